From an optimization exercise on the open Yosys and OpenROAD flow, aimed at small area; shortcuts taken in it are not production practice.
RTL that was checked went through simulation tests only; none was proved equivalent to the original.
The runs stand in the order in which they began. Some may have run side by side, so a run need not build on the results above it, and the first need not be the original design.
The series may have gaps, and a smaller design here may also do less where the tests do not look.
No functional check of the RTL was part of runs 2 to 6 and 8.
Power is estimated from default activity; no workload was simulated.

### flow/run.sh
#!/bin/bash
# synth_recipe.tcl (not shown) runs the flow's synth.tcl, then flattens the netlist and writes it again
# the make line also repeats each setting of config.mk as NAME=value (left out here)
make -C /OpenROAD-flow-scripts/flow DESIGN_CONFIG=/design/flow/config.mk WORK_HOME=/design/flow/orfs CLKGATE_MAP_FILE= SYNTH_SCRIPT=/design/flow/synth_recipe.tcl finish
### flow/config.mk
export PLATFORM = sky130hd
export DESIGN_NAME = UART_CONTROLLER
export DESIGN_NICKNAME = UART_CONTROLLER
export VERILOG_FILES = /design/flow/design.v
export SDC_FILE = /design/flow/constraint.sdc
export NUM_CORES = 4
export LEC_CHECK = 0
export CAP_MARGIN = 20
export CORE_MARGIN = 2
export CORE_UTILIZATION = 40
export SLEW_MARGIN = 20
### flow/constraint.sdc
create_clock -name core_clock -period 10.0 [get_ports {clk}]
set_input_delay 2.0000 -clock core_clock [delete_from_list [all_inputs] [get_ports {clk}]]
set_output_delay 2.0000 -clock core_clock [all_outputs]
set_load 0.01 [all_outputs]
### flow/design.v
module UART_RECEIVER 
  #(
    parameter WORD_SIZE = 8,
    parameter CLOCK_FREQ = 50000000,
    parameter BAUD_RATE = 1250000
  )
  (
    input wire clk,
    input wire rst,
    input wire rx,
    output reg[WORD_SIZE-1:0] data_read,
    output reg rx_avbl_i  
  );
  wire baud; 
  localparam BAUD_LIMIT = CLOCK_FREQ / BAUD_RATE;
  localparam QTR_BAUD = BAUD_LIMIT / 4;
  localparam THR_QTR_BAUD = BAUD_LIMIT * 4 / 5;
  reg[15:0] baud_counter;
  assign baud = (baud_counter == 0);
  wire qtr_baud, thr_qtr_baud;
  assign qtr_baud = (baud_counter == QTR_BAUD);
  assign thr_qtr_baud = (baud_counter == THR_QTR_BAUD);
  reg[2:0] STATE;
  localparam IDLE = 0;
  localparam START = 1;
  localparam WAIT = 2;
  localparam LISTEN = 3;
  localparam STOP = 4;
  localparam SECONDWAIT = 5;
  reg[$clog2(WORD_SIZE)-1:0] bit_counter;
  wire negedge_rx; reg prev_rx;
  assign negedge_rx = (prev_rx && ~rx);
  always @ (posedge clk) begin
    if (rst) begin
      STATE <= IDLE;
      bit_counter <= 0;
      rx_avbl_i <= 0;
      baud_counter <= 0;
    end else if (STATE != IDLE) begin
      if (baud_counter == BAUD_LIMIT) begin
        baud_counter <= 0;
      end else begin
        baud_counter <= (baud_counter + 1);
      end
    end else begin
      baud_counter <= 0;
    end
    if (baud && ~rst) begin
      case (STATE) 
        IDLE: begin 
          if (negedge_rx) begin  
            STATE <= START;
            baud_counter <= 1;  
          end
        end
        START: begin
          STATE <= WAIT;
        end
        WAIT: begin 
        end
        LISTEN: begin 
          data_read[WORD_SIZE-1-bit_counter] <= rx;  
          if (bit_counter == (WORD_SIZE-1)) begin
            bit_counter <= 0;
            STATE <= STOP;
          end else begin
            bit_counter <= (bit_counter + 1);
          end
        end
        STOP: begin 
          if (rx) begin  
            rx_avbl_i <= 1;
          end else begin
            rx_avbl_i <= 0;
          end
          STATE <= SECONDWAIT;
        end
        default: begin
          STATE <= IDLE;
        end
      endcase
    end else if (qtr_baud) begin
      case (STATE)
        WAIT: begin
          STATE <= LISTEN;
          baud_counter <= 0;
        end
        default: begin
        end
      endcase
    end else if (thr_qtr_baud) begin
      case (STATE)
        SECONDWAIT: begin
          STATE <= IDLE;  
        end
      endcase
    end
    if (rx_avbl_i) begin
      rx_avbl_i <= 0;
    end
    prev_rx <= rx;
  end
endmodule
module UART_TRANSMITTER
  #(
    parameter WORD_SIZE = 8,
    parameter CLOCK_FREQ = 50000000,
    parameter BAUD_RATE = 1250000
  )
  (
    input wire clk,
    input wire rst,
    input wire[WORD_SIZE-1:0] data_send,
    input wire tx_send_i,
    output reg tx_avbl_i,
    output reg tx
  );
  wire baud; 
  localparam BAUD_LIMIT = CLOCK_FREQ / BAUD_RATE;
  localparam TWO_BAUD_LIMIT = 2 * BAUD_LIMIT;  
  reg[15:0] baud_counter;
  assign baud = (baud_counter == 0);
  reg[$clog2(WORD_SIZE)-1:0] bit_counter;
  reg[1:0] STATE;
  localparam IDLE = 0;
  localparam START = 1;
  localparam TRANSMIT = 2;
  localparam DONE = 3;
  always @ (posedge clk) begin
    if (rst) begin
      baud_counter <= 0;
    end else begin
      case (STATE)
        IDLE: begin
          if (baud || baud_counter == TWO_BAUD_LIMIT) begin
            baud_counter <= 0;
          end else begin
            baud_counter <= (baud_counter + 1);
          end
        end
        START: begin
          if (baud_counter == BAUD_LIMIT) begin
            baud_counter <= 0;
          end else begin
            baud_counter <= (baud_counter + 1);
          end
        end
        TRANSMIT: begin
          if (baud_counter == BAUD_LIMIT) begin
            baud_counter <= 0;
          end else begin
            baud_counter <= (baud_counter + 1);
          end
        end
        DONE: begin
          if (baud_counter == BAUD_LIMIT) begin
            baud_counter <= 0;
          end else begin
            baud_counter <= (baud_counter + 1);
          end
        end
      endcase
    end
  end
  always @ (posedge clk) begin
    if (rst) begin
      STATE <= IDLE;
      bit_counter <= 0;
      tx <= 1;
    end else begin
      case (STATE) 
        IDLE: begin 
          if (baud) begin
            if (tx_send_i) begin
              STATE <= START;
            end
            tx <= 1;
          end
        end
        START: begin
          tx <= 0;
          STATE <= TRANSMIT;
        end
        TRANSMIT: begin 
          if (baud) begin
            tx <= data_send[WORD_SIZE-bit_counter-1];
            if (bit_counter == (WORD_SIZE-1)) begin
              bit_counter <= 0;
              STATE <= DONE;
            end else begin
              bit_counter <= (bit_counter + 1);
              STATE <= TRANSMIT;
            end
        end
        end
        DONE: begin
          if (baud) begin
            tx <= 1;
            STATE <= IDLE;
          end
        end
      endcase
    end
  end
  always @ (posedge clk) begin
    if (rst) begin
      tx_avbl_i <= 0;
    end else begin
      case (STATE) 
        IDLE: begin 
          if (baud && ~tx_send_i) begin
            tx_avbl_i <= 1;
          end else begin
            tx_avbl_i <= 0;
          end
        end
        default: begin
          tx_avbl_i <= 0;
        end
      endcase
    end
  end
endmodule
module UART_CONTROLLER 
  #(
    parameter rx_RING_SIZE =15,
    parameter tx_RING_SIZE = 15,
    parameter WORD_SIZE = 8
  )
  (
    input wire clk,
    input wire rst,
    input wire[WORD_SIZE-1:0] data_in,
    input wire write_nic,  
    input wire read_nic,  
    input wire rx,
    output reg[WORD_SIZE-1:0] data_out,
    output reg read_nic_i,  
    output wire tx
  );
  wire rx_data_i; wire[WORD_SIZE-1:0] rx_data;  
  reg tx_data_i; reg[WORD_SIZE-1:0] tx_data;  
  wire tx_avbl_i;
  reg[WORD_SIZE-1:0] rx_ring_buffer[rx_RING_SIZE-1:0];  
  reg[$clog2(rx_RING_SIZE)-1:0] rx_ring_size;  
  reg[$clog2(rx_RING_SIZE)-1:0] rx_read_ptr;  
  reg[$clog2(rx_RING_SIZE)-1:0] rx_write_ptr;  
  reg[WORD_SIZE-1:0] tx_ring_buffer[tx_RING_SIZE-1:0];  
  reg[$clog2(tx_RING_SIZE)-1:0] tx_ring_size;  
  reg[$clog2(tx_RING_SIZE)-1:0] tx_read_ptr;  
  reg[$clog2(tx_RING_SIZE)-1:0] tx_write_ptr;  
  UART_RECEIVER uart_receiver(
    .clk(clk), 
    .rst(rst), 
    .rx(rx), 
    .data_read(rx_data),
    .rx_avbl_i(rx_data_i)
  );
  UART_TRANSMITTER uart_transmitter(
    .clk(clk), 
    .rst(rst), 
    .data_send(tx_data),
    .tx_send_i(tx_data_i),
    .tx_avbl_i(tx_avbl_i),
    .tx(tx)
  );
  always @ (posedge clk) begin
    if (rst) begin
      rx_ring_size <= 0;
      rx_read_ptr <= 0;
      rx_write_ptr <= 0;
      read_nic_i <= 0;
      data_out <= 0;
    end else begin
      if (rx_data_i) begin  
        rx_ring_buffer[rx_write_ptr] <= rx_data;
        if (rx_write_ptr == (rx_RING_SIZE-1)) begin
          rx_write_ptr <= 0;
        end else begin
          rx_write_ptr <= (rx_write_ptr + 1);
        end
        if (rx_ring_size != rx_RING_SIZE) begin
          rx_ring_size = (rx_ring_size + 1);
        end else begin 
          if (rx_read_ptr == (rx_RING_SIZE-1)) begin
            rx_read_ptr <= 0;
          end else begin
            rx_read_ptr <= (rx_read_ptr + 1);
          end
        end
      end
      if (rx_ring_size >= 1 && ~read_nic_i && ~read_nic) begin
        read_nic_i <= 1;
      end else begin
        read_nic_i <= 0;
      end
      if (read_nic) begin
        data_out <= rx_ring_buffer[rx_read_ptr];
        if (rx_read_ptr == (rx_RING_SIZE - 1)) begin
          rx_read_ptr <= 0;
        end else begin
          rx_read_ptr <= (rx_read_ptr + 1);
        end
        rx_ring_size <= (rx_ring_size - 1);
      end
    end
  end
  always @ (posedge clk) begin
    if (rst) begin 
      tx_ring_size <= 0;
      tx_read_ptr <= 0;
      tx_write_ptr <= 0;
      tx_data_i <= 0;
    end else begin 
      if (tx_ring_size >= 1 && tx_avbl_i && ~tx_data_i) begin
        tx_data <= tx_ring_buffer[tx_read_ptr];
        tx_data_i <= 1;
        tx_ring_size = (tx_ring_size - 1);
        if (tx_read_ptr == (tx_RING_SIZE-1)) begin
          tx_read_ptr <= 0;
        end else begin
          tx_read_ptr <= (tx_read_ptr + 1);
        end
      end else begin
        tx_data_i <= 0;
      end
      if (write_nic) begin
        tx_ring_buffer[tx_write_ptr] <= data_in;
        if (tx_write_ptr == (tx_RING_SIZE - 1)) begin
          tx_write_ptr <= 0;
        end else begin
          tx_write_ptr <= (tx_write_ptr + 1);
        end
        if (tx_ring_size != tx_RING_SIZE) begin
          tx_ring_size <= (tx_ring_size + 1);
        end else begin
          if (tx_read_ptr == (tx_RING_SIZE - 1)) begin
            tx_read_ptr <= 0;
          end else begin
            tx_read_ptr <= (tx_read_ptr + 1);
          end
        end
      end
    end
  end
endmodule
==> key figures, run 1 <==
Global routing
  • Gr ovfl total: 0
  • Vias in the first global route: 8056
  • Largest net degree at the start of global routing: 47
  • First-pass GRT wire length: 44300 um
  • GRT Total Usage: 0.148
  • Antenna violations before repair: 0

Synth
  • Synthesized area: 14300 um^2
  • Sequential cell area fraction in the yosys report: 0.650
  • FF+latch count, synth: 337
  • Commonest cells in the netlist: edfxtp_1 (256), nor2_1 (89), dfxtp_1 (81)
  • Cell taking the most area after synthesis: edfxtp_1
  • Ys Warns: 3
  • Top_reg_cell synth: edfxtp_1
  • Synth cell types: 70
  • Mapped Cells: 1016
  • Count leader, synth: edfxtp_1
  • Post-synth EDFFs: 256
  • Ys async rst share: 0
  • Largest cells by area after synthesis: edfxtp_1 (54%), dfxtp_1 (11%), mux4_2 (7.5%)
  • Synthesized area per cell: 14.1 um^2
  • Yosys top cell area share: 0.537

STA
  • Setup violators final: 0
  • Max Freq: 260 MHz
  • Final Cycle Share: 0.385
  • Slew at the pin closest to its max-slew limit: 1.04 ns
  • Tmin final: 3.85 ns
  • Fin Clk Skew: 0.0247 ns
  • Final Slew Violations: 0
  • Slew margin rel.: 0.304
  • Final hold violation count: 0
  • RSZ-0062 raised after global routing: no
  • Setup TNS: 0 ns

Final layout
  • ANT cells: 0
  • Layout cells sized above 1: 0.130
  • Final std cells w/o fill: 1518
  • Synth-to-layout area growth: 12.7%
  • Final Util: 0.456
  • Layout net count: 1069

Clocking
  • TritonCTS clock tree: done
  • Post-CTS setup repair buffer count: 0
  • H-tree depth: 2
  • Clk sinks: 337
  • Hold_buf cts: 0
  • CTS root buffer: clkbuf_16
  • Post_cts resized: 0
  • Clk latency of the worst-skew pair: 0.52 ns
  • Total CTS buffers: 36
  • Clock Tree Buf Depth: 3
  • Clock-pin slew of the registers on the worst-case setup and hold paths: 0.06 ns

Routing
  • DRT antenna net count: 0
  • WL/cell: 18.2 um
  • Vias: 8103
  • # DRC: 0
  • Final WL: 27600 um
  • DR pass1 iterations: 4
  • Vias per cell: 5.34
  • Initial DRC count: 459

Placement
  • Post-DP HPWL: 16900 um
  • Routability congestion estimate: 0.777
  • Number of I/O port buffers: 22
  • Post-Place Cells: 1453

Pwr
  • Leak: 5.20 nW
  • Max VDD drop: 0.112 mV
  • Pwr Total: 3.41 mW
  • Pwr/cell area: 211 nW/um^2

Setup path
  • CP arrival: 3.98 ns
  • Buf/Inv on CP: 2
  • Worst-path maximum fanout: 11
  • CP Launch Type: primary input
  • CP max stage cell: clkdlybuf4s50_1
  • CP max stage delay: 0.74 ns
  • CP endpoint kind: flip-flop
  • WS Path Type: in -> reg
  • Data required time of the worst path: 10.13 ns
  • CP Cell Sequence: clkdlybuf4s50_1 -> inv_1 -> or3_1 -> nor2_1
  • Cell family with most CP delay: simple AND/OR/NAND/NOR gates

Floorplanning
  • Chip Height: 193 um
  • Die area: 37300 um^2
  • Starting Density: 0.405
  • Die W: 193 um
  • Core area: 35400 um^2
  • Site Rows: 69
  • I/O Pins: 23

Flow run
  • MaxCap Viol Count: 0

Outcome
  • Status: timing/DRC/antenna clean

Hold path
  • Worst min path class: reg -> reg
==> cell type report <==
type,count,area (um^2)
multi-input cells,595,4690
well taps,461,577
inverters,28,105
clock inverters,18,199
fillers,3155,19300
repair buffers,32,290
flip-flops and latches,337,9310
clock buffers,47,972
==> placed cells by master, fill, tap and decap left out, types with 4 or more instances in the layout <==
cell type and n:
a211oi_1 18, a21oi_1 44, a22o_1 12, a31oi_1 8, and2_1 4, and3_1 9, and4_1 5, buf_4 10
bufinv_16 4, clkbuf_1 8, clkbuf_16 36, clkdlybuf4s50_1 21, clkinv_1 7, clkinv_2 4, dfxtp_1 79, edfxtp_1 256
ha_1 26, inv_1 28, mux2i_1 43, mux4_2 48, nand2_1 56, nand2b_1 11, nand3_1 26, nand3b_1 4
nand4_1 12, nor2_1 89, nor2b_1 27, nor3_1 14, nor3_2 6, nor4_1 5, o21ai_0 30, o31ai_1 5
xnor2_1 12, xor2_1 20
==> power by group <==
| part | internal (mW) | switching, mW | total (mW) | leakage [nW] |
|---|---|---|---|---|
| registers | 1.55 | 0.0460 | 1.59 | 2.96 |
| logic | 0.223 | 0.282 | 0.505 | 1.66 |
| clock network | 0.790 | 0.521 | 1.31 | 0.569 |
| total | 2.56 | 0.849 | 3.41 | 5.20 |
==> metrics by stage <==
step / worst slack (ns) / hold slack (ns) / cell area, um^2
after global routing: 6.00 / 0.479 / 16100
after global placement: 5.48 / 0.438 / 14900
after CTS: 5.89 / 0.467 / 16100
after detailed placement: 5.37 / 0.448 / 15000
final: 6.15 / 0.454 / 16100
after floorplan: 6.27 / 0.425 / 14300
==> state kept, by name (all words and copies together), names as in the netlist, 3 cells and up <==
register                       cells
rx_ring_buffer                   120
tx_ring_buffer                   120
uart_receiver.baud_counter        16
uart_transmitter.baud_counter     16
data_out                           8
tx_data                            8
uart_receiver.data_read            8
rx_read_ptr                        4
rx_ring_size                       4
rx_write_ptr                       4
tx_read_ptr                        4
tx_ring_size                       4
tx_write_ptr                       4
uart_receiver.STATE                3
uart_receiver.bit_counter          3
uart_transmitter.bit_counter       3
==> final timing paths <==
path,startpoint,to,slack [ns],depth (start not counted)
max,write_nic,tx_ring_buffer[6][7],6.15,4
min,read_nic_i,read_nic_i,0.45,1
max reg2reg,tx_ring_size[1],tx_read_ptr[1],7.15,11
min reg2reg,read_nic_i,read_nic_i,0.45,1
==> logic make-up (layout without fill, tap and decap cells) <==
logic type               Yosys count  after routing  share of synthesized area
AND/OR/NAND/NOR                  295            295                      0.107
XOR/XNOR                          32             32                     0.0196
buffers and inverters             84            125                     0.0256
AO/OA/AOI/OAI                    151            151                     0.0699
multiplexers                      91             91                      0.105
adder cells (fa/ha/maj)           26             26                     0.0227
flip-flops                       337            337                      0.650
==> routing by layer <==
metal / vias to the layer above / routed length [um] / global-route usage
li1: 3885 / - / -
met4: 0 / 539 / 0.0416
met2: 144 / 13200 / 0.242
met3: 38 / 1020 / 0.0223
met5: - / 0 / 0
met1: 4036 / 12900 / 0.206
==> inputs of run 2 (changes only) <==
==> flow/design.v (replaced) <==
module UART_RECEIVER
  #(
    parameter WORD_SIZE = 8,
    parameter CLOCK_FREQ = 50000000,
    parameter BAUD_RATE = 1250000
  )
  (
    input wire clk,
    input wire rst,
    input wire rx,
    output reg[WORD_SIZE-1:0] data_read,
    output reg rx_avbl_i
  );
  localparam BAUD_LIMIT = CLOCK_FREQ / BAUD_RATE;
  localparam QTR_BAUD = BAUD_LIMIT / 4;
  localparam THR_QTR_BAUD = BAUD_LIMIT * 4 / 5;
  reg[5:0] baud_counter;    
  wire baud = (baud_counter == 0);
  wire qtr_baud = (baud_counter == QTR_BAUD);
  wire thr_qtr_baud = (baud_counter == THR_QTR_BAUD);
  reg[2:0] STATE;
  localparam IDLE = 0;
  localparam START = 1;
  localparam WAIT = 2;
  localparam LISTEN = 3;
  localparam STOP = 4;
  localparam SECONDWAIT = 5;
  reg[2:0] bit_counter;
  reg prev_rx;
  wire negedge_rx = (prev_rx && ~rx);
  always @ (posedge clk) begin
    if (rst) begin
      STATE <= IDLE;
      bit_counter <= 0;
      rx_avbl_i <= 0;
      baud_counter <= 0;
    end else if (STATE != IDLE) begin
      if (baud_counter == BAUD_LIMIT) begin
        baud_counter <= 0;
      end else begin
        baud_counter <= (baud_counter + 1);
      end
    end else begin
      baud_counter <= 0;
    end
    if (baud && ~rst) begin
      case (STATE)
        IDLE: begin
          if (negedge_rx) begin
            STATE <= START;
            baud_counter <= 1;
          end
        end
        START: begin
          STATE <= WAIT;
        end
        WAIT: begin
        end
        LISTEN: begin
          data_read <= {data_read[WORD_SIZE-2:0], rx};
          if (bit_counter == (WORD_SIZE-1)) begin
            bit_counter <= 0;
            STATE <= STOP;
          end else begin
            bit_counter <= (bit_counter + 1);
          end
        end
        STOP: begin
          if (rx) begin
            rx_avbl_i <= 1;
          end else begin
            rx_avbl_i <= 0;
          end
          STATE <= SECONDWAIT;
        end
        default: begin
          STATE <= IDLE;
        end
      endcase
    end else if (qtr_baud) begin
      case (STATE)
        WAIT: begin
          STATE <= LISTEN;
          baud_counter <= 0;
        end
        default: begin
        end
      endcase
    end else if (thr_qtr_baud) begin
      case (STATE)
        SECONDWAIT: begin
          STATE <= IDLE;
        end
      endcase
    end
    if (rx_avbl_i) begin
      rx_avbl_i <= 0;
    end
    prev_rx <= rx;
  end
endmodule
module UART_TRANSMITTER
  #(
    parameter WORD_SIZE = 8,
    parameter CLOCK_FREQ = 50000000,
    parameter BAUD_RATE = 1250000
  )
  (
    input wire clk,
    input wire rst,
    input wire[WORD_SIZE-1:0] data_send,
    input wire tx_send_i,
    output reg tx_avbl_i,
    output reg tx
  );
  wire baud; 
  localparam BAUD_LIMIT = CLOCK_FREQ / BAUD_RATE;
  localparam TWO_BAUD_LIMIT = 2 * BAUD_LIMIT;  
  reg[6:0] baud_counter;    
  assign baud = (baud_counter == 0);
  reg[$clog2(WORD_SIZE)-1:0] bit_counter;
  reg[1:0] STATE;
  localparam IDLE = 0;
  localparam START = 1;
  localparam TRANSMIT = 2;
  localparam DONE = 3;
  always @ (posedge clk) begin
    if (rst) begin
      baud_counter <= 0;
    end else begin
      case (STATE)
        IDLE: begin
          if (baud || baud_counter == TWO_BAUD_LIMIT) begin
            baud_counter <= 0;
          end else begin
            baud_counter <= (baud_counter + 1);
          end
        end
        START: begin
          if (baud_counter == BAUD_LIMIT) begin
            baud_counter <= 0;
          end else begin
            baud_counter <= (baud_counter + 1);
          end
        end
        TRANSMIT: begin
          if (baud_counter == BAUD_LIMIT) begin
            baud_counter <= 0;
          end else begin
            baud_counter <= (baud_counter + 1);
          end
        end
        DONE: begin
          if (baud_counter == BAUD_LIMIT) begin
            baud_counter <= 0;
          end else begin
            baud_counter <= (baud_counter + 1);
          end
        end
      endcase
    end
  end
  always @ (posedge clk) begin
    if (rst) begin
      STATE <= IDLE;
      bit_counter <= 0;
      tx <= 1;
    end else begin
      case (STATE) 
        IDLE: begin 
          if (baud) begin
            if (tx_send_i) begin
              STATE <= START;
            end
            tx <= 1;
          end
        end
        START: begin
          tx <= 0;
          STATE <= TRANSMIT;
        end
        TRANSMIT: begin 
          if (baud) begin
            tx <= data_send[WORD_SIZE-bit_counter-1];
            if (bit_counter == (WORD_SIZE-1)) begin
              bit_counter <= 0;
              STATE <= DONE;
            end else begin
              bit_counter <= (bit_counter + 1);
              STATE <= TRANSMIT;
            end
        end
        end
        DONE: begin
          if (baud) begin
            tx <= 1;
            STATE <= IDLE;
          end
        end
      endcase
    end
  end
  always @ (posedge clk) begin
    if (rst) begin
      tx_avbl_i <= 0;
    end else begin
      case (STATE) 
        IDLE: begin 
          if (baud && ~tx_send_i) begin
            tx_avbl_i <= 1;
          end else begin
            tx_avbl_i <= 0;
          end
        end
        default: begin
          tx_avbl_i <= 0;
        end
      endcase
    end
  end
endmodule
module UART_CONTROLLER
  #(
    parameter rx_RING_SIZE =15,
    parameter tx_RING_SIZE = 15,
    parameter WORD_SIZE = 8
  )
  (
    input wire clk,
    input wire rst,
    input wire[WORD_SIZE-1:0] data_in,
    input wire write_nic,
    input wire read_nic,
    input wire rx,
    output reg[WORD_SIZE-1:0] data_out,
    output reg read_nic_i,
    output wire tx
  );
  wire rx_data_i; wire[WORD_SIZE-1:0] rx_data;
  reg tx_data_i; reg[WORD_SIZE-1:0] tx_data;
  wire tx_avbl_i;
  UART_RECEIVER uart_receiver(
    .clk(clk),
    .rst(rst),
    .rx(rx),
    .data_read(rx_data),
    .rx_avbl_i(rx_data_i)
  );
  UART_TRANSMITTER uart_transmitter(
    .clk(clk),
    .rst(rst),
    .data_send(tx_data),
    .tx_send_i(tx_data_i),
    .tx_avbl_i(tx_avbl_i),
    .tx(tx)
  );
  reg[WORD_SIZE-1:0] rx_q[0:14];    
  reg[3:0] rx_ring_size;
  reg[3:0] rx_dist;                 
  integer i;
  always @ (posedge clk) begin
    if (rx_data_i) begin
      rx_q[0] <= rx_data;
      for (i = 1; i < 15; i = i + 1) rx_q[i] <= rx_q[i-1];
    end
  end
  reg[WORD_SIZE-1:0] rx_head;
  always @* begin
    case (rx_dist)
      4'd0: rx_head = rx_q[14];
      4'd1: rx_head = rx_q[0];
      4'd2: rx_head = rx_q[1];
      4'd3: rx_head = rx_q[2];
      4'd4: rx_head = rx_q[3];
      4'd5: rx_head = rx_q[4];
      4'd6: rx_head = rx_q[5];
      4'd7: rx_head = rx_q[6];
      4'd8: rx_head = rx_q[7];
      4'd9: rx_head = rx_q[8];
      4'd10: rx_head = rx_q[9];
      4'd11: rx_head = rx_q[10];
      4'd12: rx_head = rx_q[11];
      4'd13: rx_head = rx_q[12];
      default: rx_head = rx_q[13];
    endcase
  end
  wire rx_full = (rx_ring_size == 4'd15);
  wire[3:0] rx_size1 = (rx_data_i && !rx_full) ? rx_ring_size + 4'd1 : rx_ring_size;
  wire rx_inc = rx_data_i;
  wire rx_dec = read_nic | (rx_data_i & rx_full);
  always @ (posedge clk) begin
    if (rst) begin
      rx_ring_size <= 0;
      rx_dist <= 0;
      read_nic_i <= 0;
      data_out <= 0;
    end else begin
      read_nic_i <= (rx_size1 != 0) && !read_nic_i && !read_nic;
      rx_ring_size <= read_nic ? rx_size1 - 4'd1 : rx_size1;
      if (rx_inc && !rx_dec)
        rx_dist <= (rx_dist == 4'd14) ? 4'd0 : rx_dist + 4'd1;
      else if (rx_dec && !rx_inc)
        rx_dist <= (rx_dist == 4'd0) ? 4'd14 : rx_dist - 4'd1;
      if (read_nic) data_out <= rx_head;
    end
  end
  reg[WORD_SIZE-1:0] tx_q[0:14];    
  reg[3:0] tx_ring_size;
  always @ (posedge clk) begin
    if (write_nic) begin
      tx_q[0] <= data_in;
      for (i = 1; i < 15; i = i + 1) tx_q[i] <= tx_q[i-1];
    end
  end
  reg[WORD_SIZE-1:0] tx_head;
  always @* begin
    case (tx_ring_size)
      4'd1: tx_head = tx_q[0];
      4'd2: tx_head = tx_q[1];
      4'd3: tx_head = tx_q[2];
      4'd4: tx_head = tx_q[3];
      4'd5: tx_head = tx_q[4];
      4'd6: tx_head = tx_q[5];
      4'd7: tx_head = tx_q[6];
      4'd8: tx_head = tx_q[7];
      4'd9: tx_head = tx_q[8];
      4'd10: tx_head = tx_q[9];
      4'd11: tx_head = tx_q[10];
      4'd12: tx_head = tx_q[11];
      4'd13: tx_head = tx_q[12];
      4'd14: tx_head = tx_q[13];
      default: tx_head = tx_q[14];
    endcase
  end
  wire take = (tx_ring_size != 0) && tx_avbl_i && !tx_data_i;
  wire[3:0] tx_size1 = take ? tx_ring_size - 4'd1 : tx_ring_size;
  always @ (posedge clk) begin
    if (take) tx_data <= tx_head;
    if (rst) begin
      tx_ring_size <= 0;
      tx_data_i <= 0;
    end else begin
      tx_data_i <= take;
      tx_ring_size <= (write_nic && tx_size1 != 4'd15) ? tx_size1 + 4'd1 : tx_size1;
    end
  end
endmodule
==> run 2 against run 1 <==
Effect of this change: still clean; clock power down 9%; sequential power down 5%; via count down 9.7%; fmax up 13%; power down 0.39%; critical endpoint is now data_out[4].
==> key figures, run 2 <==
Outcome
  • Status: timing/DRC/antenna clean (unchanged)

Setup path
  • WS Path Type: reg -> out (was in -> reg)
  • Start point of the critical path: data_out[4] (was write_nic)
  • CP max stage delay: 0.55 ns (was 0.74 ns)
  • Worst-path maximum fanout: 2 (was 11)
  • Reg2reg end: tx_ring_size[3] (was tx_read_ptr[1])
  • CP endpoint kind: output pin (was flip-flop)
  • CP arrival: 1.42 ns (was 3.98 ns)
  • Reg2Reg Launch Point: tx_ring_size[0] (was tx_ring_size[1])
  • CP Cell Sequence: clkdlybuf4s50_1 (was clkdlybuf4s50_1 -> inv_1 -> or3_1 -> nor2_1)
  • CP max stage cell: clkdlybuf4s50_1 (unchanged)
  • Cell family with most CP delay: buffers and inverters (was simple AND/OR/NAND/NOR gates)
  • Data required time of the worst path: 8.00 ns (was 10.13 ns)
  • CP Launch Type: flip-flop (was primary input)
  • Buf/Inv on CP: 1 (was 2)
  • CP Depth: 1 (was 4)
  • Worst Reg-to-Reg Cells: 9 (was 11)
  • Reg2Reg Setup Slack: 7.37 ns (was 7.15 ns)
  • Worst Setup EP: data_out[4] (was tx_ring_buffer[6][7])

Placement
  • Post-DP HPWL: 13600 um (was 16900 um)
  • Routability congestion estimate: 0.723 (was 0.777)
  • Post-DP Area: 13100 um^2 (was 15000 um^2)
  • Number of I/O port buffers: 22 (unchanged)

Final layout
  • ANT cells: 0 (unchanged)
  • Final instance area: 14200 um^2 (was 16100 um^2)
  • Commonest non-fill, non-tap cell in the layout: edfxtp_1 (unchanged)
  • Final Util: 0.461 (was 0.456)
  • Largest regs: rx_q: 120 flops, tx_q: 120 flops (was rx_ring_buffer: 120 flops, tx_ring_buffer: 120 flops)
  • Layout net count: 932 (was 1069)
  • Synth-to-layout area growth: 12.9% (was 12.7%)
  • Commonest cells after routing, fill and taps aside: edfxtp_1 (256), nor2_1 (49), dfxtp_1 (48), nand2_1 (45), a21oi_1 (40) (was edfxtp_1 (256), nor2_1 (89), dfxtp_1 (79), nand2_1 (56), mux4_2 (48))
  • Layout cells sized above 1: 0.0962 (was 0.130)

Synth
  • Sequential cell area fraction in the yosys report: 0.693 (was 0.650)
  • Cell taking the most area after synthesis: edfxtp_1 (unchanged)
  • Ys async rst share: 0 (unchanged)
  • Mapped Cells: 867 (was 1016)
  • Commonest cells in the netlist: edfxtp_1 (256), dfxtp_1 (50), nor2_1 (49) (was edfxtp_1 (256), nor2_1 (89), dfxtp_1 (81))
  • Count leader, synth: edfxtp_1 (unchanged)
  • Top_reg_cell synth: edfxtp_1 (unchanged)
  • Synthesized area: 12500 um^2 (was 14300 um^2)
  • Synthesized area per cell: 14.5 um^2 (was 14.1 um^2)
  • Post-synth EDFFs: 256 (unchanged)
  • FF+latch count, synth: 306 (was 337)
  • Ys Warns: 5 (was 3)
  • Largest cells by area after synthesis: edfxtp_1 (61%), dfxtp_1 (8.0%), ha_1 (2.9%) (was edfxtp_1 (54%), dfxtp_1 (11%), mux4_2 (7.5%))
  • Yosys top cell area share: 0.613 (was 0.537)
  • Synth cell types: 74 (was 70)

Global routing
  • Vias in the first global route: 7126 (was 8056)
  • GRT Total Usage: 0.145 (was 0.148)
  • First-pass GRT wire length: 38600 um (was 44300 um)
  • Antenna violations before repair: 0 (unchanged)
  • Largest net degree at the start of global routing: 92 (was 47)
  • Gr ovfl total: 0 (unchanged)

Pwr
  • Pwr Total: 3.40 mW (was 3.41 mW)
  • Pwr/cell area: 240 nW/um^2 (was 211 nW/um^2)
  • Leak: 4.70 nW (was 5.20 nW)
  • Max VDD drop: 0.121 mV (was 0.112 mV)

STA
  • Final Cycle Share: 0.342 (was 0.385)
  • Slew at the pin closest to its max-slew limit: 0.921 ns (was 1.04 ns)
  • Tmin final: 3.42 ns (was 3.85 ns)
  • Slew margin rel.: 0.386 (was 0.304)
  • Setup TNS: 0 ns (unchanged)
  • Max Freq: 292 MHz (was 260 MHz)
  • Setup violators final: 0 (unchanged)
  • Fin Clk Skew: 0.0230 ns (was 0.0247 ns)
  • Final Slew Violations: 0 (unchanged)
  • RSZ-0062 raised after global routing: no (unchanged)
  • Final hold violation count: 0 (unchanged)

Hold path
  • Worst min path class: reg -> reg (unchanged)

Clocking
  • Total CTS buffers: 34 (was 36)
  • H-tree depth: 2 (unchanged)
  • Clk latency of the worst-skew pair: 0.52 ns (about the same)
  • CTS root buffer: clkbuf_16 (unchanged)
  • TritonCTS clock tree: done (unchanged)
  • Post_cts resized: 0 (unchanged)
  • Clock Tree Buf Depth: 3 (unchanged)
  • Post-CTS setup repair buffer count: 0 (unchanged)
  • Clk sinks: 306 (was 337)
  • Clock-pin slew of the registers on the worst-case setup and hold paths: 0.06 ns (about the same)
  • Hold_buf cts: 0 (unchanged)

Floorplanning
  • Chip Height: 181 um (was 193 um)
  • Site Rows: 64 (was 69)
  • Core area: 30700 um^2 (was 35400 um^2)
  • I/O Pins: 23 (unchanged)
  • Die area: 32800 um^2 (was 37300 um^2)
  • Starting Density: 0.408 (was 0.405)
  • Die W: 181 um (was 193 um)

Routing
  • Vias: 7321 (was 8103)
  • Vias per cell: 5.58 (was 5.34)
  • # DRC: 0 (unchanged)
  • WL/cell: 18.1 um (was 18.2 um)
  • Final WL: 23800 um (was 27600 um)
  • Initial DRC count: 595 (was 459)
  • DRT antenna net count: 0 (unchanged)
  • DR pass1 iterations: 5 (was 4)

Flow run
  • MaxCap Viol Count: 0 (unchanged)
==> run 2: changes by cell type in the layout (fill, tap and decap cells not counted), sizes merged, moves of 14 or more <==
cell	change
a221oi	+19
a222oi	+17
a22oi	+22
dfxtp	-31
mux2i	-30
mux4	-42
nor2	-40
nor2b	-15
xor2	-14
==> run 2: layer usage <==
metal	track usage	vias up	wire length (um)
met5	0	-	0
met1	0.207	3632	11400
li1	-	3475	-
met2	0.226	176	10800
met3	0.0248	38	1110
met4	0.0455	0	499
==> run 2: layout make-up <==
class                      instances  area [um^2]
sequential                       306         8690
multi-input combinational        487         3480
tap                              396          495
clock buffer                      40          873
fill                            2759        16600
timing repair buffer              37          334
clock inverter                    21          193
inverter                          24         90.1
==> run 2: worst min-delay path by stage <==
stage | cells after the start | from | end | slack (ns)
2_1_floorplan | 0 | uart_receiver.data_read[7] | rx_q[0][7] | 0.40
3_3_place_gp | 0 | uart_receiver.data_read[7] | rx_q[0][7] | 0.42
3_5_place_dp | 0 | uart_receiver.data_read[7] | rx_q[0][7] | 0.43
4_1_cts | 0 | tx_q[12][3] | tx_q[13][3] | 0.43
5_1_grt | 0 | rx_q[1][2] | rx_q[2][2] | 0.44
6_report | 0 | tx_q[9][5] | tx_q[10][5] | 0.43
==> run 2: metrics by stage <==
stage / setup slack, ns / hold slack [ns] / std cells
detailed placement: 6.11 / 0.432 / 1250
finish: 6.58 / 0.432 / 1311
global route: 6.37 / 0.443 / 1311
CTS: 6.53 / 0.433 / 1311
floorplan: 5.53 / 0.400 / 867
global placement: 6.14 / 0.416 / 1250
==> run 2: cells by family after synthesis <==
kind of cell / after synthesis / share of synthesized area
multiplexers: 25 / 0.0268
XOR/XNOR: 14 / 0.00977
AND/OR/NAND/NOR: 189 / 0.0796
buffers and inverters: 74 / 0.0297
adder cells (fa/ha/maj): 29 / 0.0289
AO/OA/AOI/OAI: 230 / 0.133
flip-flops: 306 / 0.693
==> run 2: power breakdown <==
part	internal, mW	leakage (nW)	switching (mW)	total, mW
logic	0.271	1.37	0.417	0.688
registers	1.47	2.81	0.0495	1.51
clock network	0.706	0.523	0.489	1.19
total	2.44	4.70	0.955	3.40
==> inputs of run 3 (changes only) <==
--- a/flow/config.mk
+++ b/flow/config.mk
@@ -8,4 +8,6 @@
 export CAP_MARGIN = 20
 export CORE_MARGIN = 2
 export CORE_UTILIZATION = 40
+export CTS_BUF_LIST = sky130_fd_sc_hd__clkbuf_4
+export HOLD_SLACK_MARGIN = 0
 export SLEW_MARGIN = 20
==> run 3 against run 2 <==
Effect of this change: clock skew increased by 0.048 ns; clock power decreased by 12%; final cell count increased by 6.2%; worst hold slack got worse by 0.0091 ns; synthesized cell count unchanged; via count increased by 4.5%; critical endpoint unchanged.
==> key figures, run 3 <==
Global routing
  • Vias in the first global route: 7538 (was 7126)
  • Antenna violations before repair: 1 (was 0)
  • Gr ovfl total: 0 (unchanged)
  • First-pass GRT wire length: 39500 um (was 38600 um)
  • Largest net degree at the start of global routing: 92 (unchanged)
  • GRT Total Usage: 0.149 (was 0.145)

Placement
  • Post-DP HPWL: 13600 um (unchanged)
  • Number of I/O port buffers: 22 (unchanged)
  • Post-DP Area: 13100 um^2 (unchanged)
  • Post-Place Cells: 1250 (unchanged)
  • Routability congestion estimate: 0.723 (unchanged)

Synth
  • Ys Warns: 5 (unchanged)
  • Cell taking the most area after synthesis: edfxtp_1 (unchanged)
  • Largest cells by area after synthesis: edfxtp_1 (61%), dfxtp_1 (8.0%), ha_1 (2.9%) (unchanged)
  • Count leader, synth: edfxtp_1 (unchanged)
  • Mapped Cells: 867 (unchanged)
  • Synth cell types: 74 (unchanged)
  • Ys async rst share: 0 (unchanged)
  • Synthesized area per cell: 14.5 um^2 (unchanged)
  • FF+latch count, synth: 306 (unchanged)
  • Synthesized area: 12500 um^2 (unchanged)
  • Top_reg_cell synth: edfxtp_1 (unchanged)
  • Yosys top cell area share: 0.613 (unchanged)
  • Sequential cell area fraction in the yosys report: 0.693 (unchanged)
  • Post-synth EDFFs: 256 (unchanged)
  • Commonest cells in the netlist: edfxtp_1 (256), dfxtp_1 (50), nor2_1 (49) (unchanged)

Floorplanning
  • Starting Density: 0.408 (unchanged)
  • Die area: 32800 um^2 (unchanged)
  • Site Rows: 64 (unchanged)
  • I/O Pins: 23 (unchanged)
  • Die W: 181 um (unchanged)
  • Chip Height: 181 um (unchanged)
  • Core area: 30700 um^2 (unchanged)

Clocking
  • H-tree depth: 3 (was 2)
  • Total CTS buffers: 83 (was 34)
  • TritonCTS clock tree: done (unchanged)
  • Post-CTS setup repair buffer count: 0 (unchanged)
  • Clk sinks: 306 (unchanged)
  • Clk latency of the worst-skew pair: 0.74 ns (was 0.52 ns)
  • Clock-pin slew of the registers on the worst-case setup and hold paths: 0.07 ns (was 0.06 ns)
  • Clock Tree Buf Depth: 3 (unchanged)
  • Post_cts resized: 0 (unchanged)
  • Hold_buf cts: 0 (unchanged)
  • CTS root buffer: clkbuf_4 (was clkbuf_16)

Hold path
  • Worst min path class: reg -> reg (unchanged)
  • Hold Path Cell Cnt: 0 (unchanged)

Routing
  • Vias per cell: 5.50 (was 5.58)
  • Final WL: 24300 um (was 23800 um)
  • # DRC: 0 (unchanged)
  • Vias: 7654 (was 7321)
  • Initial DRC count: 709 (was 595)
  • DRT antenna net count: 0 (unchanged)
  • WL/cell: 17.4 um (was 18.1 um)
  • DR pass1 iterations: 5 (unchanged)

Setup path
  • CP Launch Type: flip-flop (unchanged)
  • Worst Reg-to-Reg Cells: 9 (unchanged)
  • Worst-path maximum fanout: 2 (unchanged)
  • CP endpoint kind: output pin (unchanged)
  • CP Cell Sequence: clkdlybuf4s50_1 (unchanged)
  • CP max stage delay: 0.55 ns (about the same)
  • Cell family with most CP delay: buffers and inverters (unchanged)
  • Buf/Inv on CP: 1 (unchanged)
  • CP arrival: 1.62 ns (was 1.42 ns)
  • Data required time of the worst path: 8.00 ns (about the same)
  • CP max stage cell: clkdlybuf4s50_1 (unchanged)
  • WS Path Type: reg -> out (unchanged)
  • CP Depth: 1 (unchanged)

Final layout
  • Synth-to-layout area growth: 12.4% (was 12.9%)
  • Largest regs: rx_q: 120 flops, tx_q: 120 flops (unchanged)
  • Multi-input combinational cell area: 3480 um^2 (unchanged)
  • Layout net count: 981 (was 932)
  • Commonest cells after routing, fill and taps aside: edfxtp_1 (256), clkbuf_4 (119), nor2_1 (49), dfxtp_1 (48), nand2_1 (45) (was edfxtp_1 (256), nor2_1 (49), dfxtp_1 (48), nand2_1 (45), a21oi_1 (40))
  • Layout cells sized above 1: 0.169 (was 0.0962)
  • Final std cells w/o fill: 1392 (was 1311)
  • Commonest non-fill, non-tap cell in the layout: edfxtp_1 (unchanged)
  • Final instance area: 14100 um^2 (was 14200 um^2)
  • Fillers: 2798 (was 2759)
  • Reg area: 8690 um^2 (unchanged)

STA
  • Max Freq: 276 MHz (was 292 MHz)
  • Slew margin rel.: 0.376 (was 0.386)
  • Fin Clk Skew: 0.0710 ns (was 0.0230 ns)
  • Tmin final: 3.62 ns (was 3.42 ns)
  • Final Cycle Share: 0.362 (was 0.342)
  • Final Slew Violations: 0 (unchanged)
  • Slew at the pin closest to its max-slew limit: 0.936 ns (was 0.921 ns)
  • RSZ-0062 raised after global routing: no (unchanged)
  • Setup TNS: 0 ns (unchanged)
  • Setup violators final: 0 (unchanged)
  • Final hold violation count: 0 (unchanged)

Pwr
  • Leak: 4.77 nW (was 4.70 nW)
  • Pwr Total: 3.26 mW (was 3.40 mW)
  • Pwr/cell area: 231 nW/um^2 (was 240 nW/um^2)
  • Max VDD drop: 0.0975 mV (was 0.121 mV)

Outcome
  • Status: timing/DRC/antenna clean (unchanged)

Flow run
  • MaxCap Viol Count: 0 (unchanged)
==> run 3: cell counts after synthesis <==
No cell type changed its count.
==> run 3: cells by family (layout without fill, tap and decap cells) <==
| kind of cell | Yosys count | after routing | share of synthesized area |
|---|---|---|---|
| AOI/OAI and AO/OA | 230 | 230 | 0.133 |
| xor gates and xnor gates | 14 | 14 | 0.00977 |
| adders and majority gates | 29 | 29 | 0.0289 |
| buffers and inverters | 74 | 202 | 0.0297 |
| DFF | 306 | 306 | 0.693 |
| muxes | 25 | 25 | 0.0268 |
| other | 0 | 1 | 0 |
| and+or+nand+nor | 189 | 189 | 0.0796 |
==> run 3: power by group <==
part	internal [mW]	switching, mW	total, mW
clock network	0.546	0.507	1.05
registers	1.47	0.0497	1.51
logic	0.271	0.418	0.689
==> run 3: final cells by class <==
class,count,share of cell area
diodes,1,0.000178
clock buffers,119,0.0634
clock inverters,22,0.00728
inverters,24,0.00639
multi-input cells,487,0.247
flip-flops and latches,306,0.617
well taps,396,0.0352
repair buffers,37,0.0237
==> run 3: layer usage <==
layer | global-route usage | share of wire | wire length [um] | vias to the layer above
li1 | - | - | - | 3617
met3 | 0.0367 | 0.062 | 1500 | 47
met5 | 0 | 0 | 0 | -
met1 | 0.204 | 0.46 | 11200 | 3745
met2 | 0.227 | 0.45 | 11000 | 245
met4 | 0.0650 | 0.021 | 498 | 0
==> run 3: final timing paths <==
path	endpoint	slack (ns)	start
max	data_out[4]	6.38	data_out[4]
min	rx_q[8][2]	0.42	rx_q[7][2]
max reg2reg	tx_ring_size[3]	7.35	tx_ring_size[0]
min reg2reg	rx_q[8][2]	0.42	rx_q[7][2]
==> run 3: per-stage QoR <==
stage,hold slack (ns),setup slack [ns],util
4_1_cts,0.418,6.27,0.458
2_1_floorplan,0.400,5.53,-
3_3_place_gp,0.416,6.14,0.426
6_report,0.423,6.38,0.458
3_5_place_dp,0.432,6.11,0.426
5_1_grt,0.436,6.28,0.458
==> inputs of run 4 (changes only) <==
==> flow/design.v (replaced) <==
module uart_aoi222(input wire a1, a2, b1, b2, c1, c2, output wire y);
  assign y = ~((a1 & a2) | (b1 & b2) | (c1 & c2));
endmodule
module uart_nand4(input wire a, b, c, d, output wire y);
  assign y = ~(a & b & c & d);
endmodule
module uart_orn(input wire a, b, output wire y);
  assign y = a | ~b;
endmodule
module uart_nor2(input wire a, b, output wire y);
  assign y = ~(a | b);
endmodule
module uart_predec(input wire a1, a0, kill, output wire[3:0] n);
  assign n[0] = kill | a1 | a0;
  assign n[1] = kill | a1 | ~a0;
  assign n[2] = kill | ~a1 | a0;
  assign n[3] = kill | ~(a1 & a0);
endmodule
module uart_dec15 #(parameter [59:0] CODE = 60'h0)
  (input wire[3:0] a, input wire kill, output wire[14:0] s);
  wire[3:0] nl, nh;
  uart_predec pl(.a1(a[1]), .a0(a[0]), .kill(1'b0), .n(nl));
  uart_predec ph(.a1(a[3]), .a0(a[2]), .kill(kill), .n(nh));
  genvar k;
  for (k = 0; k < 15; k = k + 1) begin : g
    uart_nor2 u(.a(nl[CODE[4*k +: 2]]), .b(nh[CODE[4*k+2 +: 2]]), .y(s[k]));
  end
endmodule
module uart_aomux15(input wire[14:0] s, input wire[14:0] d, output wire y);
  wire[4:0] t;
  wire u;
  uart_aoi222 m0(.a1(s[0]), .a2(d[0]), .b1(s[1]), .b2(d[1]), .c1(s[2]), .c2(d[2]), .y(t[0]));
  uart_aoi222 m1(.a1(s[3]), .a2(d[3]), .b1(s[4]), .b2(d[4]), .c1(s[5]), .c2(d[5]), .y(t[1]));
  uart_aoi222 m2(.a1(s[6]), .a2(d[6]), .b1(s[7]), .b2(d[7]), .c1(s[8]), .c2(d[8]), .y(t[2]));
  uart_aoi222 m3(.a1(s[9]), .a2(d[9]), .b1(s[10]), .b2(d[10]), .c1(s[11]), .c2(d[11]), .y(t[3]));
  uart_aoi222 m4(.a1(s[12]), .a2(d[12]), .b1(s[13]), .b2(d[13]), .c1(s[14]), .c2(d[14]), .y(t[4]));
  uart_nand4 n0(.a(t[0]), .b(t[1]), .c(t[2]), .d(t[3]), .y(u));
  uart_orn o0(.a(u), .b(t[4]), .y(y));
endmodule
module UART_RECEIVER
  #(
    parameter WORD_SIZE = 8,
    parameter CLOCK_FREQ = 50000000,
    parameter BAUD_RATE = 1250000
  )
  (
    input wire clk,
    input wire rst,
    input wire rx,
    output reg[WORD_SIZE-1:0] data_read,
    output reg rx_avbl_i
  );
  localparam[3:0] IDLE = 4'd0;
  localparam[3:0] START = 4'd1;
  localparam[3:0] WAIT = 4'd2;
  localparam[3:0] SECONDWAIT = 4'd3;
  localparam[3:0] STOP = 4'd4;
  localparam[3:0] L0 = 4'd8;       
  localparam[3:0] L7 = 4'd15;
  reg[3:0] phase;
  reg[5:0] baud_counter;    
  reg prev_rx;
  wire c_zero = (baud_counter == 0);
  wire c_last = baud_counter[5] & baud_counter[3];    
  wire c_qtr = baud_counter[3] & baud_counter[1];     
  wire c_thr = baud_counter[5];                       
  wire negedge_rx = prev_rx & ~rx;
  always @ (posedge clk) begin
    prev_rx <= rx;
    if (phase[3] && c_zero)
      data_read <= {data_read[WORD_SIZE-2:0], rx};
    if (rst) begin
      phase <= (phase == WAIT && baud_counter == 6'd10) ? L0 : IDLE;
      baud_counter <= 0;
      rx_avbl_i <= 0;
    end else begin
      rx_avbl_i <= (phase == STOP) && c_zero && rx;
      if (phase == IDLE)
        baud_counter <= (c_zero && negedge_rx) ? 6'd1 : 6'd0;
      else if (c_last || (phase == WAIT && c_qtr))
        baud_counter <= 0;
      else
        baud_counter <= baud_counter + 6'd1;
      case (phase)
        IDLE: if (c_zero && negedge_rx) phase <= START;
        START: if (c_zero) phase <= WAIT;
        WAIT: if (c_qtr) phase <= L0;
        STOP: if (c_zero) phase <= SECONDWAIT;
        SECONDWAIT: if (c_thr) phase <= IDLE;
        L7: if (c_zero) phase <= STOP;
        default: if (c_zero) phase <= phase + 4'd1;    
      endcase
    end
  end
endmodule
module UART_TRANSMITTER
  #(
    parameter WORD_SIZE = 8,
    parameter CLOCK_FREQ = 50000000,
    parameter BAUD_RATE = 1250000
  )
  (
    input wire clk,
    input wire rst,
    input wire[WORD_SIZE-1:0] data_send,
    input wire tx_send_i,
    output reg tx_avbl_i,
    output wire tx
  );
  localparam BAUD_LIMIT = CLOCK_FREQ / BAUD_RATE;    
  localparam[3:0] READY = 4'd0;
  localparam[3:0] START = 4'd1;
  localparam[3:0] B0    = 4'd2;
  localparam[3:0] GAP_A = 4'd4;
  localparam[3:0] GAP_B = 4'd5;
  localparam[3:0] B1    = 4'd8;     
  localparam[3:0] B8    = 4'd15;
  reg[3:0] phase;
  reg[5:0] baud_counter;    
  wire c_zero = (baud_counter == 0);
  wire c_last = baud_counter[5] & baud_counter[3];    
  always @ (posedge clk) begin
    if (rst) begin
      phase <= READY;
      baud_counter <= 0;
      tx_avbl_i <= 0;
    end else begin
      tx_avbl_i <= (phase == READY) && !tx_send_i;
      if (phase == READY)
        baud_counter <= 0;
      else if (c_last)
        baud_counter <= (phase == GAP_A) ? 6'd1 : 6'd0;
      else
        baud_counter <= baud_counter + 6'd1;
      case (phase)
        READY: if (tx_send_i) phase <= START;
        START: phase <= B0;
        B0:    if (c_zero) phase <= B1;
        GAP_A: if (c_last) phase <= GAP_B;
        GAP_B: if (c_last) phase <= READY;
        B8:    if (c_zero) phase <= GAP_A;
        default: if (c_zero) phase <= phase + 4'd1;    
      endcase
    end
  end
  wire[2:0] bit_sel = phase[2:0];
  wire data_bit = data_send[WORD_SIZE-1-bit_sel];
  assign tx = phase[3] ? data_bit : (phase != B0);
endmodule
module UART_CONTROLLER
  #(
    parameter rx_RING_SIZE =15,
    parameter tx_RING_SIZE = 15,
    parameter WORD_SIZE = 8
  )
  (
    input wire clk,
    input wire rst,
    input wire[WORD_SIZE-1:0] data_in,
    input wire write_nic,
    input wire read_nic,
    input wire rx,
    output reg[WORD_SIZE-1:0] data_out,
    output reg read_nic_i,
    output wire tx
  );
  wire rx_data_i; wire[WORD_SIZE-1:0] rx_data;
  reg tx_data_i; reg[WORD_SIZE-1:0] tx_data;
  wire tx_avbl_i;
  UART_RECEIVER uart_receiver(
    .clk(clk),
    .rst(rst),
    .rx(rx),
    .data_read(rx_data),
    .rx_avbl_i(rx_data_i)
  );
  UART_TRANSMITTER uart_transmitter(
    .clk(clk),
    .rst(rst),
    .data_send(tx_data),
    .tx_send_i(tx_data_i),
    .tx_avbl_i(tx_avbl_i),
    .tx(tx)
  );
  integer i;
  genvar b;
  reg[WORD_SIZE-1:0] rx_q[0:14];    
  reg[3:0] rx_ring_size;
  reg[3:0] rx_dist;                 
  always @ (posedge clk) begin
    if (rx_data_i) begin
      rx_q[0] <= rx_data;
      for (i = 1; i < 15; i = i + 1) rx_q[i] <= rx_q[i-1];
    end
  end
  wire[14:0] rx_sel;
  wire[WORD_SIZE-1:0] rx_head;
  uart_dec15 #(.CODE({4'd0, 4'd14, 4'd13, 4'd12, 4'd11, 4'd10, 4'd9, 4'd8,
                      4'd7, 4'd6, 4'd5, 4'd4, 4'd3, 4'd2, 4'd1}))
    rx_decode(.a(rx_dist), .kill(rst), .s(rx_sel));
  for (b = 0; b < WORD_SIZE; b = b + 1) begin : g_rx_mux
    uart_aomux15 m(.s(rx_sel),
      .d({rx_q[14][b], rx_q[13][b], rx_q[12][b], rx_q[11][b], rx_q[10][b],
          rx_q[9][b], rx_q[8][b], rx_q[7][b], rx_q[6][b], rx_q[5][b],
          rx_q[4][b], rx_q[3][b], rx_q[2][b], rx_q[1][b], rx_q[0][b]}),
      .y(rx_head[b]));
  end
  always @ (posedge clk) begin
    if (read_nic || rst) data_out <= rx_head;
  end
  wire rx_full = (rx_ring_size == 4'd15);
  wire[3:0] rx_size1 = (rx_data_i && !rx_full) ? rx_ring_size + 4'd1 : rx_ring_size;
  wire rx_inc = rx_data_i;
  wire rx_dec = read_nic | (rx_data_i & rx_full);
  always @ (posedge clk) begin
    if (rst) begin
      rx_ring_size <= 0;
      rx_dist <= 0;
      read_nic_i <= 0;
    end else begin
      read_nic_i <= (rx_size1 != 0) && !read_nic_i && !read_nic;
      rx_ring_size <= read_nic ? rx_size1 - 4'd1 : rx_size1;
      if (rx_inc && !rx_dec)
        rx_dist <= (rx_dist == 4'd14) ? 4'd0 : rx_dist + 4'd1;
      else if (rx_dec && !rx_inc)
        rx_dist <= (rx_dist == 4'd0) ? 4'd14 : rx_dist - 4'd1;
    end
  end
  reg[WORD_SIZE-1:0] tx_q[0:14];    
  reg[3:0] tx_ring_size;
  always @ (posedge clk) begin
    if (write_nic) begin
      tx_q[0] <= data_in;
      for (i = 1; i < 15; i = i + 1) tx_q[i] <= tx_q[i-1];
    end
  end
  wire[14:0] tx_sel;
  wire[WORD_SIZE-1:0] tx_head;
  uart_dec15 #(.CODE({4'd15, 4'd14, 4'd13, 4'd12, 4'd11, 4'd10, 4'd9, 4'd8,
                      4'd7, 4'd6, 4'd5, 4'd4, 4'd3, 4'd2, 4'd1}))
    tx_decode(.a(tx_ring_size), .kill(1'b0), .s(tx_sel));
  for (b = 0; b < WORD_SIZE; b = b + 1) begin : g_tx_mux
    uart_aomux15 m(.s(tx_sel),
      .d({tx_q[14][b], tx_q[13][b], tx_q[12][b], tx_q[11][b], tx_q[10][b],
          tx_q[9][b], tx_q[8][b], tx_q[7][b], tx_q[6][b], tx_q[5][b],
          tx_q[4][b], tx_q[3][b], tx_q[2][b], tx_q[1][b], tx_q[0][b]}),
      .y(tx_head[b]));
  end
  wire take = (tx_ring_size != 0) && tx_avbl_i && !tx_data_i;
  wire[3:0] tx_size1 = take ? tx_ring_size - 4'd1 : tx_ring_size;
  always @ (posedge clk) begin
    if (take) tx_data <= tx_head;
    if (rst) begin
      tx_ring_size <= 0;
      tx_data_i <= 0;
    end else begin
      tx_data_i <= take;
      tx_ring_size <= (write_nic && tx_size1 != 4'd15) ? tx_size1 + 4'd1 : tx_size1;
    end
  end
endmodule
--- a/flow/config.mk
+++ b/flow/config.mk
@@ -8,6 +8,8 @@
 export CAP_MARGIN = 20
 export CORE_MARGIN = 2
 export CORE_UTILIZATION = 40
-export CTS_BUF_LIST = sky130_fd_sc_hd__clkbuf_4
-export HOLD_SLACK_MARGIN = 0
+export CTS_BUF_LIST = sky130_fd_sc_hd__clkbuf_8
+export CTS_CLUSTER_DIAMETER = 60
+export CTS_CLUSTER_SIZE = 16
 export SLEW_MARGIN = 20
+export SYNTH_HIERARCHICAL = 1
==> run 4 against run 3 <==
Effect of this change: still clean; sequential power rose by 7%; clock skew shrank 0.053 ns; routed wire length decreased by 15%; highest routed layer unchanged.
==> key figures, run 4 <==
Setup path
  • CP endpoint kind: output pin (unchanged)
  • CP arrival: 2.39 ns (was 1.62 ns)
  • Worst-path maximum fanout: 7 (was 2)
  • Reg2Reg Setup Slack: 7.45 ns (was 7.35 ns)
  • Reg2Reg Launch Point: tx_ring_size[0] (unchanged)
  • Reg2reg end: tx_ring_size[0] (was tx_ring_size[3])
  • WS Path Type: reg -> out (unchanged)
  • Data required time of the worst path: 8.00 ns (about the same)
  • Worst Reg-to-Reg Cells: 7 (was 9)
  • Worst Setup EP: tx (was data_out[4])
  • CP Launch Type: flip-flop (unchanged)
  • Start point of the critical path: uart_transmitter.phase[0] (was data_out[4])

Routing
  • # DRC: 0 (unchanged)
  • Vias per cell: 5.62 (was 5.50)
  • Initial DRC count: 900 (was 709)
  • Vias: 6533 (was 7654)
  • DRT antenna net count: 0 (unchanged)
  • WL/cell: 17.6 um (was 17.4 um)
  • Final WL: 20500 um (was 24300 um)
  • DR pass1 iterations: 8 (was 5)

STA
  • Slew at the pin closest to its max-slew limit: 0.867 ns (was 0.936 ns)
  • Final hold violation count: 0 (unchanged)
  • Final Cycle Share: 0.439 (was 0.362)
  • Final Slew Violations: 0 (unchanged)
  • Setup violators final: 0 (unchanged)
  • Max Freq: 228 MHz (was 276 MHz)
  • Slew margin rel.: 0.420 (was 0.376)
  • Tmin final: 4.39 ns (was 3.62 ns)
  • RSZ-0062 raised after global routing: no (unchanged)
  • Setup TNS: 0 ns (unchanged)
  • Fin Clk Skew: 0.0175 ns (was 0.0710 ns)

Clocking
  • CTS root buffer: clkbuf_8 (was clkbuf_4)
  • Clk sinks: 301 (was 306)
  • Hold_buf cts: 0 (unchanged)
  • Clock-pin slew of the registers on the worst-case setup and hold paths: 0.09 ns (was 0.07 ns)
  • Total CTS buffers: 27 (was 83)
  • Post-CTS setup repair buffer count: 0 (unchanged)
  • Post_cts resized: 0 (unchanged)
  • TritonCTS clock tree: done (unchanged)
  • Clock Tree Buf Depth: 3 (unchanged)
  • H-tree depth: 1 (was 3)
  • Clk latency of the worst-skew pair: 0.56 ns (was 0.74 ns)

Synth
  • Top_reg_cell synth: edfxtp_1 (unchanged)
  • Synth cell types: 70 (was 74)
  • Post-synth EDFFs: 268 (was 256)
  • Ys async rst share: 0 (unchanged)
  • Count leader, synth: edfxtp_1 (unchanged)
  • Largest cells by area after synthesis: edfxtp_1 (69%), a222oi_1 (6.9%), dfxtp_1 (5.6%) (was edfxtp_1 (61%), dfxtp_1 (8.0%), ha_1 (2.9%))
  • Synthesized area per cell: 16.5 um^2 (was 14.5 um^2)
  • Ys Warns: 11 (was 5)
  • Commonest cells in the netlist: edfxtp_1 (268), a222oi_1 (81), nor2_1 (60) (was edfxtp_1 (256), dfxtp_1 (50), nor2_1 (49))
  • Mapped Cells: 711 (was 867)
  • FF+latch count, synth: 301 (was 306)
  • Synthesized area: 11700 um^2 (was 12500 um^2)
  • Sequential cell area fraction in the yosys report: 0.743 (was 0.693)
  • Yosys top cell area share: 0.687 (was 0.613)
  • Cell taking the most area after synthesis: edfxtp_1 (unchanged)

Placement
  • Routability congestion estimate: 0.823 (was 0.723)
  • Number of I/O port buffers: 22 (unchanged)
  • Post-Place Cells: 1117 (was 1250)
  • Post-DP Area: 12400 um^2 (was 13100 um^2)
  • Post-DP HPWL: 13500 um (was 13600 um)

Floorplanning
  • Core area: 28800 um^2 (was 30700 um^2)
  • I/O Pins: 23 (unchanged)
  • Starting Density: 0.407 (was 0.408)
  • Die area: 30700 um^2 (was 32800 um^2)
  • Chip Height: 175 um (was 181 um)
  • Die W: 175 um (was 181 um)
  • Site Rows: 62 (was 64)

Pwr
  • NetSw: 0.759 mW (was 0.975 mW)
  • Leak: 4.21 nW (was 4.77 nW)
  • Pwr/cell area: 214 nW/um^2 (was 231 nW/um^2)
  • Switching portion of total power: 0.274 (was 0.299)
  • Internal power: 2.01 mW (was 2.28 mW)
  • Pwr Total: 2.77 mW (was 3.26 mW)
  • Combinational power share: 0.154 (was 0.212)
  • Sequential fraction of design power: 0.580 (was 0.465)
  • Clock Power Share: 0.266 (was 0.323)
  • Max VDD drop: 0.145 mV (was 0.0975 mV)

Final layout
  • Synth-to-layout area growth: 10.7% (was 12.4%)
  • Commonest cells after routing, fill and taps aside: edfxtp_1 (268), a222oi_1 (81), nor2_1 (60), dfxtp_1 (32), clkbuf_8 (27) (was edfxtp_1 (256), clkbuf_4 (119), nor2_1 (49), dfxtp_1 (48), nand2_1 (45))
  • Commonest non-fill, non-tap cell in the layout: edfxtp_1 (unchanged)
  • Largest regs: rx_q: 120 flops, tx_q: 120 flops (unchanged)
  • Fillers: 2497 (was 2798)
  • Layout net count: 796 (was 981)
  • Final std cells w/o fill: 1163 (was 1392)
  • Reg area: 8710 um^2 (was 8690 um^2)
  • Final instance area: 13000 um^2 (was 14100 um^2)
  • Multi-input combinational cell area: 2910 um^2 (was 3480 um^2)
  • ANT cells: 0 (was 1)
  • Layout cells sized above 1: 0.0770 (was 0.169)

Flow run
  • MaxCap Viol Count: 0 (unchanged)

Global routing
  • Gr ovfl total: 0 (unchanged)
  • GRT Total Usage: 0.134 (was 0.149)
  • Vias in the first global route: 6368 (was 7538)
  • Antenna violations before repair: 0 (was 1)
  • Largest net degree at the start of global routing: 92 (unchanged)
  • First-pass GRT wire length: 34000 um (was 39500 um)

Outcome
  • Status: timing/DRC/antenna clean (unchanged)

Hold path
  • Hold_sp: read_nic_i (was rx_q[7][2])
  • Worst min path class: reg -> reg (unchanged)
[run 4: changes by cell type after synthesis, sizes merged, moves of 15 or more]
cell / previous run / this run
a222oi: 17 / 81
o21ai: 36 / 7
a221oi: 19 / 0
dfxtp: 50 / 33
buf: 39 / 8
nand3: 28 / 13
a22oi: 22 / 0
a21oi: 41 / 14
nand2: 45 / 11
nand4: 3 / 18
nand2b: 6 / 24
[run 4: logic make-up after synthesis]
family / after synthesis / share of synthesized area
multiplexers: 8 / 0.0101
AND/OR/NAND/NOR: 187 / 0.0874
other: 3 / 0.000961
adder cells (fa/ha/maj): 21 / 0.0224
flip-flops: 301 / 0.743
buffers and inverters: 29 / 0.0118
AO/OA/AOI/OAI: 150 / 0.115
XOR/XNOR: 12 / 0.00897
[run 4: stage by stage]
step	setup WS, ns	utilization	hold slack [ns]
final	5.61	0.451	0.421
after global routing	5.38	0.451	0.435
after CTS	5.47	0.451	0.429
after detailed placement	5.68	0.431	0.409
after global placement	5.82	0.431	0.403
after floorplan	5.42	-	0.400
[run 4: critical path, cell delays in order (launching register included)]
cell and delay, ns:
dfxtp_1 0.51, inv_1 0.13, ha_1 0.23, nand2b_1 0.15
nor2_1 0.06, a31oi_1 0.19, clkdlybuf4s50_1 0.57
[run 4: area by class of cell]
type	count	share of cell area
inverters	17	0.00492
repair buffers	25	0.0188
multi-input cells	390	0.224
clock buffers	27	0.0287
clock inverters	19	0.0147
flip-flops and latches	301	0.672
well taps	384	0.0370
[run 4: how the worst min path moves through the flow]
stage / slack, ns / depth (start not counted) / to
2_1_floorplan: 0.40 / 0 / rx_q[0][7]
3_3_place_gp: 0.40 / 0 / rx_q[0][7]
3_5_place_dp: 0.41 / 0 / rx_q[0][7]
4_1_cts: 0.43 / 1 / read_nic_i
5_1_grt: 0.44 / 0 / rx_q[0][7]
6_report: 0.42 / 1 / read_nic_i
[run 4: modules after synthesis (local to each module, per instance), a selection]
module,cells,flops+latches
UART_TRANSMITTER,81,11
uart_orn,1,0
uart_predec,4,0
uart_nor2,1,0
uart_aoi222,1,0
UART_CONTROLLER,376,270
uart_nand4,1,0
UART_RECEIVER,94,20
[run 4: routing by layer]
metal / part of all wire / track usage / up-vias
li1: - / - / 3075
met1: 0.47 / 0.198 / 3250
met2: 0.45 / 0.205 / 180
met3: 0.056 / 0.0220 / 28
met4: 0.021 / 0.0347 / 0
met5: 0 / 0 / -
[run 4: power groups by stage]
stage	Combinational [mW]	Clock (mW)	Sequential (mW)
6_report	0.426	0.738	1.61
5_1_grt	0.481	0.813	1.63
4_1_cts	0.428	0.772	1.61
2_1_floorplan	0.347	0	1.59
3_3_place_gp	0.422	0	1.63
3_5_place_dp	0.426	0	1.64
==> inputs of run 5 (changes only) <==
--- a/flow/config.mk
+++ b/flow/config.mk
@@ -8,8 +8,8 @@
 export CAP_MARGIN = 20
 export CORE_MARGIN = 2
 export CORE_UTILIZATION = 40
-export CTS_BUF_LIST = sky130_fd_sc_hd__clkbuf_8
-export CTS_CLUSTER_DIAMETER = 60
-export CTS_CLUSTER_SIZE = 16
+export CTS_BUF_LIST = sky130_fd_sc_hd__clkbuf_16
+export CTS_CLUSTER_DIAMETER = 100
+export CTS_CLUSTER_SIZE = 30
 export SLEW_MARGIN = 20
 export SYNTH_HIERARCHICAL = 1
==> run 5 against run 4 <==
Effect of this change: still clean; flip-flop and latch count unchanged; clock power decreased by 11%; global-route usage decreased by 0.16 points; routed wire length decreased by 0.67%; critical path type unchanged; largest power group unchanged.
==> key figures, run 5 <==
STA
  • RSZ-0062 raised after global routing: no (unchanged)
  • PnR worst setup slack: 5.68 ns (was 5.61 ns)
  • Slew at the pin closest to its max-slew limit: 0.874 ns (was 0.867 ns)
  • Max Freq: 232 MHz (was 228 MHz)
  • Fin Clk Skew: 0.0134 ns (was 0.0175 ns)
  • Tmin final: 4.32 ns (was 4.39 ns)
  • Hold slack: 0.423 ns (was 0.421 ns)
  • Slew margin rel.: 0.417 (was 0.420)
  • Setup TNS: 0 ns (unchanged)
  • Setup violators final: 0 (unchanged)
  • Final Cycle Share: 0.432 (was 0.439)
  • Final hold violation count: 0 (unchanged)
  • Final Slew Violations: 0 (unchanged)

Setup path
  • CP max stage cell: clkdlybuf4s50_1 (unchanged)
  • CP arrival: 2.32 ns (was 2.39 ns)
  • Worst-path maximum fanout: 7 (unchanged)
  • CP Launch Type: flip-flop (unchanged)
  • WS Path Type: reg -> out (unchanged)
  • Worst Reg-to-Reg Cells: 7 (unchanged)
  • CP endpoint kind: output pin (unchanged)
  • CP Cell Sequence: inv_1 -> ha_1 -> nand2b_1 -> nor2_1 -> a31oi_1 -> clkdlybuf4s50_1 (unchanged)
  • Data required time of the worst path: 8.00 ns (about the same)
  • CP max stage delay: 0.57 ns (about the same)

Final layout
  • Final std cells w/o fill: 1141 (was 1163)
  • Layout net count: 783 (was 796)
  • Largest regs: rx_q: 120 flops, tx_q: 120 flops (unchanged)
  • Final Util: 0.446 (was 0.451)
  • Commonest cells after routing, fill and taps aside: edfxtp_1 (268), a222oi_1 (81), nor2_1 (60), dfxtp_1 (32), nand2b_1 (24) (was edfxtp_1 (268), a222oi_1 (81), nor2_1 (60), dfxtp_1 (32), clkbuf_8 (27))
  • ANT cells: 0 (unchanged)
  • Commonest non-fill, non-tap cell in the layout: edfxtp_1 (unchanged)
  • Synth-to-layout area growth: 9.52% (was 10.7%)
  • Layout cells sized above 1: 0.0515 (was 0.0770)

Synth
  • Top_reg_cell synth: edfxtp_1 (unchanged)
  • Mapped Cells: 711 (unchanged)
  • Synth cell types: 70 (unchanged)
  • Largest cells by area after synthesis: edfxtp_1 (69%), a222oi_1 (6.9%), dfxtp_1 (5.6%) (unchanged)
  • Sequential cell area fraction in the yosys report: 0.743 (unchanged)
  • Yosys top cell area share: 0.687 (unchanged)
  • Synthesized area per cell: 16.5 um^2 (unchanged)
  • Post-synth EDFFs: 268 (unchanged)
  • Ys Warns: 11 (unchanged)
  • Commonest cells in the netlist: edfxtp_1 (268), a222oi_1 (81), nor2_1 (60) (unchanged)
  • Ys async rst share: 0 (unchanged)
  • Cell taking the most area after synthesis: edfxtp_1 (unchanged)
  • Synthesized area: 11700 um^2 (unchanged)
  • FF+latch count, synth: 301 (unchanged)
  • Count leader, synth: edfxtp_1 (unchanged)

Floorplanning
  • Starting Density: 0.407 (unchanged)
  • Die W: 175 um (unchanged)
  • Core area: 28800 um^2 (unchanged)
  • Die area: 30700 um^2 (unchanged)
  • Chip Height: 175 um (unchanged)
  • Site Rows: 62 (unchanged)
  • I/O Pins: 23 (unchanged)

Clocking
  • Total CTS buffers: 14 (was 27)
  • Clk sinks: 301 (unchanged)
  • TritonCTS clock tree: done (unchanged)
  • Post_cts resized: 0 (unchanged)
  • CTS root buffer: clkbuf_16 (was clkbuf_8)
  • Hold_buf cts: 0 (unchanged)
  • Clk latency of the worst-skew pair: 0.49 ns (was 0.56 ns)
  • Clock Tree Buf Depth: 3 (unchanged)
  • Post-CTS setup repair buffer count: 0 (unchanged)
  • H-tree depth: 1 (unchanged)
  • Clock-pin slew of the registers on the worst-case setup and hold paths: 0.11 ns (was 0.09 ns)

Global routing
  • M3 GR Usage: 0.0215 (was 0.0220)
  • M1 GR Usage: 0.195 (was 0.198)
  • Met2 GRT Util: 0.208 (was 0.205)
  • GRT Max-Usage Layer: met2 (unchanged)
  • Largest net degree at the start of global routing: 92 (unchanged)
  • Gr ovfl total: 0 (unchanged)
  • GRT Total Usage: 0.132 (was 0.134)
  • Antenna violations before repair: 0 (unchanged)
  • First-pass GRT wire length: 33700 um (was 34000 um)
  • Vias in the first global route: 6294 (was 6368)

Routing
  • Vias: 6524 (was 6533)
  • Vias per cell: 5.72 (was 5.62)
  • DRT antenna net count: 0 (unchanged)
  • Final WL: 20400 um (was 20500 um)
  • DR pass1 iterations: 6 (was 8)
  • # DRC: 0 (unchanged)
  • WL/cell: 17.9 um (was 17.6 um)
  • Initial DRC count: 959 (was 900)

Flow run
  • MaxCap Viol Count: 0 (unchanged)

Hold path
  • Worst min path class: reg -> reg (unchanged)
  • Hold Path Cell Cnt: 1 (unchanged)

Pwr
  • Leak: 4.14 nW (was 4.21 nW)
  • Max VDD drop: 0.137 mV (was 0.145 mV)
  • Pwr/cell area: 209 nW/um^2 (was 214 nW/um^2)

Placement
  • Pre-CTS setup slack: 5.68 ns (unchanged)
  • Number of I/O port buffers: 22 (unchanged)
  • Routability congestion estimate: 0.823 (unchanged)
  • Post-DP HPWL: 13500 um (unchanged)
  • Post-Place Cells: 1117 (unchanged)

Outcome
  • Status: timing/DRC/antenna clean (unchanged)
[run 5: worst paths after layout]
check / startpoint / to / slack (ns)
worst max register to register: tx_ring_size[0] / tx_ring_size[0] / 7.43
worst min-delay path: read_nic_i / read_nic_i / 0.42
worst min register to register: read_nic_i / read_nic_i / 0.42
worst max-delay path: uart_transmitter.phase[0] / tx / 5.68
[run 5: per-module statistics from Yosys (local to each module, per instance), excerpt]
module	flops+latches	cell area [um^2]	cells
uart_nand4	0	6.26	1
uart_nor2	0	3.75	1
UART_CONTROLLER	270	8720	376
uart_predec	0	31.3	4
uart_aoi222	0	10.0	1
UART_TRANSMITTER	11	733	81
UART_RECEIVER	20	1020	94
uart_orn	0	6.26	1
[run 5: cell type report]
| type | count | area [um^2] |
|---|---|---|
| Tap cell | 384 | 480 |
| Inverter | 17 | 63.8 |
| Fill cell | 2502 | 15900 |
| Clock inverter | 9 | 53.8 |
| Timing Repair Buffer | 25 | 244 |
| Sequential cell | 301 | 8710 |
| Clock buffer | 15 | 375 |
| Multi-Input combinational cell | 390 | 2910 |
[run 5: metrics by stage]
stage | total power, mW | instance area, um^2
after detailed placement | 2.06 | 12400
after global placement | 2.06 | 12400
after floorplan | 1.94 | 11800
final | 2.69 | 12800
after global routing | 2.83 | 12800
after CTS | 2.72 | 12800
[run 5: layer usage]
metal  wire length (um)  vias up
met5                  0        -
met2               9380      204
li1                   -     3046
met1               9520     3259
met3               1250       15
met4                218        0
[run 5: kinds of logic after synthesis]
kind of cell	after synthesis	synth area share
xor+xnor	12	0.00897
buf+inv	29	0.0118
flops	301	0.743
other cells	3	0.000961
simple gates	187	0.0874
mux	8	0.0101
compound gates	150	0.115
fa+ha+maj	21	0.0224
[run 5: power by group]
| part | switching, mW | internal, mW |
|---|---|---|
| sequential | 0.106 | 1.50 |
| combinational | 0.234 | 0.191 |
| clock | 0.374 | 0.282 |
[run 5: worst max-delay path, delay by kind of cell, from the launching register on]
kind	cells	cell delay, ns
simple gates	2	0.21
compound gates	1	0.19
flops	1	0.51
fa+ha+maj	1	0.23
buf+inv	2	0.70
==> inputs of run 6 (changes only) <==
--- a/flow/config.mk
+++ b/flow/config.mk
@@ -8,7 +8,7 @@
 export CAP_MARGIN = 20
 export CORE_MARGIN = 2
 export CORE_UTILIZATION = 40
-export CTS_BUF_LIST = sky130_fd_sc_hd__clkbuf_16
+export CTS_BUF_LIST = sky130_fd_sc_hd__clkbuf_8 sky130_fd_sc_hd__clkbuf_16
 export CTS_CLUSTER_DIAMETER = 100
 export CTS_CLUSTER_SIZE = 30
 export SLEW_MARGIN = 20
==> run 6 against run 5 <==
Effect of this change: flip-flop and latch count unchanged; power unchanged; routed wire length is the same; utilization is the same; global-route usage did not move; synthesized cell count unchanged; worst setup slack did not move; worst hold slack unchanged; non-clock buffer count is the same; largest cell class unchanged; still clean; final cell count is the same; cell area unchanged; critical endpoint unchanged.
==> key figures, run 6 <==
Outcome
  • Status: timing/DRC/antenna clean (unchanged)

Setup path
  • CP Cell Sequence: inv_1 -> ha_1 -> nand2b_1 -> nor2_1 -> a31oi_1 -> clkdlybuf4s50_1 (unchanged)
  • CP max stage cell: clkdlybuf4s50_1 (unchanged)
  • CP endpoint kind: output pin (unchanged)
  • Worst Reg-to-Reg Cells: 7 (unchanged)
  • Worst-path maximum fanout: 7 (unchanged)
  • WS Path Type: reg -> out (unchanged)
  • CP arrival: 2.32 ns (about the same)
  • Data required time of the worst path: 8.00 ns (about the same)
  • CP Launch Type: flip-flop (unchanged)
  • CP max stage delay: 0.57 ns (about the same)

STA
  • Hold slack: 0.423 ns (unchanged)
  • Max Freq: 232 MHz (unchanged)
  • Final Slew Violations: 0 (unchanged)
  • Slew margin rel.: 0.417 (unchanged)
  • Final Cycle Share: 0.432 (unchanged)
  • Setup TNS: 0 ns (unchanged)
  • Final hold violation count: 0 (unchanged)
  • Tmin final: 4.32 ns (unchanged)
  • Setup violators final: 0 (unchanged)
  • Fin Clk Skew: 0.0134 ns (unchanged)
  • RSZ-0062 raised after global routing: no (unchanged)
  • Slew at the pin closest to its max-slew limit: 0.874 ns (unchanged)

Synth
  • Synthesized area per cell: 16.5 um^2 (unchanged)
  • Synthesized area: 11700 um^2 (unchanged)
  • Post-synth EDFFs: 268 (unchanged)
  • Largest cells by area after synthesis: edfxtp_1 (69%), a222oi_1 (6.9%), dfxtp_1 (5.6%) (unchanged)
  • Synth cell types: 70 (unchanged)
  • Top_reg_cell synth: edfxtp_1 (unchanged)
  • Count leader, synth: edfxtp_1 (unchanged)
  • Cell taking the most area after synthesis: edfxtp_1 (unchanged)
  • Post-synthesis adder-cell area fraction: 0.0224 (unchanged)
  • Ys Warns: 11 (unchanged)
  • Post-synthesis mux area share: 0.0101 (unchanged)
  • Ys async rst share: 0 (unchanged)
  • Commonest cells in the netlist: edfxtp_1 (268), a222oi_1 (81), nor2_1 (60) (unchanged)
  • Xor/xnor share of the synthesized area: 0.00897 (unchanged)
  • Largest family of logic cells by synthesized area: compound AO/OA/AOI/OAI gates (unchanged)
  • Yosys top cell area share: 0.687 (unchanged)
  • Compound-Gate Fraction of Synth Area: 0.115 (unchanged)
  • FF+latch count, synth: 301 (unchanged)
  • Synth Area in Simple Gates: 0.0874 (unchanged)
  • Sequential cell area fraction in the yosys report: 0.743 (unchanged)
  • Mapped Cells: 711 (unchanged)

Routing
  • WL/cell: 17.9 um (unchanged)
  • Vias: 6524 (unchanged)
  • Vias per cell: 5.72 (unchanged)
  • # DRC: 0 (unchanged)
  • DRT antenna net count: 0 (unchanged)
  • Final WL: 20400 um (unchanged)
  • DR pass1 iterations: 6 (unchanged)
  • Initial DRC count: 959 (unchanged)

Floorplanning
  • Die W: 175 um (unchanged)
  • Core area: 28800 um^2 (unchanged)
  • Chip Height: 175 um (unchanged)
  • Site Rows: 62 (unchanged)
  • I/O Pins: 23 (unchanged)
  • Starting Density: 0.407 (unchanged)
  • Die area: 30700 um^2 (unchanged)

Global routing
  • First-pass GRT wire length: 33700 um (unchanged)
  • Vias in the first global route: 6294 (unchanged)
  • GRT Total Usage: 0.132 (unchanged)
  • Antenna violations before repair: 0 (unchanged)
  • Gr ovfl total: 0 (unchanged)
  • Largest net degree at the start of global routing: 92 (unchanged)

Final layout
  • Commonest cells after routing, fill and taps aside: edfxtp_1 (268), a222oi_1 (81), nor2_1 (60), dfxtp_1 (32), nand2b_1 (24) (unchanged)
  • Layout net count: 783 (unchanged)
  • Final std cells w/o fill: 1141 (unchanged)
  • Largest regs: rx_q: 120 flops, tx_q: 120 flops (unchanged)
  • Multi-input combinational cell area: 2910 um^2 (unchanged)
  • Reg area: 8710 um^2 (unchanged)
  • Layout cells sized above 1: 0.0515 (unchanged)
  • Commonest non-fill, non-tap cell in the layout: edfxtp_1 (unchanged)
  • Synth-to-layout area growth: 9.52% (unchanged)
  • Fillers: 2502 (unchanged)
  • ANT cells: 0 (unchanged)
  • Final Util: 0.446 (unchanged)

Clocking
  • CTS root buffer: clkbuf_16 (unchanged)
  • TritonCTS clock tree: done (unchanged)
  • Clk latency of the worst-skew pair: 0.49 ns (about the same)
  • Clk sinks: 301 (unchanged)
  • Post_cts resized: 0 (unchanged)
  • Hold_buf cts: 0 (unchanged)
  • H-tree depth: 1 (unchanged)
  • Post-CTS setup repair buffer count: 0 (unchanged)
  • Clock-pin slew of the registers on the worst-case setup and hold paths: 0.11 ns (about the same)
  • Total CTS buffers: 14 (unchanged)
  • Clock Tree Buf Depth: 3 (unchanged)

Flow run
  • MaxCap Viol Count: 0 (unchanged)

Placement
  • Routability congestion estimate: 0.823 (unchanged)
  • Post-Place Cells: 1117 (unchanged)
  • Number of I/O port buffers: 22 (unchanged)
  • Post-DP HPWL: 13500 um (unchanged)

Pwr
  • Pwr/cell area: 209 nW/um^2 (unchanged)
  • Max VDD drop: 0.137 mV (unchanged)
  • Leak: 4.14 nW (unchanged)

Hold path
  • Hold Path Cell Cnt: 1 (unchanged)
  • Worst min path class: reg -> reg (unchanged)
==> run 6: cell counts after synthesis <==
Identical to the previous run, type by type.
==> run 6: metrics by stage <==
stage                     setup slack [ns]  instance area [um^2]  total power, mW
final                                 5.68                 12800             2.69
after floorplan                       5.42                 11800             1.94
after global placement                5.82                 12400             2.06
after global routing                  5.48                 12800             2.83
after CTS                             5.57                 12800             2.72
after detailed placement              5.68                 12400             2.06
==> run 6: critical path: cells and delay by family, from the launching register on <==
family | cells | cell delay (ns)
fa+ha+maj | 1 | 0.23
buf+inv | 2 | 0.70
simple gates | 2 | 0.21
flops | 1 | 0.51
compound gates | 1 | 0.19
==> run 6: path summary, 6_finish.rpt <==
| kind | from | end | slack (ns) |
|---|---|---|---|
| worst min register to register | read_nic_i | read_nic_i | 0.42 |
| worst min-delay path | read_nic_i | read_nic_i | 0.42 |
| worst max-delay path | uart_transmitter.phase[0] | tx | 5.68 |
| worst max register to register | tx_ring_size[0] | tx_ring_size[0] | 7.43 |
==> run 6: per-layer routing <==
| layer | wire length, um | part of all wire | track usage | vias up |
|---|---|---|---|---|
| met5 | 0 | 0 | 0 | - |
| met3 | 1250 | 0.061 | 0.0215 | 15 |
| li1 | - | - | - | 3046 |
| met2 | 9380 | 0.46 | 0.208 | 204 |
| met4 | 218 | 0.011 | 0.0253 | 0 |
| met1 | 9520 | 0.47 | 0.195 | 3259 |
==> run 6: Yosys stat by module, one instance, submodules excluded, excerpt <==
| module | cells inside | area [um^2] | flops+latches |
|---|---|---|---|
| UART_CONTROLLER | 376 | 8720 | 270 |
| UART_RECEIVER | 94 | 1020 | 20 |
| UART_TRANSMITTER | 81 | 733 | 11 |
| uart_predec | 4 | 31.3 | 0 |
| uart_aoi222 | 1 | 10.0 | 0 |
| uart_nand4 | 1 | 6.26 | 0 |
| uart_orn | 1 | 6.26 | 0 |
| uart_nor2 | 1 | 3.75 | 0 |
==> run 6: cell families after synthesis <==
logic type	count (synthesis)
buffers and inverters	29
flip-flops	301
AO/OA/AOI/OAI	150
adder cells (fa/ha/maj)	21
other	3
XOR/XNOR	12
AND/OR/NAND/NOR	187
multiplexers	8
==> run 6: where the power goes <==
group / switching (mW) / internal (mW) / total [mW]
clock network: 0.374 / 0.282 / 0.656
logic: 0.234 / 0.191 / 0.425
registers: 0.106 / 1.50 / 1.61
==> run 6: final cells by class <==
class	instances	share of cell area
clock inverter	9	0.00419
tap	384	0.0374
sequential	301	0.679
inverter	17	0.00497
timing repair buffer	25	0.0190
multi-input combinational	390	0.227
clock buffer	15	0.0292
==> inputs of run 7 (changes only) <==
--- a/flow/design.v
+++ b/flow/design.v
@@ -36,6 +36,38 @@
   uart_aoi222 m4(.a1(s[12]), .a2(d[12]), .b1(s[13]), .b2(d[13]), .c1(s[14]), .c2(d[14]), .y(t[4]));
   uart_nand4 n0(.a(t[0]), .b(t[1]), .c(t[2]), .d(t[3]), .y(u));
   uart_orn o0(.a(u), .b(t[4]), .y(y));
+endmodule
+module uart_g_inv(input wire a, output wire y); assign y = ~a; endmodule
+module uart_g_nand2(input wire a, b, output wire y); assign y = ~(a & b); endmodule
+module uart_g_and2(input wire a, b, output wire y); assign y = a & b; endmodule
+module uart_g_or2(input wire a, b, output wire y); assign y = a | b; endmodule
+module uart_g_orn2(input wire a, bn, output wire y); assign y = a | ~bn; endmodule
+module uart_g_and3(input wire a, b, c, output wire y); assign y = a & b & c; endmodule
+module uart_g_and3b(input wire an, b, c, output wire y); assign y = ~an & b & c; endmodule
+module uart_g_nand3b(input wire an, b, c, output wire y); assign y = ~(~an & b & c); endmodule
+module uart_g_or3(input wire a, b, c, output wire y); assign y = a | b | c; endmodule
+module uart_g_or3b(input wire a, b, cn, output wire y); assign y = a | b | ~cn; endmodule
+module uart_g_and4(input wire a, b, c, d, output wire y); assign y = a & b & c & d; endmodule
+module uart_g_nand4(input wire a, b, c, d, output wire y); assign y = ~(a & b & c & d); endmodule
+module uart_g_or4(input wire a, b, c, d, output wire y); assign y = a | b | c | d; endmodule
+module uart_g_xor2(input wire a, b, output wire y); assign y = a ^ b; endmodule
+module uart_g_xnor2(input wire a, b, output wire y); assign y = ~(a ^ b); endmodule
+module uart_g_mux2i(input wire a0, a1, s, output wire y); assign y = ~(s ? a1 : a0); endmodule
+module uart_updown4(input wire clk, rst, up, dn_n, output reg[3:0] q);
+  wire[3:0] u, n, t, x, d;
+  always @ (posedge clk) q <= d;
+  assign u[0] = up;
+  assign n[0] = dn_n;
+  genvar i;
+  for (i = 0; i < 4; i = i + 1) begin : g
+    if (i > 0) begin : c
+      uart_g_and2 ua(.a(u[i-1]), .b(q[i-1]), .y(u[i]));
+      uart_g_or2 na(.a(n[i-1]), .b(q[i-1]), .y(n[i]));
+    end
+    uart_g_orn2 tg(.a(u[i]), .bn(n[i]), .y(t[i]));             
+    uart_g_xnor2 xg(.a(q[i]), .b(t[i]), .y(x[i]));
+    uart_nor2 rg(.a(rst), .b(x[i]), .y(d[i]));
+  end
 endmodule
 module UART_RECEIVER
   #(
@@ -107,45 +139,46 @@
     output reg tx_avbl_i,
     output wire tx
   );
-  localparam BAUD_LIMIT = CLOCK_FREQ / BAUD_RATE;    
-  localparam[3:0] READY = 4'd0;
-  localparam[3:0] START = 4'd1;
-  localparam[3:0] B0    = 4'd2;
-  localparam[3:0] GAP_A = 4'd4;
-  localparam[3:0] GAP_B = 4'd5;
-  localparam[3:0] B1    = 4'd8;     
-  localparam[3:0] B8    = 4'd15;
+  localparam[3:0] GAP_A = 4'd0;
+  localparam[3:0] GAP_B = 4'd1;
+  localparam[3:0] READY = 4'd2;
+  localparam[3:0] START = 4'd3;
+  localparam[3:0] B0    = 4'd4;
+  localparam[3:0] B8    = 4'd12;    
   reg[3:0] phase;
-  reg[5:0] baud_counter;    
-  wire c_zero = (baud_counter == 0);
-  wire c_last = baud_counter[5] & baud_counter[3];    
-  always @ (posedge clk) begin
-    if (rst) begin
+  reg[5:0] baud_counter;
+  wire ready = (phase == READY);
+  wire last = baud_counter[5] & baud_counter[3] & baud_counter[0];    
+  wire adv = ready ? tx_send_i : last;
+  wire to_gap = (phase == B8) || (phase == GAP_A);
+  always @ (posedge clk) begin
+    if (ready)
+      baud_counter <= 6'd41;
+    else if (last)
+      baud_counter <= to_gap ? 6'd2 : 6'd1;
+    else
+      baud_counter <= baud_counter + 6'd1;
+    if (rst)
       phase <= READY;
-      baud_counter <= 0;
-      tx_avbl_i <= 0;
-    end else begin
-      tx_avbl_i <= (phase == READY) && !tx_send_i;
-      if (phase == READY)
-        baud_counter <= 0;
-      else if (c_last)
-        baud_counter <= (phase == GAP_A) ? 6'd1 : 6'd0;
-      else
-        baud_counter <= baud_counter + 6'd1;
-      case (phase)
-        READY: if (tx_send_i) phase <= START;
-        START: phase <= B0;
-        B0:    if (c_zero) phase <= B1;
-        GAP_A: if (c_last) phase <= GAP_B;
-        GAP_B: if (c_last) phase <= READY;
-        B8:    if (c_zero) phase <= GAP_A;
-        default: if (c_zero) phase <= phase + 4'd1;    
-      endcase
-    end
-  end
-  wire[2:0] bit_sel = phase[2:0];
-  wire data_bit = data_send[WORD_SIZE-1-bit_sel];
-  assign tx = phase[3] ? data_bit : (phase != B0);
+    else if (adv)
+      phase <= (phase == B8) ? GAP_A : phase + 4'd1;
+    tx_avbl_i <= !rst && ready && !tx_send_i;
+  end
+  wire in_data = (phase > B0) && (phase <= B8);
+  reg data_bit;
+  always @* begin
+    case (phase[2:0])
+      3'd5: data_bit = data_send[7];
+      3'd6: data_bit = data_send[6];
+      3'd7: data_bit = data_send[5];
+      3'd0: data_bit = data_send[4];
+      3'd1: data_bit = data_send[3];
+      3'd2: data_bit = data_send[2];
+      3'd3: data_bit = data_send[1];
+      default: data_bit = data_send[0];
+    endcase
+  end
+  assign tx = in_data ? data_bit : (phase != B0);
 endmodule
 module UART_CONTROLLER
   #(
@@ -185,8 +218,6 @@
   integer i;
   genvar b;
   reg[WORD_SIZE-1:0] rx_q[0:14];    
-  reg[3:0] rx_ring_size;
-  reg[3:0] rx_dist;                 
   always @ (posedge clk) begin
     if (rx_data_i) begin
       rx_q[0] <= rx_data;
@@ -195,8 +226,7 @@
   end
   wire[14:0] rx_sel;
   wire[WORD_SIZE-1:0] rx_head;
-  uart_dec15 #(.CODE({4'd0, 4'd14, 4'd13, 4'd12, 4'd11, 4'd10, 4'd9, 4'd8,
-                      4'd7, 4'd6, 4'd5, 4'd4, 4'd3, 4'd2, 4'd1}))
+  uart_dec15 #(.CODE({4'd8, 4'd12, 4'd14, 4'd15, 4'd7, 4'd11, 4'd5, 4'd10, 4'd13, 4'd6, 4'd3, 4'd9, 4'd4, 4'd2, 4'd1}))
     rx_decode(.a(rx_dist), .kill(rst), .s(rx_sel));
   for (b = 0; b < WORD_SIZE; b = b + 1) begin : g_rx_mux
     uart_aomux15 m(.s(rx_sel),
@@ -208,26 +238,15 @@
   always @ (posedge clk) begin
     if (read_nic || rst) data_out <= rx_head;
   end
-  wire rx_full = (rx_ring_size == 4'd15);
-  wire[3:0] rx_size1 = (rx_data_i && !rx_full) ? rx_ring_size + 4'd1 : rx_ring_size;
-  wire rx_inc = rx_data_i;
-  wire rx_dec = read_nic | (rx_data_i & rx_full);
-  always @ (posedge clk) begin
-    if (rst) begin
-      rx_ring_size <= 0;
-      rx_dist <= 0;
-      read_nic_i <= 0;
-    end else begin
-      read_nic_i <= (rx_size1 != 0) && !read_nic_i && !read_nic;
-      rx_ring_size <= read_nic ? rx_size1 - 4'd1 : rx_size1;
-      if (rx_inc && !rx_dec)
-        rx_dist <= (rx_dist == 4'd14) ? 4'd0 : rx_dist + 4'd1;
-      else if (rx_dec && !rx_inc)
-        rx_dist <= (rx_dist == 4'd0) ? 4'd14 : rx_dist - 4'd1;
-    end
+  wire[3:0] rx_ring_size, rx_dist;
+  uart_rx_count rx_count(.clk(clk), .rst(rst), .rx_data_i(rx_data_i), .read_nic(read_nic),
+    .rx_ring_size(rx_ring_size), .rx_dist(rx_dist));
+  always @ (posedge clk) begin
+    if (rst) read_nic_i <= 0;
+    else read_nic_i <= (rx_ring_size != 0 || rx_data_i) && !read_nic_i && !read_nic;
   end
   reg[WORD_SIZE-1:0] tx_q[0:14];    
-  reg[3:0] tx_ring_size;
+  wire[3:0] tx_ring_size;
   always @ (posedge clk) begin
     if (write_nic) begin
       tx_q[0] <= data_in;
@@ -246,16 +265,47 @@
           tx_q[4][b], tx_q[3][b], tx_q[2][b], tx_q[1][b], tx_q[0][b]}),
       .y(tx_head[b]));
   end
-  wire take = (tx_ring_size != 0) && tx_avbl_i && !tx_data_i;
-  wire[3:0] tx_size1 = take ? tx_ring_size - 4'd1 : tx_ring_size;
+  wire take, take_n, tx_data_i_d;
+  uart_tx_count tx_count(.clk(clk), .rst(rst), .tx_avbl_i(tx_avbl_i), .tx_data_i(tx_data_i),
+    .write_nic(write_nic), .tx_ring_size(tx_ring_size), .take(take), .take_n(take_n));
+  uart_nor2 g_tdi(.a(rst), .b(take_n), .y(tx_data_i_d));
   always @ (posedge clk) begin
     if (take) tx_data <= tx_head;
-    if (rst) begin
-      tx_ring_size <= 0;
-      tx_data_i <= 0;
-    end else begin
-      tx_data_i <= take;
-      tx_ring_size <= (write_nic && tx_size1 != 4'd15) ? tx_size1 + 4'd1 : tx_size1;
-    end
-  end
-endmodule
+    tx_data_i <= tx_data_i_d;
+  end
+endmodule
+module uart_rx_count(input wire clk, rst, rx_data_i, read_nic, output wire[3:0] rx_ring_size, output reg[3:0] rx_dist);
+  wire nfull, a, rn_n, up, size_dn_n, dist_dn_n, en;
+  uart_g_nand4 g_nf(.a(rx_ring_size[0]), .b(rx_ring_size[1]), .c(rx_ring_size[2]), .d(rx_ring_size[3]), .y(nfull));
+  uart_g_and2 g_a(.a(rx_data_i), .b(nfull), .y(a));                  
+  uart_g_inv g_rn(.a(read_nic), .y(rn_n));
+  uart_g_and2 g_up(.a(a), .b(rn_n), .y(up));
+  uart_g_orn2 g_sd(.a(a), .bn(read_nic), .y(size_dn_n));
+  uart_g_orn2 g_dd(.a(rx_data_i), .bn(read_nic), .y(dist_dn_n));
+  uart_updown4 size_ctr(.clk(clk), .rst(rst), .up(up), .dn_n(size_dn_n), .q(rx_ring_size));
+  wire fb_f, fb_b;
+  wire[3:0] m, d;
+  uart_g_xor2 g_ff(.a(rx_dist[3]), .b(rx_dist[2]), .y(fb_f));
+  uart_g_xor2 g_fb(.a(rx_dist[0]), .b(rx_dist[3]), .y(fb_b));
+  uart_g_mux2i m3(.a0(fb_b), .a1(rx_dist[2]), .s(up), .y(m[3]));
+  uart_g_mux2i m2(.a0(rx_dist[3]), .a1(rx_dist[1]), .s(up), .y(m[2]));
+  uart_g_mux2i m1(.a0(rx_dist[2]), .a1(rx_dist[0]), .s(up), .y(m[1]));
+  uart_g_mux2i m0(.a0(rx_dist[1]), .a1(fb_f), .s(up), .y(m[0]));
+  uart_g_orn2 r3(.a(rst), .bn(m[3]), .y(d[3]));
+  uart_nor2 r2(.a(rst), .b(m[2]), .y(d[2]));
+  uart_nor2 r1(.a(rst), .b(m[1]), .y(d[1]));
+  uart_nor2 r0(.a(rst), .b(m[0]), .y(d[0]));
+  uart_g_or3b g_en(.a(up), .b(rst), .cn(dist_dn_n), .y(en));
+  always @ (posedge clk) if (en) rx_dist <= d;
+endmodule
+module uart_tx_count(input wire clk, rst, tx_avbl_i, tx_data_i, write_nic,
+                     output wire[3:0] tx_ring_size, output wire take, take_n);
+  wire nz, nfull, up, dn_n;
+  uart_g_or4 g_nz(.a(tx_ring_size[0]), .b(tx_ring_size[1]), .c(tx_ring_size[2]), .d(tx_ring_size[3]), .y(nz));
+  uart_g_nand4 g_nf(.a(tx_ring_size[0]), .b(tx_ring_size[1]), .c(tx_ring_size[2]), .d(tx_ring_size[3]), .y(nfull));
+  uart_g_nand3b g_tk(.an(tx_data_i), .b(tx_avbl_i), .c(nz), .y(take_n));
+  uart_g_inv g_t(.a(take_n), .y(take));
+  uart_g_and3 g_up(.a(write_nic), .b(nfull), .c(take_n), .y(up));
+  uart_g_or2 g_dn(.a(take_n), .b(write_nic), .y(dn_n));
+  uart_updown4 size_ctr(.clk(clk), .rst(rst), .up(up), .dn_n(dn_n), .q(tx_ring_size));
+endmodule
--- a/flow/config.mk
+++ b/flow/config.mk
@@ -8,7 +8,7 @@
 export CAP_MARGIN = 20
 export CORE_MARGIN = 2
 export CORE_UTILIZATION = 40
-export CTS_BUF_LIST = sky130_fd_sc_hd__clkbuf_8 sky130_fd_sc_hd__clkbuf_16
+export CTS_BUF_LIST = sky130_fd_sc_hd__clkbuf_16
 export CTS_CLUSTER_DIAMETER = 100
 export CTS_CLUSTER_SIZE = 30
 export SLEW_MARGIN = 20
==> run 7 against run 6 <==
Effect of this change: fmax down 15%; critical path depth up 1; flip-flop and latch count stayed put; synthesized cell count fell by 7.2%; largest power group unchanged; highest routed layer unchanged.
==> key figures, run 7 <==
Clocking
  • Clock-pin slew of the registers on the worst-case setup and hold paths: 0.11 ns (about the same)
  • Total CTS buffers: 14 (unchanged)
  • Clock Tree Buf Depth: 3 (unchanged)
  • Clk latency of the worst-skew pair: 0.50 ns (was 0.49 ns)
  • TritonCTS clock tree: done (unchanged)
  • CTS root buffer: clkbuf_16 (unchanged)
  • Post-CTS setup repair buffer count: 0 (unchanged)
  • Post_cts resized: 0 (unchanged)
  • Clk sinks: 301 (unchanged)
  • H-tree depth: 1 (unchanged)
  • Hold_buf cts: 0 (unchanged)

STA
  • RSZ-0062 raised after global routing: no (unchanged)
  • Final hold violation count: 0 (unchanged)
  • Slew at the pin closest to its max-slew limit: 0.817 ns (was 0.874 ns)
  • Setup TNS: 0 ns (unchanged)
  • Hold slack: 0.438 ns (was 0.423 ns)
  • Setup violators final: 0 (unchanged)
  • Final Cycle Share: 0.505 (was 0.432)
  • Slew margin rel.: 0.456 (was 0.417)
  • Max Freq: 198 MHz (was 232 MHz)
  • Final Slew Violations: 0 (unchanged)
  • PnR worst setup slack: 4.95 ns (was 5.68 ns)
  • Fin Clk Skew: 0.0349 ns (was 0.0134 ns)
  • Tmin final: 5.05 ns (was 4.32 ns)

Routing
  • DRT antenna net count: 0 (unchanged)
  • Initial DRC count: 863 (was 959)
  • Vias: 6111 (was 6524)
  • WL/cell: 18.0 um (was 17.9 um)
  • # DRC: 0 (unchanged)
  • DR pass1 iterations: 7 (was 6)
  • Final WL: 19600 um (was 20400 um)
  • Vias per cell: 5.62 (was 5.72)

Global routing
  • Largest net degree at the start of global routing: 93 (was 92)
  • First-pass GRT wire length: 31900 um (was 33700 um)
  • Gr ovfl total: 0 (unchanged)
  • GRT Total Usage: 0.133 (was 0.132)
  • Vias in the first global route: 5917 (was 6294)
  • Antenna violations before repair: 0 (unchanged)

Synth
  • FF+latch count, synth: 301 (unchanged)
  • Commonest cells in the netlist: edfxtp_1 (272), a222oi_1 (81), nor2_1 (53) (was edfxtp_1 (268), a222oi_1 (81), nor2_1 (60))
  • Synth Area in Simple Gates: 0.0864 (was 0.0874)
  • Yosys top cell area share: 0.720 (was 0.687)
  • Ys Warns: 13 (was 11)
  • Largest cells by area after synthesis: edfxtp_1 (72%), a222oi_1 (7.1%), dfxtp_1 (5.1%) (was edfxtp_1 (69%), a222oi_1 (6.9%), dfxtp_1 (5.6%))
  • Synth cell types: 57 (was 70)
  • Synthesized area: 11300 um^2 (was 11700 um^2)
  • Xor/xnor share of the synthesized area: 0.0124 (was 0.00897)
  • Count leader, synth: edfxtp_1 (unchanged)
  • Cell taking the most area after synthesis: edfxtp_1 (unchanged)
  • Post-synthesis adder-cell area fraction: 0.0154 (was 0.0224)
  • Mapped Cells: 660 (was 711)
  • Largest family of logic cells by synthesized area: compound AO/OA/AOI/OAI gates (unchanged)
  • Post-synth EDFFs: 272 (was 268)
  • Synthesized area per cell: 17.2 um^2 (was 16.5 um^2)
  • Post-synthesis mux area share: 0.00838 (was 0.0101)
  • Sequential cell area fraction in the yosys report: 0.771 (was 0.743)
  • Top_reg_cell synth: edfxtp_1 (unchanged)
  • Compound-Gate Fraction of Synth Area: 0.0956 (was 0.115)
  • Ys async rst share: 0 (unchanged)

Placement
  • Post-DP HPWL: 13100 um (was 13500 um)
  • Post-Place Cells: 1064 (was 1117)
  • Routability congestion estimate: 0.799 (was 0.823)
  • Pre-CTS setup slack: 5.45 ns (was 5.68 ns)
  • Number of I/O port buffers: 22 (unchanged)
  • Post-DP Area: 12000 um^2 (was 12400 um^2)

Final layout
  • Commonest non-fill, non-tap cell in the layout: edfxtp_1 (unchanged)
  • Final std cells w/o fill: 1088 (was 1141)
  • ANT cells: 0 (unchanged)
  • Fillers: 2383 (was 2502)
  • Layout net count: 729 (was 783)
  • Commonest cells after routing, fill and taps aside: edfxtp_1 (272), a222oi_1 (81), nor2_1 (53), nand2b_1 (29), dfxtp_1 (28) (was edfxtp_1 (268), a222oi_1 (81), nor2_1 (60), dfxtp_1 (32), nand2b_1 (24))
  • Largest regs: rx_q: 120 flops, tx_q: 120 flops (unchanged)
  • Synth-to-layout area growth: 10.2% (was 9.52%)
  • Final instance area: 12500 um^2 (was 12800 um^2)
  • Layout cells sized above 1: 0.0479 (was 0.0515)

Floorplanning
  • Die area: 29700 um^2 (was 30700 um^2)
  • Chip Height: 172 um (was 175 um)
  • Site Rows: 61 (was 62)
  • Starting Density: 0.407 (about the same)
  • I/O Pins: 23 (unchanged)
  • Core area: 27900 um^2 (was 28800 um^2)
  • Die W: 172 um (was 175 um)

Hold path
  • Worst min path class: reg -> reg (unchanged)

Pwr
  • Sequential fraction of design power: 0.609 (was 0.598)
  • Combinational power share: 0.130 (was 0.158)
  • Max VDD drop: 0.0989 mV (was 0.137 mV)
  • Clock Power Share: 0.261 (was 0.244)
  • Switching portion of total power: 0.252 (was 0.266)
  • Internal power: 1.96 mW (was 1.97 mW)
  • Pwr/cell area: 210 nW/um^2 (was 209 nW/um^2)
  • Leak: 4.04 nW (was 4.14 nW)
  • NetSw: 0.660 mW (was 0.715 mW)

Setup path
  • Buf/Inv on CP: 2 (unchanged)
  • Worst-path maximum fanout: 12 (was 7)
  • CP Cell Sequence: inv_1 -> ha_1 -> or4_1 -> a2bb2oi_1 -> a221o_1 -> o211ai_1 -> clkdlybuf4s50_1 (was inv_1 -> ha_1 -> nand2b_1 -> nor2_1 -> a31oi_1 -> clkdlybuf4s50_1)
  • CP arrival: 3.05 ns (was 2.32 ns)
  • CP max stage cell: dfxtp_1 (was clkdlybuf4s50_1)
  • CP max stage delay: 0.57 ns (about the same)
  • CP Launch Type: flip-flop (unchanged)
  • Cell family with most CP delay: buffers and inverters (unchanged)
  • WS Path Type: reg -> out (unchanged)
  • CP endpoint kind: output pin (unchanged)
  • Data required time of the worst path: 8.00 ns (about the same)

Outcome
  • Status: timing/DRC/antenna clean (unchanged)

Flow run
  • MaxCap Viol Count: 0 (unchanged)
[run 7: cells by family after synthesis]
logic type / Yosys count
flops: 301
simple gates: 178
compound gates: 118
buf+inv: 22
xor+xnor: 16
fa+ha+maj: 14
mux: 8
other cells: 3
[run 7: path summary, 6_finish.rpt]
check                                                from                      to  slack, ns  depth (start not counted)
worst min-delay path                           read_nic_i              read_nic_i       0.44                          1
worst min register to register                 read_nic_i              read_nic_i       0.44                          1
worst max-delay path            uart_transmitter.phase[2]                      tx       4.95                          7
worst max register to register     tx_count.size_ctr.q[1]  tx_count.size_ctr.q[3]       7.79                          9
[run 7: area by class of cell]
class / count / area [um^2] / area share
well taps: 378 / 473 / 0.0378
multi-input cells: 346 / 2520 / 0.202
flip-flops and latches: 301 / 8750 / 0.700
repair buffers: 25 / 244 / 0.0195
inverters: 14 / 52.6 / 0.00420
clock inverters: 9 / 87.6 / 0.00700
clock buffers: 15 / 375 / 0.0300
[run 7: stage by stage]
stage          total power, mW  utilization
4_1_cts                   2.65        0.449
3_3_place_gp              1.94        0.432
3_5_place_dp              1.96        0.432
2_1_floorplan             1.86            -
6_report                  2.62        0.449
5_1_grt                   2.75        0.449
[run 7: per-module statistics from Yosys (local to each module, per instance), a selection]
module / times used / flops+latches / cells inside / cell area, um^2
UART_CONTROLLER: 1 / 258 / 263 / 7760
UART_TRANSMITTER: 1 / 11 / 73 / 669
uart_rx_count: 1 / 4 / 4 / 120
uart_updown4: 2 / 4 / 4 / 80.1
uart_predec: 4 / 0 / 4 / 31.3
uart_g_mux2i: 4 / 0 / 1 / 10.0
uart_aoi222: 80 / 0 / 1 / 10.0
uart_g_xnor2: 8 / 0 / 1 / 8.76
uart_g_xor2: 2 / 0 / 1 / 8.76
uart_g_nand3b: 1 / 0 / 1 / 7.51
uart_g_orn2: 11 / 0 / 1 / 6.26
uart_g_or2: 7 / 0 / 1 / 6.26
uart_g_nand4: 2 / 0 / 1 / 6.26
uart_nand4: 16 / 0 / 1 / 6.26
uart_nor2: 42 / 0 / 1 / 3.75
uart_g_inv: 2 / 0 / 1 / 3.75
[run 7: routing by layer]
metal	GRT usage	vias up	routed length (um)
met2	0.217	199	9360
met4	0.0267	0	222
met3	0.0238	19	1270
met1	0.188	3080	8770
met5	0	-	0
li1	-	2813	-
[run 7: power groups by stage]
stage / registers, mW / logic [mW] / clock network [mW]
2_1_floorplan: 1.60 / 0.260 / 0
3_3_place_gp: 1.61 / 0.322 / 0
3_5_place_dp: 1.62 / 0.341 / 0
4_1_cts: 1.60 / 0.342 / 0.711
5_1_grt: 1.61 / 0.381 / 0.753
6_report: 1.60 / 0.342 / 0.684
[run 7: worst reg2reg max path: stages, from the launching register on]
cell and delay [ns]:
dfxtp_1 0.40, or4_1 0.60, nand3b_1 0.21, and3_1 0.19
and2_1 0.13, and2_1 0.13, and2_1 0.12, nand2b_1 0.12
xnor2_1 0.12, nor2_1 0.06
==> inputs of run 8 (changes only) <==
--- a/flow/design.v
+++ b/flow/design.v
@@ -10,17 +10,27 @@
 module uart_nor2(input wire a, b, output wire y);
   assign y = ~(a | b);
 endmodule
-module uart_predec(input wire a1, a0, kill, output wire[3:0] n);
+module uart_predec(input wire a1, a0, output wire[3:0] n);
+  assign n[0] = a1 | a0;
+  assign n[1] = a1 | ~a0;
+  assign n[2] = ~a1 | a0;
+  assign n[3] = ~(a1 & a0);
+endmodule
+module uart_predec_k(input wire a1, a0, kill, output wire[3:0] n);
   assign n[0] = kill | a1 | a0;
   assign n[1] = kill | a1 | ~a0;
   assign n[2] = kill | ~a1 | a0;
   assign n[3] = kill | ~(a1 & a0);
 endmodule
-module uart_dec15 #(parameter [59:0] CODE = 60'h0)
+module uart_dec15 #(parameter [59:0] CODE = 60'h0, parameter KILL = 0)
   (input wire[3:0] a, input wire kill, output wire[14:0] s);
   wire[3:0] nl, nh;
-  uart_predec pl(.a1(a[1]), .a0(a[0]), .kill(1'b0), .n(nl));
-  uart_predec ph(.a1(a[3]), .a0(a[2]), .kill(kill), .n(nh));
+  uart_predec pl(.a1(a[1]), .a0(a[0]), .n(nl));
+  if (KILL) begin : g_k
+    uart_predec_k ph(.a1(a[3]), .a0(a[2]), .kill(kill), .n(nh));
+  end else begin : g_n
+    uart_predec ph(.a1(a[3]), .a0(a[2]), .n(nh));
+  end
   genvar k;
   for (k = 0; k < 15; k = k + 1) begin : g
     uart_nor2 u(.a(nl[CODE[4*k +: 2]]), .b(nh[CODE[4*k+2 +: 2]]), .y(s[k]));
@@ -82,47 +92,39 @@
     output reg[WORD_SIZE-1:0] data_read,
     output reg rx_avbl_i
   );
-  localparam[3:0] IDLE = 4'd0;
-  localparam[3:0] START = 4'd1;
-  localparam[3:0] WAIT = 4'd2;
-  localparam[3:0] SECONDWAIT = 4'd3;
   localparam[3:0] STOP = 4'd4;
-  localparam[3:0] L0 = 4'd8;       
-  localparam[3:0] L7 = 4'd15;
+  localparam[3:0] SECONDWAIT = 4'd5;
+  localparam[3:0] IDLE = 4'd6;
+  localparam[3:0] START = 4'd7;
+  localparam[3:0] WAIT = 4'd8;      
+  localparam[5:0] T1  = 6'b001100;
+  localparam[5:0] T9  = 6'b001001;
+  localparam[5:0] T31 = 6'b001101;
+  localparam[5:0] T40 = 6'b100111;
   reg[3:0] phase;
-  reg[5:0] baud_counter;    
+  reg[5:0] baud_counter;
   reg prev_rx;
-  wire c_zero = (baud_counter == 0);
-  wire c_last = baud_counter[5] & baud_counter[3];    
-  wire c_qtr = baud_counter[3] & baud_counter[1];     
-  wire c_thr = baud_counter[5];                       
-  wire negedge_rx = prev_rx & ~rx;
+  wire idle = (phase == IDLE);
+  wire last = (baud_counter[3:0] == 4'b1111);
+  wire adv = idle ? (prev_rx & ~rx) : last;
+  wire[5:0] step = {baud_counter[4:0], ~(baud_counter[5] ^ baud_counter[0])};
+  wire hold = (phase == WAIT) && (baud_counter == T40);
   always @ (posedge clk) begin
     prev_rx <= rx;
-    if (phase[3] && c_zero)
+    if (phase[3] && last)
       data_read <= {data_read[WORD_SIZE-2:0], rx};
+    if (idle)
+      baud_counter <= T1;
+    else if (last)
+      baud_counter <= (phase == START) ? T31 : (phase == STOP) ? T9 : T1;
+    else
+      baud_counter <= step;
     if (rst) begin
-      phase <= (phase == WAIT && baud_counter == 6'd10) ? L0 : IDLE;
-      baud_counter <= 0;
-      rx_avbl_i <= 0;
-    end else begin
-      rx_avbl_i <= (phase == STOP) && c_zero && rx;
-      if (phase == IDLE)
-        baud_counter <= (c_zero && negedge_rx) ? 6'd1 : 6'd0;
-      else if (c_last || (phase == WAIT && c_qtr))
-        baud_counter <= 0;
-      else
-        baud_counter <= baud_counter + 6'd1;
-      case (phase)
-        IDLE: if (c_zero && negedge_rx) phase <= START;
-        START: if (c_zero) phase <= WAIT;
-        WAIT: if (c_qtr) phase <= L0;
-        STOP: if (c_zero) phase <= SECONDWAIT;
-        SECONDWAIT: if (c_thr) phase <= IDLE;
-        L7: if (c_zero) phase <= STOP;
-        default: if (c_zero) phase <= phase + 4'd1;    
-      endcase
+      if (!hold) phase <= IDLE;
+    end else if (adv) begin
+      phase <= (phase == 4'd15) ? STOP : phase + 4'd1;
     end
+    rx_avbl_i <= !rst && (phase == STOP) && last && rx;
   end
 endmodule
 module UART_TRANSMITTER
@@ -139,46 +141,36 @@
     output reg tx_avbl_i,
     output wire tx
   );
-  localparam[3:0] GAP_A = 4'd0;
-  localparam[3:0] GAP_B = 4'd1;
-  localparam[3:0] READY = 4'd2;
-  localparam[3:0] START = 4'd3;
-  localparam[3:0] B0    = 4'd4;
-  localparam[3:0] B8    = 4'd12;    
+  localparam[3:0] GAP_A = 4'd3;
+  localparam[3:0] GAP_B = 4'd4;
+  localparam[3:0] READY = 4'd5;
+  localparam[3:0] START = 4'd6;
+  localparam[3:0] B0    = 4'd7;     
+  localparam[5:0] T1  = 6'b000001;
+  localparam[5:0] T3  = 6'b000111;
+  localparam[5:0] T41 = 6'b001011;
   reg[3:0] phase;
   reg[5:0] baud_counter;
   wire ready = (phase == READY);
-  wire last = baud_counter[5] & baud_counter[3] & baud_counter[0];    
+  wire gap_a = (phase == GAP_A);
+  wire last = (baud_counter[5:1] == 5'b00101);
   wire adv = ready ? tx_send_i : last;
-  wire to_gap = (phase == B8) || (phase == GAP_A);
+  wire[5:0] step = {baud_counter[4:0], baud_counter[5] ^ baud_counter[0]};
   always @ (posedge clk) begin
     if (ready)
-      baud_counter <= 6'd41;
+      baud_counter <= T41;
     else if (last)
-      baud_counter <= to_gap ? 6'd2 : 6'd1;
+      baud_counter <= gap_a ? T3 : T1;
     else
-      baud_counter <= baud_counter + 6'd1;
+      baud_counter <= step;
     if (rst)
       phase <= READY;
     else if (adv)
-      phase <= (phase == B8) ? GAP_A : phase + 4'd1;
+      phase <= (phase == 4'd15) ? GAP_A : phase + 4'd1;
     tx_avbl_i <= !rst && ready && !tx_send_i;
   end
-  wire in_data = (phase > B0) && (phase <= B8);
-  reg data_bit;
-  always @* begin
-    case (phase[2:0])
-      3'd5: data_bit = data_send[7];
-      3'd6: data_bit = data_send[6];
-      3'd7: data_bit = data_send[5];
-      3'd0: data_bit = data_send[4];
-      3'd1: data_bit = data_send[3];
-      3'd2: data_bit = data_send[2];
-      3'd3: data_bit = data_send[1];
-      default: data_bit = data_send[0];
-    endcase
-  end
-  assign tx = in_data ? data_bit : (phase != B0);
+  wire data_bit = data_send[WORD_SIZE-1-phase[2:0]];
+  assign tx = phase[3] ? data_bit : (phase != B0);
 endmodule
 module UART_CONTROLLER
   #(
@@ -226,7 +218,7 @@
   end
   wire[14:0] rx_sel;
   wire[WORD_SIZE-1:0] rx_head;
-  uart_dec15 #(.CODE({4'd8, 4'd12, 4'd14, 4'd15, 4'd7, 4'd11, 4'd5, 4'd10, 4'd13, 4'd6, 4'd3, 4'd9, 4'd4, 4'd2, 4'd1}))
+  uart_dec15 #(.CODE({4'd8, 4'd12, 4'd14, 4'd15, 4'd7, 4'd11, 4'd5, 4'd10, 4'd13, 4'd6, 4'd3, 4'd9, 4'd4, 4'd2, 4'd1}), .KILL(1))
     rx_decode(.a(rx_dist), .kill(rst), .s(rx_sel));
   for (b = 0; b < WORD_SIZE; b = b + 1) begin : g_rx_mux
     uart_aomux15 m(.s(rx_sel),
@@ -257,7 +249,7 @@
   wire[WORD_SIZE-1:0] tx_head;
   uart_dec15 #(.CODE({4'd15, 4'd14, 4'd13, 4'd12, 4'd11, 4'd10, 4'd9, 4'd8,
                       4'd7, 4'd6, 4'd5, 4'd4, 4'd3, 4'd2, 4'd1}))
-    tx_decode(.a(tx_ring_size), .kill(1'b0), .s(tx_sel));
+    tx_decode(.a(tx_ring_size), .kill(rst), .s(tx_sel));
   for (b = 0; b < WORD_SIZE; b = b + 1) begin : g_tx_mux
     uart_aomux15 m(.s(tx_sel),
       .d({tx_q[14][b], tx_q[13][b], tx_q[12][b], tx_q[11][b], tx_q[10][b],
==> run 8 against run 7 <==
Effect of this change: still clean on timing, DRC and antenna; global-route usage hardly changed; first-iteration DRC count is 14% higher; clock skew decreased by 0.0075 ns; critical path type unchanged; critical endpoint unchanged.
==> key figures, run 8 <==
Clocking
  • Clk latency of the worst-skew pair: 0.49 ns (was 0.50 ns)
  • Total CTS buffers: 14 (unchanged)
  • Hold_buf cts: 0 (unchanged)
  • Clock Tree Buf Depth: 3 (unchanged)
  • H-tree depth: 1 (unchanged)
  • Clock-pin slew of the registers on the worst-case setup and hold paths: 0.11 ns (about the same)
  • CTS root buffer: clkbuf_16 (unchanged)
  • Clk sinks: 301 (unchanged)
  • Post_cts resized: 0 (unchanged)
  • TritonCTS clock tree: done (unchanged)
  • Post-CTS setup repair buffer count: 0 (unchanged)

Pwr
  • Max VDD drop: 0.114 mV (was 0.0989 mV)
  • Leak: 3.90 nW (was 4.04 nW)
  • Pwr/cell area: 210 nW/um^2 (about the same)

Routing
  • # DRC: 0 (unchanged)
  • WL/cell: 19.2 um (was 18.0 um)
  • DRT antenna net count: 0 (unchanged)
  • Vias: 5750 (was 6111)
  • DR pass1 iterations: 6 (was 7)
  • Vias per cell: 5.78 (was 5.62)
  • Final WL: 19000 um (was 19600 um)
  • Initial DRC count: 988 (was 863)

STA
  • Final hold violation count: 0 (unchanged)
  • Final Slew Violations: 0 (unchanged)
  • Setup TNS: 0 ns (unchanged)
  • Fin Clk Skew: 0.0274 ns (was 0.0349 ns)
  • Max Freq: 229 MHz (was 198 MHz)
  • Slew margin rel.: 0.378 (was 0.456)
  • Final Cycle Share: 0.436 (was 0.505)
  • RSZ-0062 raised after global routing: no (unchanged)
  • Tmin final: 4.36 ns (was 5.05 ns)
  • Setup violators final: 0 (unchanged)
  • PnR worst setup slack: 5.64 ns (was 4.95 ns)
  • Slew at the pin closest to its max-slew limit: 0.933 ns (was 0.817 ns)

Hold path
  • Hold Path Cell Cnt: 0 (was 1)
  • Worst min path class: reg -> reg (unchanged)

Setup path
  • CP Launch Type: flip-flop (unchanged)
  • Data required time of the worst path: 8.00 ns (about the same)
  • CP endpoint kind: output pin (unchanged)
  • Worst Reg-to-Reg Cells: 8 (was 9)
  • Reg2Reg Setup Slack: 7.70 ns (was 7.79 ns)
  • CP arrival: 2.36 ns (was 3.05 ns)
  • WS Path Type: reg -> out (unchanged)
  • Worst-path maximum fanout: 8 (was 12)

Placement
  • Pre-CTS setup slack: 5.66 ns (was 5.45 ns)
  • Post-Place Cells: 972 (was 1064)
  • Routability congestion estimate: 0.793 (was 0.799)
  • Number of I/O port buffers: 22 (unchanged)
  • Post-DP HPWL: 12800 um (was 13100 um)
  • Post-DP Area: 11700 um^2 (was 12000 um^2)

Synth
  • Post-synth EDFFs: 272 (unchanged)
  • Yosys top cell area share: 0.741 (was 0.720)
  • Ys async rst share: 0 (unchanged)
  • Cell taking the most area after synthesis: edfxtp_1 (unchanged)
  • Synthesized area per cell: 18.1 um^2 (was 17.2 um^2)
  • Top_reg_cell synth: edfxtp_1 (unchanged)
  • Largest cells by area after synthesis: edfxtp_1 (74%), a222oi_1 (7.3%), dfxtp_1 (5.3%) (was edfxtp_1 (72%), a222oi_1 (7.1%), dfxtp_1 (5.1%))
  • FF+latch count, synth: 301 (unchanged)
  • Ys Warns: 13 (unchanged)
  • Mapped Cells: 609 (was 660)
  • Sequential cell area fraction in the yosys report: 0.794 (was 0.771)
  • Synth cell types: 51 (was 57)
  • Commonest cells in the netlist: edfxtp_1 (272), a222oi_1 (80), nor2_1 (54) (was edfxtp_1 (272), a222oi_1 (81), nor2_1 (53))
  • Synthesized area: 11000 um^2 (was 11300 um^2)
  • Count leader, synth: edfxtp_1 (unchanged)

Global routing
  • Antenna violations before repair: 0 (unchanged)
  • Vias in the first global route: 5777 (was 5917)
  • First-pass GRT wire length: 31100 um (was 31900 um)
  • Largest net degree at the start of global routing: 76 (was 93)
  • GRT Total Usage: 0.134 (was 0.133)
  • Gr ovfl total: 0 (unchanged)

Final layout
  • Largest regs: rx_q: 120 flops, tx_q: 120 flops (unchanged)
  • Synth-to-layout area growth: 9.91% (was 10.2%)
  • ANT cells: 0 (unchanged)
  • Layout net count: 665 (was 729)
  • Final instance area: 12100 um^2 (was 12500 um^2)
  • Fillers: 2338 (was 2383)
  • Layout cells sized above 1: 0.0536 (was 0.0479)
  • Final std cells w/o fill: 994 (was 1088)
  • Commonest cells after routing, fill and taps aside: edfxtp_1 (272), a222oi_1 (80), nor2_1 (54), nand2b_1 (35), dfxtp_1 (28) (was edfxtp_1 (272), a222oi_1 (81), nor2_1 (53), nand2b_1 (29), dfxtp_1 (28))
  • Commonest non-fill, non-tap cell in the layout: edfxtp_1 (unchanged)

Floorplanning
  • I/O Pins: 23 (unchanged)
  • Die area: 28900 um^2 (was 29700 um^2)
  • Site Rows: 60 (was 61)
  • Die W: 170 um (was 172 um)
  • Starting Density: 0.408 (was 0.407)
  • Core area: 27000 um^2 (was 27900 um^2)
  • Chip Height: 170 um (was 172 um)

Outcome
  • Status: timing/DRC/antenna clean (unchanged)

Flow run
  • MaxCap Viol Count: 0 (unchanged)
==> run 8: critical path: stages (launching register included) <==
cell and delay (ns):
dfxtp_1 0.56, mux4_2 0.57, a21oi_1 0.16, a21oi_1 0.06
clkdlybuf4s50_1 0.52
==> run 8: layout make-up <==
cell class	count	area, um^2	area share
inverters	7	26.3	0.00217
flip-flops and latches	301	8750	0.722
clock buffers	16	400	0.0330
well taps	341	427	0.0352
clock inverters	6	48.8	0.00403
multi-input cells	298	2220	0.183
repair buffers	25	240	0.0198
==> run 8: kinds of logic (layout without fill, tap and decap cells) <==
logic type / after synthesis / in the layout / share of synthesized area
flops: 301 / 301 / 0.794
simple gates: 169 / 169 / 0.0865
compound gates: 104 / 104 / 0.0902
xor+xnor: 12 / 12 / 0.00953
buf+inv: 10 / 54 / 0.00488
mux: 8 / 8 / 0.00953
fa+ha+maj: 5 / 5 / 0.00568
==> run 8: final timing paths <==
path	startpoint	end
worst max-delay path	uart_transmitter.phase[0]	tx
worst min-delay path	uart_receiver.data_read[7]	rx_q[0][7]
worst max register to register	uart_receiver.rx_avbl_i	rx_count.size_ctr.q[3]
worst min register to register	uart_receiver.data_read[7]	rx_q[0][7]
==> run 8: per-stage QoR <==
step                      hold WS (ns)   util  power (mW)
after CTS                        0.431  0.448        2.57
final                            0.429  0.448        2.54
after global placement           0.402  0.432        1.88
after global routing             0.453  0.448        2.66
after floorplan                  0.400      -        1.78
after detailed placement         0.406  0.432        1.90
==> run 8: layer usage <==
| layer | vias up | global-route usage | wire [um] |
|---|---|---|---|
| met2 | 181 | 0.212 | 8770 |
| met1 | 2911 | 0.196 | 9010 |
| met3 | 22 | 0.0195 | 903 |
| li1 | 2636 | - | - |
| met5 | - | 0 | 0 |
| met4 | 0 | 0.0312 | 363 |
==> run 8: where the power goes <==
part           leakage, nW  total (mW)  switching (mW)  internal, mW
clock                0.235       0.666           0.370         0.296
combinational        0.862       0.337           0.184         0.154
sequential            2.81        1.54          0.0698          1.47
total                 3.90        2.54           0.624          1.92
==> run 8: per-module statistics from Yosys, one instance, submodules excluded, excerpt <==
| module | flops+latches | copies in the design |
|---|---|---|
| uart_g_inv | 0 | 2 |
| uart_g_or3b | 0 | 1 |
| uart_g_nand3b | 0 | 1 |
| uart_predec | 0 | 3 |
| uart_g_or2 | 0 | 7 |
| uart_aoi222 | 0 | 80 |
| uart_g_mux2i | 0 | 4 |
| uart_g_nand4 | 0 | 2 |
| UART_RECEIVER | 20 | 1 |
| uart_g_xor2 | 0 | 2 |
| uart_g_and2 | 0 | 8 |

[what the ideal ports hide]
The flow's constraints put no driver on any port. The routed layouts listed below were extracted and timed again, unchanged, in two steps. Step 1 sets driving cells, clkbuf_16 on the clock port and buf_2 on the other inputs (assumed; they add their load-dependent delay and slew). Step 2, shift: input delay + t, output delay - t, t = (earliest + latest rising clock arrival at the registers) / 2. This alone moves slack from input paths to output paths. Three values: ideal ports, drivers, drivers and shift; two values: the first two.
run	t, ns	setup slack, ns	clock arrival spread, ns	pins driven straight from the clock port
run 1	0.563	6.151 / 6.161 / 5.598	0.027 / 0.028	1
run 2	0.551	6.581 / 6.534 / 6.060	0.024 / 0.024	1
run 3	0.744	6.376 / 6.336 / 6.066	0.071 / 0.071	1
run 4	0.600	5.610 / 5.565 / 5.676	0.021 / 0.022	1
run 5	0.538	5.682 / 5.635 / 5.671	0.019 / 0.019	1
run 6	0.538	5.682 / 5.635 / 5.671	0.019 / 0.019	1
run 7	0.528	4.947 / 4.905 / 5.433	0.036 / 0.035	1
run 8	0.528	5.637 / 5.590 / 5.656	0.032 / 0.033	1
After both steps setup and hold are still met in every run listed. For run 1, which loses most, drivers alone change the setup slack by +0.010 ns; drivers and shift together by -0.553 ns.
